Context: an optimization exercise on an open-source flow, tuned for small area. The choices shown serve that exercise and are no tape-out recipe.
RTL that was checked went through simulation tests only; none was proved equivalent to the original.
Order is by start time. A run may have started before the one above it ended, and the first run may already hold edits.
Some runs may be left out. An edit can pass the tests and still lose a function that they never use.
Function not checked in run 2: the RTL went through the layout flow alone.
No activity file was given, so power comes from the tool's default toggle rates.

===== flow/config.mk =====
export PLATFORM = sky130hd
export DESIGN_NAME = Single_Cycle_Top
export DESIGN_NICKNAME = Single_Cycle_Top
export VERILOG_FILES = /design/flow/design.v
export SDC_FILE = /design/flow/constraint.sdc
export NUM_CORES = 4
export LEC_CHECK = 0
export CAP_MARGIN = 20
export CELL_PAD_IN_SITES_DETAIL_PLACEMENT = 2
export CELL_PAD_IN_SITES_GLOBAL_PLACEMENT = 2
export CORE_MARGIN = 2
export CORE_UTILIZATION = 30
export PLACE_DENSITY = 0.45
export SLEW_MARGIN = 20

===== flow/design.v =====
module PC_adder(a,b,s);
input [31:0] a, b;
output [31:0] s;
assign s = a + b;
endmodule
module Program_Counter(clk, reset, PC_Next, PC);
input clk, reset;
input [31:0] PC_Next;
output reg [31:0] PC;
always @ (posedge clk or posedge reset)
begin
  if(reset) begin
    PC <= 32'h00000000;
  end else begin
    PC <= PC_Next;
  end
end
endmodule
module MUX(a,b,s,o);
input [31:0] a,b;
input s;
output [31:0] o;
assign o = (s) ? b : a;
endmodule
module Branch_Target(ImmExtendOutput, PCOutPut, BranchTarget);
input [31:0] ImmExtendOutput, PCOutPut;
output [31:0] BranchTarget;
assign BranchTarget = ImmExtendOutput + PCOutPut;
endmodule
module ImmExtend (
  input [31:0] instr,
  input [1:0] ImmSrc,
  output reg [31:0] extendedImm
);
always @*
begin
  case (ImmSrc)
    2'b00:  
      extendedImm = {{20{instr[31]}}, instr[31:20]};
    2'b01:  
      extendedImm = {{20{instr[31]}}, instr[31:25], instr[11:7]};
    2'b10:  
      extendedImm = {{19{instr[31]}}, instr[31], instr[7], instr[30:25], instr[11:8], 1'b0};
    2'b11:  
      extendedImm = {{12{instr[31]}}, instr[31], instr[19:12], instr[20], instr[30:21], 1'b0};
    default:
      extendedImm = 32'h0;
  endcase
end
endmodule
module ALU(A, B,ALU_Control, Result, zeroFlag, negativeFlag, carryFlag, overflowFlag, branch_out);
input [31:0] A,B;
input [2:0] ALU_Control;
output [31:0] Result;
output zeroFlag,negativeFlag,carryFlag,overflowFlag, branch_out;
wire [31:0] A_AND_B, A_OR_B, NOT_B, MUX_1, SUM, SLT, MUX_2, XOR;
wire carry_out;
assign A_AND_B = A & B;
assign A_OR_B = A | B;
assign NOT_B = ~B;
assign XOR = A ^ B;
assign branch_out = (ALU_Control == 3'b110) ? (A==B) : 1'b0;
assign MUX_1 = (ALU_Control[0] == 1'b0) ? B : NOT_B;
assign {carry_out, SUM} = A + MUX_1 + ALU_Control[0];
assign SLT = {31'b0000000000000000000000000000000, SUM[31]};
assign MUX_2 = (ALU_Control == 3'b000) ? SUM : 
                (ALU_Control == 3'b001) ? SUM : 
                (ALU_Control == 3'b010) ? A_AND_B : 
                (ALU_Control == 3'b011) ? A_OR_B : 
                (ALU_Control == 3'b101) ? SLT :  
                (ALU_Control == 3'b111) ? XOR : 32'h00000000; 
assign Result = MUX_2;
assign zeroFlag = &(~Result);
assign negativeFlag = Result[31];
assign carryFlag = carry_out & (~(ALU_Control[1]));
assign overflowFlag = (A[31] ^ SUM[31]) & (~(A[31] ^ B[31] ^ ALU_Control[0])) & (~ALU_Control[1]);
endmodule
module ALU_Decoder(ALU_Op, func3, func7, ALU_Control);
  input [1:0] ALU_Op;
  input [2:0] func3;
  input [6:0] func7;
  output [2:0] ALU_Control;
  assign ALU_Control = (ALU_Op == 2'b00) ? 3'b000 :                    
                       (ALU_Op == 2'b10 && func3 == 3'b000 && func7 == 7'b0000000) ? 3'b000 :   
                       (ALU_Op == 2'b10 && func3 == 3'b000 && func7 == 7'b0100000) ? 3'b001 :   
                       (ALU_Op == 2'b10 && func3 == 3'b010 && func7 == 7'b0000000) ? 3'b101 :   
                       (ALU_Op == 2'b10 && func3 == 3'b110 && func7 == 7'b0000000) ? 3'b011 :   
                       (ALU_Op == 2'b10 && func3 == 3'b111 && func7 == 7'b0000000) ? 3'b010 :   
                       (ALU_Op == 2'b10 && func3 == 3'b100 && func7 == 7'b0000000) ? 3'b111 :   
                       (ALU_Op == 2'b01 && func3 == 3'b000) ? 3'b110 :   
                       (ALU_Op == 2'b10 && func3 == 3'b000) ? 3'b000 :    
                       3'b000;  
endmodule
module Main_Decoder(zero, opcode, regWrite, ImmSrc, ALUSrc, MemWrite, MemReg, ResultSrc, ALU_Op, PCSrc, Branch, Jump);
input zero;
input [6:0] opcode;
output reg regWrite, ALUSrc, MemWrite, MemReg, PCSrc, Branch, Jump;
output reg [1:0] ImmSrc, ResultSrc, ALU_Op;
always @ (opcode or zero)
begin
  if(opcode == 7'b0000011) begin   
    regWrite = 1'b1;
    ImmSrc = 2'b00;
    ALUSrc = 1'b1;
    MemWrite = 1'b0;
    ResultSrc = 2'b10;
    Branch = 1'b0;
    ALU_Op = 2'b00;
    MemReg = 1'b1;
    Jump = 1'b0;
    PCSrc = Branch & zero;
  end
  else if (opcode == 7'b0100011) begin  
    regWrite = 1'b0;
    ImmSrc = 2'b01;
    ALUSrc = 1'b1;
    MemWrite = 1'b1;
    ResultSrc = 2'b00;
    Branch = 1'b0;
    ALU_Op = 2'b00;
    MemReg = 1'b0;
    Jump = 1'b0;
    PCSrc = Branch & zero;
  end
  else if (opcode == 7'b0110011) begin  
    regWrite = 1'b1;
    ImmSrc = 2'b00;
    ALUSrc = 1'b0;
    MemWrite = 1'b0;
    ResultSrc = 2'b01;
    Branch = 1'b0;
    ALU_Op = 2'b10;
    MemReg = 1'b0;
    Jump = 1'b0;
    PCSrc = Branch & zero;
  end
  else if (opcode == 7'b0010011) begin   
    regWrite = 1'b1;
    ImmSrc = 2'b00;
    ALUSrc = 1'b1;
    MemWrite = 1'b0;
    ResultSrc = 2'b01;
    Branch = 1'b0;
    ALU_Op = 2'b10;
    MemReg = 1'b0;
    Jump = 1'b0;
    PCSrc = Branch & zero;
  end else if (opcode == 7'b1100011) begin   
    regWrite = 1'b0;
    ImmSrc = 2'b10;
    ALUSrc = 1'b0;
    MemWrite = 1'b0;
    ResultSrc = 2'b00;
    Branch = 1'b1;
    ALU_Op = 2'b01;
    MemReg = 1'b0;
    Jump = 1'b0;
    PCSrc = Branch & zero;
  end else if (opcode == 7'b1101111) begin   
    regWrite = 1'b1;
    ImmSrc = 2'b11;
    ALUSrc = 1'b0;
    MemWrite = 1'b0;
    ResultSrc = 2'b10;
    Branch = 1'b0;
    ALU_Op = 2'b00;
    MemReg = 1'b0;
    Jump = 1'b1;
    PCSrc = Branch & zero;
  end else begin
    regWrite = 1'b1;
    ImmSrc = 2'b00;
    ALUSrc = 1'b1;
    MemWrite = 1'b0;
    ResultSrc = 2'b10;
    Branch = 1'b0;
    ALU_Op = 2'b00;
    MemReg = 1'b1;
    Jump = 1'b0;
    PCSrc = Branch & zero;
  end
end
endmodule
module Control_unit_top(
    input zero,
    input [6:0] opcode,
    input [2:0] func3,
    input [6:0] func7,
    output wire regWrite,
    output [1:0] ImmSrc, ResultSrc,
    output [2:0] ALU_Control,
    output ALUSrc, MemReg, PCSrc,
    output MemWrite, Branch, Jump,
    output [1:0] ALU_Op
);
Main_Decoder Main_Decoder(
    .zero(zero),
    .opcode(opcode),
    .regWrite(regWrite),
    .ImmSrc(ImmSrc),
    .ALUSrc(ALUSrc),
    .MemWrite(MemWrite),
    .MemReg(MemReg),
    .PCSrc(PCSrc),
    .ResultSrc(ResultSrc),
    .ALU_Op(ALU_Op),
    .Branch(Branch),
    .Jump(Jump)
);
ALU_Decoder ALU_Decoder(
    .ALU_Op(ALU_Op),
    .func3(func3),
    .func7(func7),
    .ALU_Control(ALU_Control)  
);
endmodule
module Register_File (
    input [4:0] A1, A2, A3,
    input clk, reset, WE3,
    input [31:0] WD3,
    output reg [31:0] RD1, RD2
);
reg [31:0] Register [0:31];  
always @(posedge clk or posedge reset) begin
    if (reset) begin
        for (integer i = 0; i < 32; i = i + 1) begin
            Register[i] <= 32'h00000000;  
        end
    end else begin
        if (WE3) begin
            Register[A3] <= WD3;  
        end
    end
end
always @(*) begin
    RD1 = (A1 == 5'd0) ? 32'b0 : Register[A1];
    RD2 = (A2 == 5'd0) ? 32'b0 : Register[A2];
end
endmodule
module Single_Cycle_Top(clk, reset, imem_addr, imem_rdata, dmem_addr, dmem_wdata, dmem_we, dmem_rdata);
input clk, reset;
output [31:0] imem_addr;
input [31:0] imem_rdata;
output [31:0] dmem_addr, dmem_wdata;
output dmem_we;
input [31:0] dmem_rdata;
wire [31:0] instr, PC_Plus_4, PC_out, RD_1_top, RD_2_top, ImmExtend_top, srcB, MUXBDM_OUT, ALU_result_top, DM_RD, PC_Mux_out, Final_result, BT;
wire regWrite, ALUSrc, zero, MemWrite, MemReg, PCSrc, branch_out, Branch, Jump;
wire [1:0] ImmSrc, ResultSrc, ALU_Op;
wire [2:0] ALU_Control_top;
Program_Counter Program_Counter(
    .clk(clk), 
    .reset(reset), 
    .PC_Next(PC_Mux_out), 
    .PC(PC_out)
    );
PC_adder PC_adder(
    .a(PC_out),
    .b(32'd4),
    .s(PC_Plus_4)
    );
Branch_Target Branch_Target(
    .ImmExtendOutput(ImmExtend_top), 
    .PCOutPut(PC_out), 
    .BranchTarget(BT)
    );
MUX Mux_PC(
    .a(PC_Plus_4),
    .b(BT),
    .s((branch_out && Branch) || Jump),
    .o(PC_Mux_out)
);
assign imem_addr = PC_out;
assign instr = (reset) ? 32'h00000000 : imem_rdata;
Register_File Register_File(
    .clk(clk),
    .reset(reset),
    .A1(instr[19:15]), 
    .A2(instr[24:20]), 
    .A3(instr[11:7]),  
    .WE3(regWrite), 
    .WD3(Final_result), 
    .RD1(RD_1_top), 
    .RD2(RD_2_top)
    );
ImmExtend ImmExtend(
    .instr(instr), 
    .ImmSrc(ImmSrc), 
    .extendedImm(ImmExtend_top)
    );
MUX MUX(
    .a(RD_2_top),
    .b(ImmExtend_top),
    .s(ALUSrc),
    .o(srcB)
    );
ALU ALU(
    .A(RD_1_top), 
    .B(srcB),
    .ALU_Control(ALU_Control_top), 
    .Result(ALU_result_top),
    .branch_out(branch_out)
    );
assign dmem_addr = ALU_result_top;
assign dmem_wdata = RD_2_top;
assign dmem_we = MemWrite;
assign DM_RD = dmem_rdata;
MUX MUX_Before_DM(
    .a(ALU_result_top),
    .b(PC_Plus_4),
    .s(Jump),
    .o(MUXBDM_OUT)
);
MUX MUX_after_DM(
    .a(MUXBDM_OUT),
    .b(DM_RD),
    .s(MemReg),
    .o(Final_result)
    );
Control_unit_top Control_unit_top(
    .zero(1'b0),
    .opcode(instr[6:0]), 
    .func3(instr[14:12]), 
    .func7(instr[31:25]), 
    .regWrite(regWrite), 
    .ImmSrc(ImmSrc), 
    .ResultSrc(ResultSrc), 
    .ALU_Control(ALU_Control_top), 
    .ALUSrc(ALUSrc), 
    .MemWrite(MemWrite), 
    .MemReg(MemReg),
    .Jump(Jump),
    .PCSrc(PCSrc),
    .Branch(Branch),
    .ALU_Op(ALU_Op)
    );
endmodule

===== flow/constraint.sdc =====
create_clock -name core_clock -period 14.0 [get_ports {clk}]
set_input_delay 2.8000 -clock core_clock [delete_from_list [all_inputs] [get_ports {clk}]]
set_output_delay 2.8000 -clock core_clock [all_outputs]
set_load 0.01 [all_outputs]

===== flow/run.sh =====
#!/bin/bash
# synth_recipe.tcl (not shown) runs the flow's synth.tcl, then flattens the netlist and writes it again
# the make line also repeats each setting of config.mk as NAME=value (left out here)
make -C /OpenROAD-flow-scripts/flow DESIGN_CONFIG=/design/flow/config.mk WORK_HOME=/design/flow/orfs CLKGATE_MAP_FILE= SYNTH_SCRIPT=/design/flow/synth_recipe.tcl finish

==> metrics.cfg, run 1 <==
[power]
largest_voltage_drop_on_the_vdd_net_mv=0.0919
clockPowerShare=0.387
internal_power_mw=6.13
p_comb_frac=0.166
switchingPower_mw=3.20
swShare=0.343
part_of_the_power_in_registers=0.447
power.leakage_nw=27.9
power_density_nw_per_um2=143

[floorplanning]
design.core.area_sq_um=183000
initial_utilization=0.302
floorplan.io_pins=163
die_h_microns=433
die_w_microns=433
die_area_sq_um=187000
core.rowCount=157

[final_layout]
final_common_cell=sky130_fd_sc_hd__dfrtp_1
num-nets-final=6460
syn_to_final_growth_pct=18.4
post_route_cells_drive_above_1_share=0.107
layout_common_cells=sky130_fd_sc_hd__dfrtp_1 (1024), sky130_fd_sc_hd__nand2_1 (1018), sky130_fd_sc_hd__o21ai_0 (837)

[drt]
via_count=57700
route.detailed.vias_per_inst=6.53
drc=0
detail-route-antenna-nets=0
post_drt_wl_per_cell_microns=43.5
detail_route.iter0.violations=6864
routed_wl_microns=385000
drtPass1Iterations=9

[cts]
cts_tree=built
ctsResizeCount=0
numCtsBuffers=133
cts_setup_buffers=0
hold_buffers=0
cts_buffer_depth=3
htree_num_levels=4
clk_root_buffer_cell=sky130_fd_sc_hd__clkbuf_16
cts.sink_count=1024
clock_insertion_delay_worst_skew_ns=0.82
cts.clk_slew.worst_paths_ns=0.05

[global_route]
number_of_global_route_vias_before_repair=58400
initial_antenna_violation_count=14
maximum_number_of_pins_on_one_net_before_global_route_repair=149
grt_first_pass_wirelength_microns=520000
grt_util_all_layers=0.405
global_route.overflow_total=0

[logic_synthesis]
asyncSetResetFlopFracSynth=1.00
avgSynthCellArea_sq_um=8.81
count_of_synthesis_stage_warnings_from_yosys=5
seq_area_frac_synth=0.464
number_of_distinct_library_cells_after_synthesis=90
post_synth_instance_area_sq_um=55200
synthCells=6265
ys_dominant_reg_cell=sky130_fd_sc_hd__dfrtp_1
ys_top_cells_by_area=sky130_fd_sc_hd__dfrtp_1 (46%), sky130_fd_sc_hd__o21ai_0 (7.7%), sky130_fd_sc_hd__a22oi_1 (7.5%)
yosys_top_cell_by_area=sky130_fd_sc_hd__dfrtp_1
ys_ff_latch=1024
synth_edf_count=0
synthDominantCellAreaShare=0.464

[place]
portBuffers=162
post-dp-hpwl_microns=254000
gpl.final_weighted_congestion=0.958

[critical_path]
cpPeakStageDelay_ns=1.10
critical_path.reg2reg.startpoint=Register_File.Register[28][0]
path_delay_family=buffers and inverters
crit-reg2reg-capture=Register_File.Register[9][18]
crit_arrival_ns=10.85
critical_path.cell_chain=clkdlybuf4s50_1 > nand4b_1 > nor2_4 > buf_4 > a22oi_1 > nand4_1 > nor2_1 > a21oi_1 > mux2i_1 > xnor2_1 > ha_1 > nand2_1 > nor3_1 > nand2_1 > a211oi_2 > a31oi_4 > o211ai_2 > a311oi_2 > xnor2_1 > a21oi_1 > clkdlybuf4s50_1
worst_reg2reg_path_length_in_cells=24
path_class=in -> out
worst_ep_required_time_ns=11.20
critical_path.slowest_cell=sky130_fd_sc_hd__clkdlybuf4s50_1
worstSetupEndpointType=output port
worst_setup_path_start_kind=input pin
cp_num_buf_inv=3
setup_slack_on_the_worst_flop_to_flop_path_ns=7.15
crit_fanout=21

[sta]
layout_min_cycle_time_ns=13.65
worst_pin_slew_ns=1.25
fmaxAchievable_mhz=73.3
whs_ns=0.506
finalSetupViolCount=0
final.setup_skew_ns=0.0386
timing.slew.headroom=0.159
rsz_0062_raised_after_global_routing=false
final-hold-violation-count=0
post-route-period-util=0.975
drv_slew=0
fin_tns_setup_ns=0

[min_path]
min-delay-start=Register_File.Register[1][7]
timing.hold.worst_path_depth=2
min_delay_worst_endpoint=Register_File.Register[1][7]
hold_path.class=reg -> reg

[outcome]
run_status=complete, no violations

[flow_run]
cap_viol_max_count=0

-- worst register-to-register path: cells and delay by family (launching register included) --
kind | cells | cell delay [ns]
mux | 1 | 0.28
compound gates | 13 | 3.95
fa+ha+maj | 1 | 0.47
flops | 1 | 0.42
buf+inv | 5 | 1.04
simple gates | 3 | 0.47
xor+xnor | 1 | 0.09
-- cell families (layout without fill, tap and decap cells) --
kind of cell	count (synthesis)	in the layout	share of synthesized area
and+or+nand+nor	1876	1876	0.148
DFF	1024	1024	0.464
xor gates and xnor gates	114	114	0.0181
muxes	33	33	0.00612
AOI/OAI and AO/OA	2429	2429	0.288
buffers and inverters	661	762	0.0466
other	0	13	0
adders and majority gates	128	128	0.0293
-- per-layer routing --
layer	track usage	share of wire
met4	0.244	0.071
met5	0	0.000029
met1	0.531	0.42
met3	0.0892	0.080
met2	0.608	0.43
-- how the worst max path moves through the flow --
stage	start	endpoint	slack (ns)	cells past startpoint
2_1_floorplan	reset	dmem_addr[28]	1.23	21
3_3_place_gp	imem_rdata[23]	dmem_addr[22]	0.78	24
3_5_place_dp	imem_rdata[23]	dmem_addr[19]	0.59	21
4_1_cts	imem_rdata[23]	dmem_addr[19]	0.56	21
5_1_grt	imem_rdata[23]	dmem_addr[31]	0.26	24
6_report	imem_rdata[23]	dmem_addr[19]	0.35	21
-- Yosys cell counts, types with 6 or more instances --
cell,number
sky130_fd_sc_hd__a31oi_1,40
sky130_fd_sc_hd__nand4bb_1,6
sky130_fd_sc_hd__o21ai_0,845
sky130_fd_sc_hd__nand3_1,145
sky130_fd_sc_hd__o21a_1,15
sky130_fd_sc_hd__or2_2,7
sky130_fd_sc_hd__buf_2,33
sky130_fd_sc_hd__o21bai_1,8
sky130_fd_sc_hd__o31ai_2,31
sky130_fd_sc_hd__nor2b_1,14
sky130_fd_sc_hd__and3_1,31
sky130_fd_sc_hd__and2_1,11
sky130_fd_sc_hd__nand2b_1,19
sky130_fd_sc_hd__ha_1,126
sky130_fd_sc_hd__nor3_1,65
sky130_fd_sc_hd__o21ai_1,187
sky130_fd_sc_hd__and4_1,8
sky130_fd_sc_hd__xor2_1,35
sky130_fd_sc_hd__nor4_1,18
sky130_fd_sc_hd__buf_4,6
sky130_fd_sc_hd__a21o_1,69
sky130_fd_sc_hd__mux2i_1,27
sky130_fd_sc_hd__a22oi_1,554
sky130_fd_sc_hd__nor2_2,6
sky130_fd_sc_hd__o211ai_1,18
sky130_fd_sc_hd__buf_1,38
sky130_fd_sc_hd__clkbuf_1,479
sky130_fd_sc_hd__dfrtp_1,1024
sky130_fd_sc_hd__xnor2_1,79
sky130_fd_sc_hd__nor2_1,348
sky130_fd_sc_hd__nand4_1,116
sky130_fd_sc_hd__nand3b_1,6
sky130_fd_sc_hd__a222oi_1,61
sky130_fd_sc_hd__a22o_1,152
sky130_fd_sc_hd__a21oi_1,233
sky130_fd_sc_hd__a221oi_1,150
sky130_fd_sc_hd__mux2_2,6
sky130_fd_sc_hd__nand2_1,1040
sky130_fd_sc_hd__inv_1,97
-- power groups by stage --
stage | clock network [mW] | registers, mW | logic [mW]
after floorplan | 0 | 3.84 | 0.897
after global placement | 0 | 4.20 | 1.46
after detailed placement | 0 | 4.20 | 1.53
after CTS | 3.65 | 4.16 | 1.53
after global routing | 3.75 | 4.21 | 1.70
final | 3.61 | 4.17 | 1.54
-- area by class of cell --
type                       count  area, sq um
clock buffer                 194         3900
sequential                  1024        25600
multi-input combinational   4580        28000
clock inverter                41          533
tap                         2464         3080
timing repair buffer         428         3850
antenna                       13         32.5
fill                       20000       117000
inverter                      99          398
-- flip-flops by register name (all words and copies together) (netlist names) --
register                flops
Program_Counter.PC         32
Register_File.Register    992
-- stage by stage --
stage	cell area [sq um]	instances	utilization	total power [mW]	setup slack (ns)
after global placement	60800	8592	0.333	5.67	0.783
final	65400	8843	0.358	9.33	0.353
after detailed placement	60900	8595	0.333	5.72	0.588
after global routing	65400	8831	0.357	9.67	0.262
after CTS	65400	8830	0.357	9.34	0.560
after floorplan	55200	6265	-	4.74	1.23
==> run 2: changes to the inputs <==
==> flow/design.v (replaced) <==
module rf_aoi222(input a0, s0, a1, s1, a2, s2, output y);
  assign y = ~((a0 & s0) | (a1 & s1) | (a2 & s2));
endmodule
module rf_nand2(input a, s, output y);
  assign y = ~(a & s);
endmodule
module rf_nand4(input a, b, c, d, output y);
  assign y = ~(a & b & c & d);
endmodule
module rf_nand3(input a, b, c, output y);
  assign y = ~(a & b & c);
endmodule
module rf_or3(input a, b, c, output y);
  assign y = a | b | c;
endmodule
module rf_hold(input we, d, hold, q, output y);
  assign y = (we & d) | (hold & q);
endmodule
module rf_read_bit(input [30:0] a, input [30:0] s, output y);
  wire [10:0] t;
  genvar j;
  generate
    for (j = 0; j < 10; j = j + 1) begin : g
      rf_aoi222 u(.a0(a[3*j]), .s0(s[3*j]), .a1(a[3*j+1]), .s1(s[3*j+1]),
                  .a2(a[3*j+2]), .s2(s[3*j+2]), .y(t[j]));
    end
  endgenerate
  rf_nand2 u10(.a(a[30]), .s(s[30]), .y(t[10]));
  wire n0, n1, n2;
  rf_nand4 u11(.a(t[0]), .b(t[1]), .c(t[2]), .d(t[3]), .y(n0));
  rf_nand4 u12(.a(t[4]), .b(t[5]), .c(t[6]), .d(t[7]), .y(n1));
  rf_nand3 u13(.a(t[8]), .b(t[9]), .c(t[10]), .y(n2));
  rf_or3   u14(.a(n0), .b(n1), .c(n2), .y(y));
endmodule
module Single_Cycle_Top(clk, reset, imem_addr, imem_rdata, dmem_addr, dmem_wdata, dmem_we, dmem_rdata);
input clk, reset;
output [31:0] imem_addr;
input [31:0] imem_rdata;
output [31:0] dmem_addr, dmem_wdata;
output dmem_we;
input [31:0] dmem_rdata;
wire [31:0] instr = imem_rdata;
wire [6:0] opcode = instr[6:0];
wire [2:0] f3 = instr[14:12];
wire [6:0] f7 = instr[31:25];
wire [4:0] a1 = instr[19:15];
wire [4:0] a2 = instr[24:20];
wire [4:0] a3 = instr[11:7];
wire is_r   = (opcode == 7'b0110011);
wire is_i   = (opcode == 7'b0010011);
wire is_st  = (opcode == 7'b0100011);
wire is_br  = (opcode == 7'b1100011);
wire is_jal = (opcode == 7'b1101111);
wire is_alu = is_r | is_i;
wire is_ld  = ~(is_alu | is_st | is_br | is_jal);    
reg  [31:0] R [1:31];
reg  [31:1] valid;
wire [31:1] we, sel1, sel2;
wire [31:0] wd;
wire reg_we = ~(is_st | is_br);
genvar k, b;
generate
  for (k = 1; k < 32; k = k + 1) begin : rf
    assign we[k]   = reg_we && (a3 == k);
    assign sel1[k] = valid[k] && (a1 == k);
    assign sel2[k] = valid[k] && (a2 == k);
    wire hold = ~we[k];
    wire [31:0] nxt;
    for (b = 0; b < 32; b = b + 1) begin : hb
      rf_hold h(.we(we[k]), .d(wd[b]), .hold(hold), .q(R[k][b]), .y(nxt[b]));
    end
    always @(posedge clk)
      R[k] <= nxt;
    always @(posedge clk or posedge reset)
      if (reset) valid[k] <= 1'b0;
      else if (we[k]) valid[k] <= 1'b1;
  end
endgenerate
wire [31:0] rs1, rs2;
generate
  for (b = 0; b < 32; b = b + 1) begin : rd
    wire [30:0] col;
    for (k = 1; k < 32; k = k + 1) begin : c
      assign col[k-1] = R[k][b];
    end
    rf_read_bit p1(.a(col), .s(sel1), .y(rs1[b]));
    rf_read_bit p2(.a(col), .s(sel2), .y(rs2[b]));
  end
endgenerate
reg [31:1] pc;
wire [31:0] immI = {{20{instr[31]}}, instr[31:20]};
wire [31:0] immS = {{20{instr[31]}}, instr[31:25], instr[11:7]};
wire [31:0] immB = {{19{instr[31]}}, instr[31], instr[7], instr[30:25], instr[11:8], 1'b0};
wire [31:0] immJ = {{12{instr[31]}}, instr[31], instr[19:12], instr[20], instr[30:21], 1'b0};
wire f7z = (f7 == 7'b0000000);
wire f7s = (f7 == 7'b0100000);
wire op_slt = f7z & (f3 == 3'b010);
wire op_or  = f7z & (f3 == 3'b110);
wire op_and = f7z & (f3 == 3'b111);
wire op_xor = f7z & (f3 == 3'b100);
wire sub    = is_alu & (op_slt | (f7s & (f3 == 3'b000)));
wire [31:0] opB = (is_r | is_br) ? rs2 : is_st ? immS : immI;
wire [31:0] sum = rs1 + (opB ^ {32{sub}}) + {31'b0, sub};
wire [31:0] x_and = rs1 & opB;
wire [31:0] x_or  = rs1 | opB;
wire [31:0] x_xor = rs1 ^ opB;
wire [31:0] alu_res = (op_slt) ? {31'b0, sum[31]} :
                      (op_or)  ? x_or :
                      (op_and) ? x_and :
                      (op_xor) ? x_xor : sum;
wire [31:1] pc_plus4 = pc + 31'd2;
wire [31:1] target = pc + (is_jal ? immJ[31:1] : immB[31:1]);
wire taken = is_jal | (is_br & (f3 == 3'b000) & ~|x_xor);
always @(posedge clk or posedge reset)
  if (reset) pc <= 31'b0;
  else pc <= taken ? target : pc_plus4;
assign wd = is_ld ? dmem_rdata : is_jal ? {pc_plus4, 1'b0} : alu_res;
assign imem_addr = {pc, 1'b0};
assign dmem_addr = sum;
assign dmem_wdata = rs2;
assign dmem_we = is_st & ~reset;
endmodule
==> flow/config.mk (replaced) <==
export PLATFORM = sky130hd
export DESIGN_NAME = Single_Cycle_Top
export DESIGN_NICKNAME = Single_Cycle_Top
export VERILOG_FILES = /design/flow/design.v
export SDC_FILE = /design/flow/constraint.sdc
export NUM_CORES = 4
export LEC_CHECK = 0
export CAP_MARGIN = 20
export CORE_MARGIN = 2
export CORE_UTILIZATION = 50
export CTS_BUF_LIST = sky130_fd_sc_hd__clkbuf_8
export CTS_CLUSTER_SIZE = 30
export PLACE_DENSITY = 0.6
export SLEW_MARGIN = 20
export SYNTH_HIERARCHICAL = 1
export SYNTH_MINIMUM_KEEP_SIZE = 0
==> run 2 against run 1 <==
Compared with the run above: still clean; critical path depth unchanged; sequential power up 5%; design area down 16%; worst hold slack worse by 0.025 ns; clock power down 24%; global-route usage up 4.3 points; combinational power up 49%; largest power group unchanged; highest routed layer unchanged.
==> metrics.cfg, run 2 <==
[floorplanning]
initial_utilization=0.503  ; was 0.302
design.core.area_sq_um=93000  ; was 183000 sq um
floorplan.io_pins=163  ; unchanged
core.rowCount=112  ; was 157
die_area_sq_um=96000  ; was 187000 sq um
die_w_microns=310  ; was 433 microns
die_h_microns=310  ; was 433 microns

[power]
power_density_nw_per_um2=172  ; was 143 nW/um^2
power.leakage_nw=23.4  ; was 27.9 nW
largest_voltage_drop_on_the_vdd_net_mv=0.102  ; was 0.0919 mV

[final_layout]
finalNonFillerCells=6156  ; was 8843
largestRegisters=R x992, pc x31, valid x31  ; was Register_File.Register x992, Program_Counter.PC x32
layout_common_cells=sky130_fd_sc_hd__a22o_1 (993), sky130_fd_sc_hd__dfxtp_1 (992), sky130_fd_sc_hd__a222oi_1 (647)  ; was sky130_fd_sc_hd__dfrtp_1 (1024), sky130_fd_sc_hd__nand2_1 (1018), sky130_fd_sc_hd__o21ai_0 (837)
finalCoreUtilization=0.589  ; was 0.358
num-nets-final=4953  ; was 6460
post_route_cells_drive_above_1_share=0.111  ; was 0.107
syn_to_final_growth_pct=17.1  ; was 18.4%
fill_cells=8111  ; was 20000
final_common_cell=sky130_fd_sc_hd__a22o_1  ; was sky130_fd_sc_hd__dfrtp_1
layout.area.seq_sq_um=21400  ; was 25600 sq um
max_flop_register=R  ; was Register_File.Register
largest_register_ff_count=992  ; unchanged
multi_input_area_sq_um=25000  ; was 28000 sq um

[cts]
hold_buffers=0  ; unchanged
htree_num_levels=4  ; unchanged
cts_tree=built  ; unchanged
numCtsBuffers=173  ; was 133
clk_root_buffer_cell=sky130_fd_sc_hd__clkbuf_8  ; was sky130_fd_sc_hd__clkbuf_16
cts.clk_slew.worst_paths_ns=0.06  ; was 0.05 ns
ctsResizeCount=0  ; unchanged
cts.sink_count=1054  ; was 1024
cts_buffer_depth=3  ; unchanged
clock_insertion_delay_worst_skew_ns=0.90  ; was 0.82 ns
cts_setup_buffers=0  ; unchanged

[drt]
drc=0  ; unchanged
route.detailed.vias_per_inst=7.78  ; was 6.53
drtPass1Iterations=15  ; was 9
detail-route-antenna-nets=0  ; unchanged
post_drt_wl_per_cell_microns=36.5  ; was 43.5 microns
routed_wl_microns=225000  ; was 385000 microns
detail_route.iter0.violations=11800  ; was 6864
via_count=47900  ; was 57700

[global_route]
grt_first_pass_wirelength_microns=315000  ; was 520000 microns
number_of_global_route_vias_before_repair=43500  ; was 58400
maximum_number_of_pins_on_one_net_before_global_route_repair=51  ; was 149
grt_util_all_layers=0.448  ; was 0.405
initial_antenna_violation_count=11  ; was 14
global_route.overflow_total=0  ; unchanged

[logic_synthesis]
synthDominantCellAreaShare=0.424  ; was 0.464
post_synth_most_frequent_cells=sky130_fd_sc_hd__a22o_1 (993), sky130_fd_sc_hd__dfxtp_1 (992), sky130_fd_sc_hd__a222oi_1 (647)  ; was sky130_fd_sc_hd__nand2_1 (1040), sky130_fd_sc_hd__dfrtp_1 (1024), sky130_fd_sc_hd__o21ai_0 (845)
asyncSetResetFlopFracSynth=0.0588  ; was 1.00
ys_top_cells_by_area=sky130_fd_sc_hd__dfxtp_1 (42%), sky130_fd_sc_hd__a22o_1 (19%), sky130_fd_sc_hd__a222oi_1 (14%)  ; was sky130_fd_sc_hd__dfrtp_1 (46%), sky130_fd_sc_hd__o21ai_0 (7.7%), sky130_fd_sc_hd__a22oi_1 (7.5%)
number_of_distinct_library_cells_after_synthesis=76  ; was 90
count_of_synthesis_stage_warnings_from_yosys=9  ; was 5
ys_dominant_reg_cell=sky130_fd_sc_hd__dfxtp_1  ; was sky130_fd_sc_hd__dfrtp_1
synth_edf_count=0  ; unchanged
yosys.cell_count.top_type=sky130_fd_sc_hd__a22o_1  ; was sky130_fd_sc_hd__nand2_1
yosys_top_cell_by_area=sky130_fd_sc_hd__dfxtp_1  ; was sky130_fd_sc_hd__dfrtp_1
avgSynthCellArea_sq_um=10.8  ; was 8.81 sq um
ys_ff_latch=1054  ; was 1024
post_synth_instance_area_sq_um=46800  ; was 55200 sq um
synthCells=4322  ; was 6265
seq_area_frac_synth=0.458  ; was 0.464

[min_path]
min-delay-start=valid[19]  ; was Register_File.Register[1][7]
hold_path.class=reg -> reg  ; unchanged

[place]
dpl.cell_count=5838  ; was 8595
gpl.final_weighted_congestion=1.07  ; was 0.958
portBuffers=161  ; was 162
post-dp-hpwl_microns=147000  ; was 254000 microns

[flow_run]
cap_viol_max_count=0  ; unchanged

[critical_path]
timing.critical_path.from=imem_rdata[22]  ; was imem_rdata[23]
worst_ep_required_time_ns=11.20  ; about the same
crit_fanout=32  ; was 21
worst_setup_path_start_kind=input pin  ; unchanged
crit_arrival_ns=10.26  ; was 10.85 ns
worstSetupEndpointType=output port  ; unchanged
critical_path.reg2reg.startpoint=valid[16]  ; was Register_File.Register[28][0]
path_class=in -> out  ; unchanged

[sta]
final-hold-violation-count=0  ; unchanged
timing.slew.headroom=0.201  ; was 0.159
layout_min_cycle_time_ns=13.06  ; was 13.65 ns
finalSetupViolCount=0  ; unchanged
final.setup_skew_ns=0.0597  ; was 0.0386 ns
post-route-period-util=0.933  ; was 0.975
fmaxAchievable_mhz=76.5  ; was 73.3 MHz
rsz_0062_raised_after_global_routing=false  ; unchanged
worst_pin_slew_ns=1.19  ; was 1.25 ns
drv_slew=0  ; unchanged
fin_tns_setup_ns=0  ; unchanged
whs_ns=0.481  ; was 0.506 ns

[outcome]
run_status=complete, no violations  ; unchanged

[run 2: critical path, cell delays in order]
cell and delay (ns):
sky130_fd_sc_hd__clkdlybuf4s50_1 0.65, sky130_fd_sc_hd__nor2b_1 0.71, sky130_fd_sc_hd__and3_2 0.94, sky130_fd_sc_hd__a222oi_1 0.24
sky130_fd_sc_hd__nand4_1 0.24, sky130_fd_sc_hd__or3_1 0.29, sky130_fd_sc_hd__mux2_2 0.20, sky130_fd_sc_hd__nor4_1 0.07
sky130_fd_sc_hd__a211oi_4 0.36, sky130_fd_sc_hd__mux2i_1 0.24, sky130_fd_sc_hd__fa_1 0.50, sky130_fd_sc_hd__nor2b_1 0.18
sky130_fd_sc_hd__o31a_1 0.20, sky130_fd_sc_hd__o31a_1 0.22, sky130_fd_sc_hd__a22oi_1 0.20, sky130_fd_sc_hd__o21a_1 0.27
sky130_fd_sc_hd__o31ai_1 0.53, sky130_fd_sc_hd__buf_4 0.22, sky130_fd_sc_hd__o31a_1 0.15, sky130_fd_sc_hd__xor2_1 0.38
sky130_fd_sc_hd__clkdlybuf4s50_1 0.62
[run 2: worst paths after layout]
path                            endpoint  slack, ns  depth (start not counted)
setup reg to reg                R[23][8]       6.74                         22
min in group asynchronous      valid[11]       2.48                          2
setup / recovery           dmem_addr[28]       0.94                         21
max in group asynchronous      valid[27]      10.54                          3
hold / removal                 valid[19]       0.48                          1
hold reg to reg                valid[19]       0.48                          1
[run 2: report_power, final]
group,total [mW],internal (mW),switching (mW)
clock,2.75,1.42,1.33
sequential,4.36,3.72,0.638
combinational,2.30,1.02,1.28
total,9.41,6.16,3.25
[run 2: per-module statistics from Yosys (local to each module, per instance), a selection]
module / cells / cell area, sq um / flops+latches / copies in the design
rf_nand3: 1 / 5.00 / 0 / 64
rf_or3: 1 / 6.26 / 0 / 64
rf_nand4: 1 / 6.26 / 0 / 128
rf_aoi222: 1 / 10.0 / 0 / 640
rf_nand2: 1 / 3.75 / 0 / 64
rf_hold: 1 / 8.76 / 0 / 992
Single_Cycle_Top: 2370 / 29900 / 1054 / 1
[run 2: per-stage QoR]
stage	setup WS, ns	total power [mW]	cell area, sq um
2_1_floorplan	3.71	5.55	46800
3_3_place_gp	1.39	6.55	51300
3_5_place_dp	1.22	6.57	51300
4_1_cts	1.23	9.29	54700
5_1_grt	0.883	9.73	54800
6_report	0.936	9.41	54800
[run 2: cells by family (layout without fill, tap and decap cells)]
logic type      Yosys count  in the layout  synth area share
other cells               1              8         0.0000801
mux                      31             31           0.00685
fa+ha+maj               128            128            0.0345
buf+inv                 187            760            0.0152
flops                  1054           1054             0.458
compound gates         1981           1981             0.372
simple gates            825            825            0.0919
xor+xnor                115            115            0.0215
[run 2: area by class of cell]
cell class	count	area share
Antenna cell	7	0.000320
Clock buffer	213	0.0535
Clock inverter	98	0.0101
Inverter	127	0.00870
Multi-Input combinational cell	3081	0.456
Sequential cell	1054	0.391
Tap cell	1254	0.0286
Timing Repair Buffer	322	0.0522
[run 2: layer usage]
layer  share of wire  vias to the layer above  global-route usage
met2            0.39                     4312               0.598
met3            0.15                      666               0.147
met5        0.000058                        -                   0
met1            0.39                    23200               0.618
li1                -                    19800                   -
met4           0.069                        2               0.277
==> run 3: changes to the inputs <==
==> flow/design.v (replaced) <==
module rf_aoi222(input a0, s0, a1, s1, a2, s2, output y);
  assign y = ~((a0 & s0) | (a1 & s1) | (a2 & s2));
endmodule
module rf_nand2(input a, b, output y);
  assign y = ~(a & b);
endmodule
module rf_nand4(input a, b, c, d, output y);
  assign y = ~(a & b & c & d);
endmodule
module rf_nand3(input a, b, c, output y);
  assign y = ~(a & b & c);
endmodule
module rf_or3(input a, b, c, output y);
  assign y = a | b | c;
endmodule
module rf_hold(input we, d, hold, q, output y);
  assign y = (we & d) | (hold & q);
endmodule
module rf_read_bit #(parameter W = 32) (input [W-1:0] a, input [W-1:0] s, output y);
  wire [10:0] t;
  genvar j;
  generate
    for (j = 0; j < 10; j = j + 1) begin : g
      rf_aoi222 u(.a0(a[3*j]), .s0(s[3*j]), .a1(a[3*j+1]), .s1(s[3*j+1]),
                  .a2(a[3*j+2]), .s2(s[3*j+2]), .y(t[j]));
    end
    if (W == 32) begin : w32
      rf_aoi222 u10(.a0(a[30]), .s0(s[30]), .a1(a[31]), .s1(s[31]),
                    .a2(a[31]), .s2(s[31]), .y(t[10]));
    end else begin : w31
      rf_nand2 u10(.a(a[30]), .b(s[30]), .y(t[10]));
    end
  endgenerate
  wire n0, n1, n2;
  rf_nand4 u11(.a(t[0]), .b(t[1]), .c(t[2]), .d(t[3]), .y(n0));
  rf_nand4 u12(.a(t[4]), .b(t[5]), .c(t[6]), .d(t[7]), .y(n1));
  rf_nand3 u13(.a(t[8]), .b(t[9]), .c(t[10]), .y(n2));
  rf_or3   u14(.a(n0), .b(n1), .c(n2), .y(y));
endmodule
module cy_stage(input p, g, c, output y);
  assign y = ~(p ? c : g);
endmodule
module Single_Cycle_Top(clk, reset, imem_addr, imem_rdata, dmem_addr, dmem_wdata, dmem_we, dmem_rdata);
input clk, reset;
output [31:0] imem_addr;
input [31:0] imem_rdata;
output [31:0] dmem_addr, dmem_wdata;
output dmem_we;
input [31:0] dmem_rdata;
wire [31:0] instr = imem_rdata;
wire [6:0] opcode = instr[6:0];
wire [2:0] f3 = instr[14:12];
wire [6:0] f7 = instr[31:25];
wire [4:0] a1 = instr[19:15];
wire [4:0] a2 = instr[24:20];
wire [4:0] a3 = instr[11:7];
wire is_r   = (opcode == 7'b0110011);
wire is_i   = (opcode == 7'b0010011);
wire is_st  = (opcode == 7'b0100011);
wire is_br  = (opcode == 7'b1100011);
wire is_jal = (opcode == 7'b1101111);
wire is_alu = is_r | is_i;
wire is_ld  = ~(is_alu | is_st | is_br | is_jal);    
reg [31:1] pc;
wire [31:0] pc32 = {pc, 1'b0};
reg  [31:0] R [1:31];
reg  [31:1] valid;
wire [31:1] we;
wire [31:0] sel1;
wire [30:0] sel2;
wire [31:0] wd;
wire reg_we = ~(is_st | is_br);
genvar k, b, i;
generate
  for (k = 1; k < 32; k = k + 1) begin : rf
    assign we[k]   = reg_we && (a3 == k);
    assign sel1[k-1] = valid[k] && (a1 == k) && !is_jal;
    assign sel2[k-1] = valid[k] && (a2 == k);
    wire hold = ~we[k];
    wire [31:0] nxt;
    for (b = 0; b < 32; b = b + 1) begin : hb
      rf_hold h(.we(we[k]), .d(wd[b]), .hold(hold), .q(R[k][b]), .y(nxt[b]));
    end
    always @(posedge clk)
      R[k] <= nxt;
    always @(posedge clk or posedge reset)
      if (reset) valid[k] <= 1'b0;
      else if (we[k]) valid[k] <= 1'b1;
  end
endgenerate
assign sel1[31] = is_jal;
wire [31:0] opA, rs2;
generate
  for (b = 0; b < 32; b = b + 1) begin : rd
    wire [31:0] col;
    for (k = 1; k < 32; k = k + 1) begin : c
      assign col[k-1] = R[k][b];
    end
    assign col[31] = pc32[b];
    rf_read_bit #(.W(32)) p1(.a(col), .s(sel1), .y(opA[b]));
    rf_read_bit #(.W(31)) p2(.a(col[30:0]), .s(sel2), .y(rs2[b]));
  end
endgenerate
wire [31:0] immI = {{20{instr[31]}}, instr[31:20]};
wire [31:0] immS = {{20{instr[31]}}, instr[31:25], instr[11:7]};
wire [31:0] immB = {{19{instr[31]}}, instr[31], instr[7], instr[30:25], instr[11:8], 1'b0};
wire [31:0] immJ = {{12{instr[31]}}, instr[31], instr[19:12], instr[20], instr[30:21], 1'b0};
wire f7z = (f7 == 7'b0000000);
wire f7s = (f7 == 7'b0100000);
wire op_slt = is_alu & f7z & (f3 == 3'b010);
wire op_or  = is_alu & f7z & (f3 == 3'b110);
wire op_and = is_alu & f7z & (f3 == 3'b111);
wire op_xor = is_alu & f7z & (f3 == 3'b100);
wire sub    = op_slt | (is_alu & f7s & (f3 == 3'b000));
wire [31:0] opB = (is_r | is_br) ? rs2 : is_st ? immS : is_jal ? 32'd4 : immI;
wire [31:0] bq = opB ^ {32{sub}};
wire [31:0] p  = opA ^ bq;
wire [31:0] x  = opA & bq;
localparam M = 11, T = 22;
wire [M:0] cl;                      
assign cl[0] = sub;
generate
  for (i = 0; i < M; i = i + 1) begin : lo
    if (i % 2 == 0) begin : ev
      cy_stage u(.p(p[i]), .g(opA[i]), .c(cl[i]), .y(cl[i+1]));
    end else begin : od
      cy_stage u(.p(p[i]), .g(~bq[i]), .c(cl[i]), .y(cl[i+1]));
    end
  end
endgenerate
wire [T:M+1] m0, m1;
wire [32:T+1] t0, t1;
assign m0[M+1] = ~p[M] & bq[M];
assign m1[M+1] = p[M] | bq[M];
generate
  for (i = M + 1; i < T; i = i + 1) begin : mid
    if (i % 2 == 0) begin : ev
      cy_stage u0(.p(p[i]), .g(opA[i]), .c(m0[i]), .y(m0[i+1]));
      cy_stage u1(.p(p[i]), .g(opA[i]), .c(m1[i]), .y(m1[i+1]));
    end else begin : od
      cy_stage u0(.p(p[i]), .g(~bq[i]), .c(m0[i]), .y(m0[i+1]));
      cy_stage u1(.p(p[i]), .g(~bq[i]), .c(m1[i]), .y(m1[i+1]));
    end
  end
endgenerate
assign t0[T+1] = ~(~p[T] & opA[T]);
assign t1[T+1] = ~(p[T] | opA[T]);
generate
  for (i = T + 1; i < 32; i = i + 1) begin : top
    if (i % 2 == 0) begin : ev
      cy_stage u0(.p(p[i]), .g(opA[i]), .c(t0[i]), .y(t0[i+1]));
      cy_stage u1(.p(p[i]), .g(opA[i]), .c(t1[i]), .y(t1[i+1]));
    end else begin : od
      cy_stage u0(.p(p[i]), .g(~bq[i]), .c(t0[i]), .y(t0[i+1]));
      cy_stage u1(.p(p[i]), .g(~bq[i]), .c(t1[i]), .y(t1[i+1]));
    end
  end
endgenerate
wire c11 = ~cl[M];                  
wire [31:0] cin_t;                  
generate
  for (i = 0; i < M; i = i + 1) begin : ct
    assign cin_t[i] = (i % 2 == 0) ? cl[i] : ~cl[i];
  end
  for (i = M + 1; i <= T; i = i + 1) begin : cm
    wire v = c11 ? m1[i] : m0[i];
    assign cin_t[i] = (i % 2 == 0) ? v : ~v;
  end
  for (i = T + 1; i < 32; i = i + 1) begin : ch
    wire v = cin_t[T] ? t1[i] : t0[i];
    assign cin_t[i] = (i % 2 == 0) ? v : ~v;
  end
endgenerate
assign cin_t[M] = c11;
wire [31:0] sum = p ^ cin_t;
wire taken_br = is_br & (f3 == 3'b000) & ~|p;    
wire taken = is_jal | taken_br;
wire [31:1] o = taken ? (is_jal ? immJ[31:1] : immB[31:1]) : 31'd2;
wire [31:1] q = pc ^ o;
wire [17:2] cp;                     
assign cp[2] = pc[1] & o[1];
generate
  for (i = 2; i < 17; i = i + 1) begin : pa
    if (i % 2 == 0) begin : ev
      cy_stage u(.p(q[i]), .g(pc[i]), .c(cp[i]), .y(cp[i+1]));
    end else begin : od
      cy_stage u(.p(q[i]), .g(~o[i]), .c(cp[i]), .y(cp[i+1]));
    end
  end
endgenerate
wire [32:18] u0, u1;                
assign u0[18] = ~q[17] & o[17];
assign u1[18] = q[17] | o[17];
generate
  for (i = 18; i < 32; i = i + 1) begin : pu
    if (i % 2 == 0) begin : ev
      cy_stage v0(.p(q[i]), .g(pc[i]), .c(u0[i]), .y(u0[i+1]));
      cy_stage v1(.p(q[i]), .g(pc[i]), .c(u1[i]), .y(u1[i+1]));
    end else begin : od
      cy_stage v0(.p(q[i]), .g(~o[i]), .c(u0[i]), .y(u0[i+1]));
      cy_stage v1(.p(q[i]), .g(~o[i]), .c(u1[i]), .y(u1[i+1]));
    end
  end
endgenerate
wire c17 = ~cp[17];
wire [31:1] cpt;                    
assign cpt[1] = 1'b0;
generate
  for (i = 2; i < 17; i = i + 1) begin : pt
    assign cpt[i] = (i % 2 == 0) ? cp[i] : ~cp[i];
  end
  for (i = 18; i < 32; i = i + 1) begin : ps
    wire v = c17 ? u1[i] : u0[i];
    assign cpt[i] = (i % 2 == 0) ? v : ~v;
  end
endgenerate
assign cpt[17] = c17;
wire [31:1] npc = q ^ cpt;
always @(posedge clk or posedge reset)
  if (reset) pc <= 31'b0;
  else pc <= npc;
wire e_p = op_xor | op_or;
wire e_x = op_and | op_or;
wire e_s = is_jal | (is_alu & ~(op_xor | op_or | op_and | op_slt));
wire [31:0] res = ({32{e_p}} & p) | ({32{e_x}} & x) | ({32{e_s}} & sum) |
                  {31'b0, op_slt & sum[31]};
assign wd = is_ld ? dmem_rdata : res;
assign imem_addr = pc32;
assign dmem_addr = sum;
assign dmem_wdata = rs2;
assign dmem_we = is_st & ~reset;
endmodule
==> flow/flow/run.sh (new file) <==
#!/bin/bash
# Layout flow: the standard ORFS flow (standard.sh) with two changes:
#  - ports are buffered with sky130_fd_sc_hd__buf_2 instead of the default
#    delay-cell buffer (every input and output port still gets a buffer);
#  - clock tree synthesis clusters up to 25 sinks within 100 um per leaf
#    buffer and inserts no dummy loads.
# Each ORFS step writes its full log under orfs/logs/; make's own output goes
# to flow_make.log in the work folder.
set -euo pipefail
export BUFFER_PORTS_ARGS="-buffer_cell sky130_fd_sc_hd__buf_2"
export CTS_ARGS="-sink_clustering_enable -repair_clock_nets -dont_use_dummy_load -sink_clustering_size 25 -sink_clustering_max_diameter 100"
bash standard.sh finish > flow_make.log 2>&1
==> flow/standard.sh (new file) <==
#!/bin/bash
# synth_recipe.tcl (not shown) runs the flow's synth.tcl, then flattens the netlist and writes it again
# the make line also repeats each setting of config.mk as NAME=value (left out here)
make -C /OpenROAD-flow-scripts/flow DESIGN_CONFIG=/design/flow/config.mk WORK_HOME=/design/flow/orfs CLKGATE_MAP_FILE= SYNTH_SCRIPT=/design/flow/synth_recipe.tcl "${@:-finish}"
--- a/flow/config.mk
+++ b/flow/config.mk
@@ -7,9 +7,9 @@
 export LEC_CHECK = 0
 export CAP_MARGIN = 20
+export CELL_PAD_IN_SITES_DETAIL_PLACEMENT = 2
+export CELL_PAD_IN_SITES_GLOBAL_PLACEMENT = 2
 export CORE_MARGIN = 2
-export CORE_UTILIZATION = 50
-export CTS_BUF_LIST = sky130_fd_sc_hd__clkbuf_8
-export CTS_CLUSTER_SIZE = 30
-export PLACE_DENSITY = 0.6
+export CORE_UTILIZATION = 40
+export PLACE_DENSITY = 0.55
 export SLEW_MARGIN = 20
 export SYNTH_HIERARCHICAL = 1
removed: flow/run.sh
==> run 3 against run 2 <==
Compared with the run above: still clean; non-clock buffer count grew 37; routed wire length rose by 13%; design area down 8.0%; core utilization shrank 13 points; first-iteration DRC count decreased by 28%; critical path depth grew 4; synthesized cell count decreased by 11%; total power decreased by 11%; clock power is 39% lower; die area rose by 19%; final cell count is 6.8% lower; critical path type unchanged; largest cell class unchanged.
==> metrics.cfg, run 3 <==
[logic_synthesis]
post_synth_instance_area_sq_um=44500  ; was 46800 sq um
yosys.cell_count.top_type=sky130_fd_sc_hd__a22o_1  ; unchanged
asyncSetResetFlopFracSynth=0.0588  ; unchanged
count_of_synthesis_stage_warnings_from_yosys=9  ; unchanged
synthCells=3864  ; was 4322
number_of_distinct_library_cells_after_synthesis=59  ; was 76
ys_top_cells_by_area=sky130_fd_sc_hd__dfxtp_1 (45%), sky130_fd_sc_hd__a22o_1 (20%), sky130_fd_sc_hd__a222oi_1 (15%)  ; was sky130_fd_sc_hd__dfxtp_1 (42%), sky130_fd_sc_hd__a22o_1 (19%), sky130_fd_sc_hd__a222oi_1 (14%)
ys_ff_latch=1054  ; unchanged
yosys_top_cell_by_area=sky130_fd_sc_hd__dfxtp_1  ; unchanged
ys_dominant_reg_cell=sky130_fd_sc_hd__dfxtp_1  ; unchanged
post_synth_most_frequent_cells=sky130_fd_sc_hd__a22o_1 (996), sky130_fd_sc_hd__dfxtp_1 (992), sky130_fd_sc_hd__a222oi_1 (672)  ; was sky130_fd_sc_hd__a22o_1 (993), sky130_fd_sc_hd__dfxtp_1 (992), sky130_fd_sc_hd__a222oi_1 (647)
synthDominantCellAreaShare=0.446  ; was 0.424
synth_edf_count=0  ; unchanged
seq_area_frac_synth=0.481  ; was 0.458
avgSynthCellArea_sq_um=11.5  ; was 10.8 sq um

[power]
power_density_nw_per_um2=166  ; was 172 nW/um^2
largest_voltage_drop_on_the_vdd_net_mv=0.139  ; was 0.102 mV
power.leakage_nw=21.4  ; was 23.4 nW

[sta]
final-hold-violation-count=0  ; unchanged
whs_ns=0.498  ; was 0.481 ns
fin_ws_ns=0.323  ; was 0.936 ns
final.setup_skew_ns=0.0820  ; was 0.0597 ns
layout_min_cycle_time_ns=13.68  ; was 13.06 ns
fmaxAchievable_mhz=73.1  ; was 76.5 MHz
rsz_0062_raised_after_global_routing=false  ; unchanged
timing.slew.headroom=0.130  ; was 0.201
worst_pin_slew_ns=1.29  ; was 1.19 ns
finalSetupViolCount=0  ; unchanged
post-route-period-util=0.977  ; was 0.933
fin_tns_setup_ns=0  ; unchanged
drv_slew=0  ; unchanged

[cts]
cts.clk_slew.worst_paths_ns=0.10  ; was 0.06 ns
cts_buffer_depth=3  ; unchanged
clk_root_buffer_cell=sky130_fd_sc_hd__clkbuf_16  ; was sky130_fd_sc_hd__clkbuf_8
cts_setup_buffers=0  ; unchanged
numCtsBuffers=50  ; was 173
htree_num_levels=2  ; was 4
cts.sink_count=1054  ; unchanged
clock_insertion_delay_worst_skew_ns=0.71  ; was 0.90 ns
cts_tree=built  ; unchanged

[critical_path]
worst_ep_required_time_ns=11.20  ; about the same
crit_fanout=19  ; was 32
worstSetupEndpointType=output port  ; unchanged
path_class=in -> out  ; unchanged
critical_path.slowest_cell=sky130_fd_sc_hd__and3_2  ; unchanged
cpMostUsedCell=sky130_fd_sc_hd__mux2i_1  ; was sky130_fd_sc_hd__o31a_1
critical_path.reg2reg.startpoint=valid[19]  ; was valid[16]
cp_num_buf_inv=3  ; unchanged
worst_setup_path_start_kind=input pin  ; unchanged
timing.critical_path.from=imem_rdata[21]  ; was imem_rdata[22]
crit_arrival_ns=10.88  ; was 10.26 ns
cpPeakStageDelay_ns=0.84  ; was 0.94 ns
path_delay_family=multiplexers  ; was simple AND/OR/NAND/NOR gates
setup_slack_on_the_worst_flop_to_flop_path_ns=3.13  ; was 6.74 ns

[final_layout]
layout_common_cells=sky130_fd_sc_hd__a22o_1 (996), sky130_fd_sc_hd__dfxtp_1 (992), sky130_fd_sc_hd__a222oi_1 (672)  ; was sky130_fd_sc_hd__a22o_1 (993), sky130_fd_sc_hd__dfxtp_1 (992), sky130_fd_sc_hd__a222oi_1 (647)
finalCoreUtilization=0.456  ; was 0.589
post_route_cells_drive_above_1_share=0.128  ; was 0.111
max_flop_register=R  ; unchanged
syn_to_final_growth_pct=13.2  ; was 17.1%
largestRegisters=R x992, pc x31, valid x31  ; unchanged
fill_cells=11200  ; was 8111
multi_input_area_sq_um=23200  ; was 25000 sq um
layout.area.seq_sq_um=21400  ; unchanged
num-nets-final=4332  ; was 4953
finalNonFillerCells=5736  ; was 6156
final_common_cell=sky130_fd_sc_hd__a22o_1  ; unchanged
largest_register_ff_count=992  ; unchanged

[drt]
drtPass1Iterations=14  ; was 15
routed_wl_microns=254000  ; was 225000 microns
drc=0  ; unchanged
detail-route-antenna-nets=0  ; unchanged
route.detailed.vias_per_inst=7.93  ; was 7.78
detail_route.iter0.violations=8502  ; was 11800
via_count=45500  ; was 47900
post_drt_wl_per_cell_microns=44.2  ; was 36.5 microns

[place]
gpl.final_weighted_congestion=0.975  ; was 1.07
post-place-ws_ns=0.387  ; was 1.22 ns
portBuffers=161  ; unchanged
dpl.cell_count=5659  ; was 5838
post-dp-hpwl_microns=169000  ; was 147000 microns

[flow_run]
cap_viol_max_count=0  ; unchanged

[global_route]
grt_first_pass_wirelength_microns=355000  ; was 315000 microns
number_of_global_route_vias_before_repair=45900  ; was 43500
initial_antenna_violation_count=27  ; was 11
global_route.overflow_total=0  ; unchanged
grt_util_all_layers=0.430  ; was 0.448
maximum_number_of_pins_on_one_net_before_global_route_repair=63  ; was 51

[floorplanning]
die_h_microns=338  ; was 310 microns
die_area_sq_um=114000  ; was 96000 sq um
floorplan.io_pins=163  ; unchanged
design.core.area_sq_um=111000  ; was 93000 sq um
die_w_microns=338  ; was 310 microns
core.rowCount=122  ; was 112
initial_utilization=0.403  ; was 0.503

[min_path]
hold_path.class=reg -> reg  ; unchanged
min-delay-start=valid[8]  ; was valid[19]

[outcome]
run_status=complete, no violations  ; unchanged

run 3: through the flow:
step / instance area (sq um) / power [mW]
after floorplan: 44600 / 5.56
after global placement: 48900 / 6.44
after detailed placement: 49000 / 6.62
after CTS: 50300 / 8.26
after global routing: 50400 / 8.64
final: 50400 / 8.35
run 3: path summary, 6_finish.rpt:
path | cells after the start | endpoint
worst max-delay path | 25 | dmem_addr[23]
worst min-delay path | 1 | valid[8]
worst max register to register | 33 | pc[31]
worst min register to register | 1 | valid[8]
max in group asynchronous | 3 | pc[14]
min in group asynchronous | 3 | pc[1]
run 3: Yosys stat by module, one instance, submodules excluded, a selection:
module            flops+latches  copies in the design  cells inside
cy_stage                      0                    88             1
rf_nand3                      0                    64             1
rf_or3                        0                    64             1
rf_nand2                      0                    32             1
Single_Cycle_Top           1054                     1          1824
rf_aoi222                     0                   672             1
run 3: metal layers:
metal | GRT usage | vias to the layer above | routed length, microns | part of all wire
li1 | - | 17900 | - | -
met1 | 0.562 | 23700 | 98400 | 0.39
met2 | 0.632 | 3239 | 107000 | 0.42
met3 | 0.117 | 629 | 30800 | 0.12
met4 | 0.257 | 14 | 16900 | 0.067
met5 | 0 | - | 90 | 0.00035
run 3: timing repair:
| item | CTS | global route |
|---|---|---|
| setup endpoints to repair | 0 | 1 |
| hold buffers | 0 | 0 |
| resized for setup | 0 | 1 |
run 3: where the power goes:
group / total (mW) / switching, mW / internal [mW] / leakage, nW
Clock: 1.67 / 1.03 / 0.640 / 0.616
Combinational: 2.19 / 1.24 / 0.955 / 11.8
Sequential: 4.48 / 0.760 / 3.72 / 8.98
run 3: area by class of cell:
| type | instances | area share |
|---|---|---|
| Inverter | 64 | 0.00479 |
| Tap cell | 1488 | 0.0369 |
| Clock buffer | 50 | 0.0248 |
| Antenna cell | 22 | 0.00109 |
| Multi-Input combinational cell | 2699 | 0.460 |
| Timing Repair Buffer | 359 | 0.0477 |
| Sequential cell | 1054 | 0.425 |
run 3: cell families after synthesis:
| kind of cell | share of synthesized area |
|---|---|
| adder cells (fa/ha/maj) | 0.0109 |
| AND/OR/NAND/NOR | 0.0726 |
| multiplexers | 0.0284 |
| other | 0.0000842 |
| buffers and inverters | 0.0106 |
| XOR/XNOR | 0.0289 |
| flip-flops | 0.481 |
| AO/OA/AOI/OAI | 0.368 |
==> run 4: changes to the inputs <==
==> flow/flow/run.sh (replaced) <==
#!/bin/bash
# Layout flow: the standard ORFS flow (standard.sh) with two changes:
#  - ports are buffered with sky130_fd_sc_hd__buf_1 instead of the default
#    delay-cell buffer (every input and output port still gets a buffer);
#  - clock tree synthesis clusters up to 25 sinks within 100 um per leaf
#    buffer and inserts no dummy loads.
# Each ORFS step writes its full log under orfs/logs/; make's own output goes
# to flow_make.log in the work folder.
set -euo pipefail
export BUFFER_PORTS_ARGS="-buffer_cell sky130_fd_sc_hd__buf_1"
export CTS_ARGS="-sink_clustering_enable -repair_clock_nets -dont_use_dummy_load -sink_clustering_size 25 -sink_clustering_max_diameter 100"
bash standard.sh finish > flow_make.log 2>&1
==> run 4 against run 3 <==
Compared with the run above: still clean; first-iteration DRC count grew 5.0%; count of clock-buffer cells in the layout up 1; combinational power down 3%; global-route usage down 1.0 points; setup slack improved by 0.085 ns; critical endpoint is now dmem_addr[22]; highest routed layer unchanged.
==> metrics.cfg, run 4 <==
[final_layout]
final_common_cell=sky130_fd_sc_hd__a22o_1  ; unchanged
layout_common_cells=sky130_fd_sc_hd__a22o_1 (996), sky130_fd_sc_hd__dfxtp_1 (992), sky130_fd_sc_hd__a222oi_1 (672)  ; unchanged
largest_register_ff_count=992  ; unchanged
syn_to_final_growth_pct=13.1  ; was 13.2%
num-nets-final=4333  ; was 4332
largestRegisters=R x992, pc x31, valid x31  ; unchanged
post_route_cells_drive_above_1_share=0.0989  ; was 0.128
finalCoreUtilization=0.456  ; about the same
max_flop_register=R  ; unchanged
fill_cells=11400  ; was 11200

[power]
power_density_nw_per_um2=165  ; was 166 nW/um^2
largest_voltage_drop_on_the_vdd_net_mv=0.119  ; was 0.139 mV
power.leakage_nw=20.9  ; was 21.4 nW
post-layout-total-power_mw=8.32  ; was 8.35 mW

[cts]
cts_buffer_depth=3  ; unchanged
clk_root_buffer_cell=sky130_fd_sc_hd__clkbuf_16  ; unchanged
cts.clk_slew.worst_paths_ns=0.09  ; was 0.10 ns
ctsResizeCount=0  ; unchanged
cts_tree=built  ; unchanged
htree_num_levels=2  ; unchanged
cts.sink_count=1054  ; unchanged
clock_insertion_delay_worst_skew_ns=0.72  ; was 0.71 ns
numCtsBuffers=51  ; was 50
cts_setup_buffers=0  ; unchanged
hold_buffers=0  ; unchanged

[drt]
detail_route.iter0.violations=8923  ; was 8502
drc=0  ; unchanged
detail-route-antenna-nets=0  ; unchanged
drtPass1Iterations=14  ; unchanged
via_count=45100  ; was 45500
route.detailed.vias_per_inst=7.83  ; was 7.93
routed_wl_microns=249000  ; was 254000 microns
post_drt_wl_per_cell_microns=43.2  ; was 44.2 microns

[critical_path]
worst_reg2reg_path_length_in_cells=34  ; was 33
setup_slack_on_the_worst_flop_to_flop_path_ns=3.59  ; was 3.13 ns
path_delay_family=multiplexers  ; unchanged
cpPeakStageDelay_ns=0.71  ; was 0.84 ns
cpMostUsedCell=sky130_fd_sc_hd__mux2i_1  ; unchanged
critical_path.slowest_cell=sky130_fd_sc_hd__xnor2_1  ; was sky130_fd_sc_hd__and3_2
crit_fanout=31  ; was 19
path_class=in -> out  ; unchanged
worst_ep_required_time_ns=11.20  ; about the same
worstSetupEndpointType=output port  ; unchanged
cp_num_buf_inv=5  ; was 3
crit_arrival_ns=10.79  ; was 10.88 ns
worst_setup_path_start_kind=input pin  ; unchanged
critical_path.reg2reg.startpoint=valid[4]  ; was valid[19]
crit-reg2reg-capture=pc[18]  ; was pc[31]

[sta]
final-hold-violation-count=0  ; unchanged
final.setup_skew_ns=0.0871  ; was 0.0820 ns
whs_ns=0.488  ; was 0.498 ns
post-route-period-util=0.971  ; was 0.977
layout_min_cycle_time_ns=13.59  ; was 13.68 ns
fmaxAchievable_mhz=73.6  ; was 73.1 MHz
drv_slew=0  ; unchanged
rsz_0062_raised_after_global_routing=false  ; unchanged
fin_tns_setup_ns=0  ; unchanged
finalSetupViolCount=0  ; unchanged
worst_pin_slew_ns=1.19  ; was 1.29 ns
timing.slew.headroom=0.204  ; was 0.130

[outcome]
run_status=complete, no violations  ; unchanged

[logic_synthesis]
asyncSetResetFlopFracSynth=0.0588  ; unchanged
synth_edf_count=0  ; unchanged
number_of_distinct_library_cells_after_synthesis=59  ; unchanged
count_of_synthesis_stage_warnings_from_yosys=9  ; unchanged
ys_dominant_reg_cell=sky130_fd_sc_hd__dfxtp_1  ; unchanged
synthDominantCellAreaShare=0.446  ; unchanged
yosys.cell_count.top_type=sky130_fd_sc_hd__a22o_1  ; unchanged
yosys_top_cell_by_area=sky130_fd_sc_hd__dfxtp_1  ; unchanged
post_synth_instance_area_sq_um=44500  ; unchanged
ys_ff_latch=1054  ; unchanged
post_synth_most_frequent_cells=sky130_fd_sc_hd__a22o_1 (996), sky130_fd_sc_hd__dfxtp_1 (992), sky130_fd_sc_hd__a222oi_1 (672)  ; unchanged
seq_area_frac_synth=0.481  ; unchanged
synthCells=3864  ; unchanged
avgSynthCellArea_sq_um=11.5  ; unchanged
ys_top_cells_by_area=sky130_fd_sc_hd__dfxtp_1 (45%), sky130_fd_sc_hd__a22o_1 (20%), sky130_fd_sc_hd__a222oi_1 (15%)  ; unchanged

[floorplanning]
die_area_sq_um=114000  ; unchanged
die_h_microns=338  ; unchanged
die_w_microns=338  ; unchanged
floorplan.io_pins=163  ; unchanged
design.core.area_sq_um=111000  ; unchanged
core.rowCount=122  ; unchanged
initial_utilization=0.403  ; unchanged

[flow_run]
cap_viol_max_count=0  ; unchanged

[global_route]
global_route.overflow_total=0  ; unchanged
number_of_global_route_vias_before_repair=43900  ; was 45900
grt_first_pass_wirelength_microns=345000  ; was 355000 microns
grtUsageMet1=0.574  ; was 0.562
maximum_number_of_pins_on_one_net_before_global_route_repair=63  ; unchanged
initial_antenna_violation_count=32  ; was 27
groute.layer.met3.usage=0.113  ; was 0.117
grt_util_all_layers=0.420  ; was 0.430
grt_use_met2=0.608  ; was 0.632
grt-busiest-layer=met2  ; unchanged

[place]
post-dp-hpwl_microns=162000  ; was 169000 microns
gpl.final_weighted_congestion=0.929  ; was 0.975
portBuffers=161  ; unchanged

[min_path]
hold_path.class=reg -> reg  ; unchanged
min_delay_worst_endpoint=valid[12]  ; was valid[8]
min-delay-start=valid[12]  ; was valid[8]
timing.hold.worst_path_depth=1  ; unchanged

==> run 4: layout make-up <==
class,count,area (sq um),area share
diodes,38,95.1,0.00189
clock buffers,51,1280,0.0253
inverters,64,241,0.00479
multi-input cells,2699,23300,0.463
flip-flops and latches,1054,21400,0.425
well taps,1488,1860,0.0370
repair buffers,359,2180,0.0434
==> run 4: power breakdown <==
group	internal (mW)	switching [mW]
logic	0.913	1.22
clock network	0.652	1.05
registers	3.72	0.762
total	5.28	3.03
==> run 4: worst max path at each step <==
stage | to | depth (start not counted) | slack [ns] | from
2_1_floorplan | dmem_addr[31] | 28 | 1.41 | imem_rdata[4]
3_3_place_gp | dmem_addr[23] | 25 | 0.68 | imem_rdata[4]
3_5_place_dp | pc[18] | 37 | 0.43 | imem_rdata[4]
4_1_cts | dmem_addr[23] | 25 | 0.42 | imem_rdata[4]
5_1_grt | dmem_addr[31] | 26 | 0.17 | imem_rdata[4]
6_report | dmem_addr[22] | 25 | 0.41 | imem_rdata[4]
==> run 4: per-module statistics from Yosys (local to each module, per instance), excerpt <==
module            cells inside  flops+latches  times used  area (sq um)
rf_nand2                     1              0          32          3.75
rf_nand3                     1              0          64          5.00
rf_or3                       1              0          64          6.26
rf_aoi222                    1              0         672          10.0
cy_stage                     1              0          88          10.0
Single_Cycle_Top          1824           1054           1         26600
rf_nand4                     1              0         128          6.26
rf_hold                      1              0         992          8.76
==> run 4: per-layer routing <==
| metal | part of all wire | vias to the layer above | routed length (microns) |
|---|---|---|---|
| met5 | 0.00043 | - | 107 |
| li1 | - | 18000 | - |
| met1 | 0.41 | 23600 | 102000 |
| met2 | 0.42 | 2992 | 104000 |
| met4 | 0.052 | 16 | 13000 |
| met3 | 0.12 | 475 | 29500 |
==> run 4: cell families (layout without fill, tap and decap cells) <==
logic type               after synthesis  in the layout  synth area share
buffers and inverters                113            474            0.0106
flip-flops                          1054           1054             0.481
other                                  1             41         0.0000842
XOR/XNOR                             128            128            0.0289
AND/OR/NAND/NOR                      589            589            0.0726
AO/OA/AOI/OAI                       1814           1814             0.368
adder cells (fa/ha/maj)               39             39            0.0109
multiplexers                         126            126            0.0284
==> run 4: stage by stage <==
| stage | setup WS [ns] | cell area [sq um] | instances |
|---|---|---|---|
| global route | 0.167 | 50300 | 5735 |
| CTS | 0.419 | 50200 | 5712 |
| floorplan | 1.41 | 44600 | 3866 |
| global placement | 0.682 | 48900 | 5659 |
| detailed placement | 0.427 | 48900 | 5661 |
| finish | 0.408 | 50400 | 5753 |
==> run 4: worst register-to-register path: cells and delay by family (launching register included) <==
kind                       cells  cell delay (ns)
AOI/OAI and AO/OA              5             1.36
xor gates and xnor gates       3             0.66
adders and majority gates      1             0.40
buffers and inverters          2             0.48
DFF                            1             0.40
muxes                         15             3.36
and+or+nand+nor                8             3.57
==> run 5: changes to the inputs <==
--- a/flow/config.mk
+++ b/flow/config.mk
@@ -12,4 +12,5 @@
 export CORE_UTILIZATION = 40
 export PLACE_DENSITY = 0.55
+export SETUP_SLACK_MARGIN = 1.0
 export SLEW_MARGIN = 20
 export SYNTH_HIERARCHICAL = 1
==> run 5 against run 4 <==
Compared with the run above: still clean on timing, DRC and antenna; synthesized cell count did not move; design area rose by 0.16%; sequential power barely moved; synthesized area did not move; routed wire length rose by 0.15%; fmax rose by 3.8%; sequential share of layout area fell by 0.066 points; clock power barely moved; critical endpoint unchanged; largest cell class unchanged; largest power group unchanged.
==> metrics.cfg, run 5 <==
[cts]
cts_buffer_depth=3  ; unchanged
cts_setup_buffers=0  ; unchanged
cts.sink_count=1054  ; unchanged
numCtsBuffers=51  ; unchanged
clk_root_buffer_cell=sky130_fd_sc_hd__clkbuf_16  ; unchanged
clock_insertion_delay_worst_skew_ns=0.72  ; about the same
htree_num_levels=2  ; unchanged
hold_buffers=0  ; unchanged
cts_tree=built  ; unchanged
cts.clk_slew.worst_paths_ns=0.08  ; was 0.09 ns

[final_layout]
layout_common_cells=sky130_fd_sc_hd__a22o_1 (996), sky130_fd_sc_hd__dfxtp_1 (992), sky130_fd_sc_hd__a222oi_1 (672)  ; unchanged
final_common_cell=sky130_fd_sc_hd__a22o_1  ; unchanged
fill_cells=11400  ; about the same
final_design_area_no_fill_sq_um=50500  ; was 50400 sq um
post_route_cells_drive_above_1_share=0.102  ; was 0.0989
syn_to_final_growth_pct=13.3  ; was 13.1%
finalCoreUtilization=0.457  ; was 0.456
num-nets-final=4333  ; unchanged
largestRegisters=R x992, pc x31, valid x31  ; unchanged
max_flop_register=R  ; unchanged
multi_input_area_sq_um=23400  ; was 23300 sq um
largest_register_ff_count=992  ; unchanged
layout.area.seq_sq_um=21400  ; unchanged

[logic_synthesis]
post_synth_most_frequent_cells=sky130_fd_sc_hd__a22o_1 (996), sky130_fd_sc_hd__dfxtp_1 (992), sky130_fd_sc_hd__a222oi_1 (672)  ; unchanged
seq_area_frac_synth=0.481  ; unchanged
avgSynthCellArea_sq_um=11.5  ; unchanged
synthCells=3864  ; unchanged
post_synth_instance_area_sq_um=44500  ; unchanged
yosys_top_cell_by_area=sky130_fd_sc_hd__dfxtp_1  ; unchanged
yosys.cell_count.top_type=sky130_fd_sc_hd__a22o_1  ; unchanged
number_of_distinct_library_cells_after_synthesis=59  ; unchanged
asyncSetResetFlopFracSynth=0.0588  ; unchanged
ys_top_cells_by_area=sky130_fd_sc_hd__dfxtp_1 (45%), sky130_fd_sc_hd__a22o_1 (20%), sky130_fd_sc_hd__a222oi_1 (15%)  ; unchanged
ys_dominant_reg_cell=sky130_fd_sc_hd__dfxtp_1  ; unchanged
synthDominantCellAreaShare=0.446  ; unchanged
ys_ff_latch=1054  ; unchanged
count_of_synthesis_stage_warnings_from_yosys=9  ; unchanged
synth_edf_count=0  ; unchanged

[sta]
fin_tns_setup_ns=0  ; unchanged
finalSetupViolCount=0  ; unchanged
drv_slew=0  ; unchanged
layout_min_cycle_time_ns=13.09  ; was 13.59 ns
final-hold-violation-count=0  ; unchanged
rsz_0062_raised_after_global_routing=false  ; unchanged
worst_pin_slew_ns=1.23  ; was 1.19 ns
fmaxAchievable_mhz=76.4  ; was 73.6 MHz
post-route-period-util=0.935  ; was 0.971
final.setup_skew_ns=0.0768  ; was 0.0871 ns
timing.slew.headroom=0.179  ; was 0.204

[critical_path]
crit_fanout=24  ; was 31
worst_setup_path_start_kind=input pin  ; unchanged
cpMostUsedCell=sky130_fd_sc_hd__mux2i_1  ; unchanged
worst_ep_required_time_ns=11.20  ; about the same
cpPeakStageDelay_ns=0.77  ; was 0.71 ns
critical_path.slowest_cell=sky130_fd_sc_hd__a222oi_1  ; was sky130_fd_sc_hd__xnor2_1
critical_path.reg2reg.startpoint=valid[4]  ; unchanged
crit_arrival_ns=10.29  ; was 10.79 ns
critical_path.cell_chain=buf_1 > nand4b_1 > or2_1 > and3_1 > and3_2 > buf_4 > a222oi_1 > nand4_1 > or3_1 > ha_1 > mux2i_1 > mux2i_1 > mux2i_1 > mux2i_1 > mux2i_1 > mux2i_4 > mux2i_1 > mux2i_1 > mux2i_1 > mux2i_1 > buf_4 > xnor2_1 > buf_1
crit-reg2reg-capture=pc[18]  ; unchanged
setup_slack_on_the_worst_flop_to_flop_path_ns=3.81  ; was 3.59 ns
worst_reg2reg_path_length_in_cells=34  ; unchanged
worstSetupEndpointType=output port  ; unchanged
path_class=in -> out  ; unchanged

[drt]
met2RoutedLength_microns=105000  ; was 104000 microns
post_drt_wl_per_cell_microns=43.4  ; was 43.2 microns
routed_wl_microns=249000  ; about the same
drtPass1Iterations=13  ; was 14
wl_met3_microns=30400  ; was 29500 microns
route.detailed.vias_per_inst=7.83  ; about the same
via_count=44900  ; was 45100
wl_met1_microns=101000  ; was 102000 microns
drc=0  ; unchanged
detail_route.iter0.violations=9022  ; was 8923
detail-route-antenna-nets=0  ; unchanged
top_layer_used=met5  ; unchanged

[floorplanning]
design.core.area_sq_um=111000  ; unchanged
floorplan.io_pins=163  ; unchanged
core.rowCount=122  ; unchanged
die_w_microns=338  ; unchanged
initial_utilization=0.403  ; unchanged
die_area_sq_um=114000  ; unchanged
die_h_microns=338  ; unchanged

[min_path]
timing.hold.worst_path_depth=1  ; unchanged
min-delay-start=valid[12]  ; unchanged
hold_path.class=reg -> reg  ; unchanged
min_delay_worst_endpoint=valid[12]  ; unchanged

[global_route]
number_of_global_route_vias_before_repair=44000  ; was 43900
global_route.overflow_total=0  ; unchanged
initial_antenna_violation_count=29  ; was 32
grt_first_pass_wirelength_microns=345000  ; about the same
grt_util_all_layers=0.420  ; about the same
maximum_number_of_pins_on_one_net_before_global_route_repair=63  ; unchanged

[power]
power_density_nw_per_um2=165  ; about the same
switchingPower_mw=3.04  ; was 3.03 mW
swShare=0.365  ; about the same
p_comb_frac=0.259  ; was 0.257
power.leakage_nw=20.9  ; about the same
largest_voltage_drop_on_the_vdd_net_mv=0.120  ; was 0.119 mV
clockPowerShare=0.204  ; was 0.205
part_of_the_power_in_registers=0.537  ; was 0.539
internal_power_mw=5.30  ; was 5.28 mW

[flow_run]
cap_viol_max_count=0  ; unchanged

[place]
gpl.final_weighted_congestion=0.929  ; unchanged
placed_cell_area_sq_um=48900  ; unchanged
post-dp-hpwl_microns=162000  ; unchanged
portBuffers=161  ; unchanged

[outcome]
run_status=complete, no violations  ; unchanged

[run 5: cell counts after synthesis]
No cell type changed its count.
[run 5: kinds of logic (layout without fill, tap and decap cells)]
kind of cell | after synthesis | in the layout | synth area share
other cells | 1 | 29 | 0.0000842
flops | 1054 | 1054 | 0.481
xor+xnor | 128 | 128 | 0.0289
compound gates | 1814 | 1814 | 0.368
simple gates | 589 | 589 | 0.0726
fa+ha+maj | 39 | 39 | 0.0109
mux | 126 | 126 | 0.0284
buf+inv | 113 | 474 | 0.0106
[run 5: final cells by class]
class                      instances  share of cell area
timing repair buffer             359              0.0433
sequential                      1054               0.424
inverter                          64             0.00479
tap                             1488              0.0369
antenna                           26             0.00129
clock buffer                      51              0.0253
multi-input combinational       2699               0.464
[run 5: how the worst max path moves through the flow]
stage / from / to / slack (ns) / cells past startpoint
floorplan: imem_rdata[4] / dmem_addr[31] / 1.41 / 28
finish: imem_rdata[4] / dmem_addr[22] / 0.91 / 23
detailed placement: imem_rdata[4] / pc[18] / 0.43 / 37
CTS: imem_rdata[4] / dmem_addr[23] / 1.00 / 26
global route: imem_rdata[4] / dmem_addr[31] / 0.97 / 25
global placement: imem_rdata[4] / dmem_addr[23] / 0.68 / 25
[run 5: repair_timing]
action	4_1_cts	5_1_grt
pin swaps	0	1
setup endpoints to repair	20	35
resized for setup	6	17
[run 5: power by group through the flow]
stage | Sequential [mW] | Clock, mW | Combinational [mW]
after floorplan | 4.24 | 0 | 1.32
after global placement | 4.47 | 0 | 1.98
after detailed placement | 4.49 | 0 | 2.06
after CTS | 4.44 | 1.71 | 2.08
after global routing | 4.55 | 1.82 | 2.27
final | 4.48 | 1.70 | 2.16
[run 5: per-stage QoR]
stage	total power, mW	hold slack (ns)	setup WS, ns	std cells
5_1_grt	8.64	0.503	0.971	5734
2_1_floorplan	5.56	0.440	1.41	3866
4_1_cts	8.23	0.491	1.00	5712
3_3_place_gp	6.46	0.459	0.682	5659
6_report	8.34	0.488	0.906	5741
3_5_place_dp	6.56	0.468	0.427	5661
[run 5: layer usage]
| metal | track usage | vias to the layer above |
|---|---|---|
| met5 | 0 | - |
| met4 | 0.215 | 16 |
| met3 | 0.115 | 473 |
| met2 | 0.603 | 3084 |
| met1 | 0.573 | 23500 |
| li1 | - | 17900 |
[run 5: worst max-delay path, delay by kind of cell]
family | cells | cell delay, ns
mux | 10 | 2.12
buf+inv | 4 | 0.91
simple gates | 6 | 2.42
xor+xnor | 1 | 0.67
fa+ha+maj | 1 | 0.54
compound gates | 1 | 0.77
[run 5: modules after synthesis (local to each module, per instance), excerpt]
| module | cells | area, sq um | flops+latches | copies in the design |
|---|---|---|---|---|
| Single_Cycle_Top | 1824 | 26600 | 1054 | 1 |
| rf_aoi222 | 1 | 10.0 | 0 | 672 |
| rf_hold | 1 | 8.76 | 0 | 992 |
| rf_nand2 | 1 | 3.75 | 0 | 32 |
| rf_nand3 | 1 | 5.00 | 0 | 64 |
| rf_nand4 | 1 | 6.26 | 0 | 128 |
==> run 6: changes to the inputs <==
--- a/flow/design.v
+++ b/flow/design.v
@@ -8,9 +8,6 @@
   assign y = ~(a & b & c & d);
 endmodule
-module rf_nand3(input a, b, c, output y);
-  assign y = ~(a & b & c);
-endmodule
-module rf_or3(input a, b, c, output y);
-  assign y = a | b | c;
+module rf_nor2(input a, b, output y);
+  assign y = ~(a | b);
 endmodule
 module rf_hold(input we, d, hold, q, output y);
@@ -32,9 +29,9 @@
     end
   endgenerate
-  wire n0, n1, n2;
+  wire n0, n1, m;
   rf_nand4 u11(.a(t[0]), .b(t[1]), .c(t[2]), .d(t[3]), .y(n0));
   rf_nand4 u12(.a(t[4]), .b(t[5]), .c(t[6]), .d(t[7]), .y(n1));
-  rf_nand3 u13(.a(t[8]), .b(t[9]), .c(t[10]), .y(n2));
-  rf_or3   u14(.a(n0), .b(n1), .c(n2), .y(y));
+  rf_nor2  u13(.a(n0), .b(n1), .y(m));
+  rf_nand4 u14(.a(m), .b(t[8]), .c(t[9]), .d(t[10]), .y(y));
 endmodule
 module cy_stage(input p, g, c, output y);
@@ -117,9 +114,15 @@
 wire [31:0] p  = opA ^ bq;
 wire [31:0] x  = opA & bq;
-localparam M = 11, T = 22;
-wire [M:0] cl;                      
+localparam NS = 4;                  
+function integer SB(input integer k);    
+  case (k)
+    0: SB = 0;  1: SB = 8;  2: SB = 16;  3: SB = 24;  default: SB = 32;
+  endcase
+endfunction
+wire [31:0] cin_t;                  
+wire [SB(1):0] cl;
 assign cl[0] = sub;
 generate
-  for (i = 0; i < M; i = i + 1) begin : lo
+  for (i = 0; i < SB(1); i = i + 1) begin : lo
     if (i % 2 == 0) begin : ev
       cy_stage u(.p(p[i]), .g(opA[i]), .c(cl[i]), .y(cl[i+1]));
@@ -128,49 +131,40 @@
     end
   end
-endgenerate
-wire [T:M+1] m0, m1;
-wire [32:T+1] t0, t1;
-assign m0[M+1] = ~p[M] & bq[M];
-assign m1[M+1] = p[M] | bq[M];
-generate
-  for (i = M + 1; i < T; i = i + 1) begin : mid
-    if (i % 2 == 0) begin : ev
-      cy_stage u0(.p(p[i]), .g(opA[i]), .c(m0[i]), .y(m0[i+1]));
-      cy_stage u1(.p(p[i]), .g(opA[i]), .c(m1[i]), .y(m1[i+1]));
-    end else begin : od
-      cy_stage u0(.p(p[i]), .g(~bq[i]), .c(m0[i]), .y(m0[i+1]));
-      cy_stage u1(.p(p[i]), .g(~bq[i]), .c(m1[i]), .y(m1[i+1]));
-    end
-  end
-endgenerate
-assign t0[T+1] = ~(~p[T] & opA[T]);
-assign t1[T+1] = ~(p[T] | opA[T]);
-generate
-  for (i = T + 1; i < 32; i = i + 1) begin : top
-    if (i % 2 == 0) begin : ev
-      cy_stage u0(.p(p[i]), .g(opA[i]), .c(t0[i]), .y(t0[i+1]));
-      cy_stage u1(.p(p[i]), .g(opA[i]), .c(t1[i]), .y(t1[i+1]));
-    end else begin : od
-      cy_stage u0(.p(p[i]), .g(~bq[i]), .c(t0[i]), .y(t0[i+1]));
-      cy_stage u1(.p(p[i]), .g(~bq[i]), .c(t1[i]), .y(t1[i+1]));
-    end
-  end
-endgenerate
-wire c11 = ~cl[M];                  
-wire [31:0] cin_t;                  
-generate
-  for (i = 0; i < M; i = i + 1) begin : ct
+  for (i = 0; i < SB(1); i = i + 1) begin : ct
     assign cin_t[i] = (i % 2 == 0) ? cl[i] : ~cl[i];
   end
-  for (i = M + 1; i <= T; i = i + 1) begin : cm
-    wire v = c11 ? m1[i] : m0[i];
-    assign cin_t[i] = (i % 2 == 0) ? v : ~v;
-  end
-  for (i = T + 1; i < 32; i = i + 1) begin : ch
-    wire v = cin_t[T] ? t1[i] : t0[i];
-    assign cin_t[i] = (i % 2 == 0) ? v : ~v;
-  end
-endgenerate
-assign cin_t[M] = c11;
+  for (k = 1; k < NS; k = k + 1) begin : sec
+    localparam S = SB(k), E = SB(k + 1);
+    wire [(E == 32 ? 31 : E):S+1] x0, x1;   
+    wire cs;
+    if (k == 1) begin : c1
+      assign cs = (S % 2 == 0) ? cl[S] : ~cl[S];
+    end else begin : cn
+      wire v = sec[k-1].cs ? sec[k-1].x1[S] : sec[k-1].x0[S];
+      assign cs = (S % 2 == 0) ? v : ~v;
+    end
+    if (S % 2 == 0) begin : fe      
+      assign x0[S+1] = ~(~p[S] & opA[S]);
+      assign x1[S+1] = ~(p[S] | opA[S]);
+    end else begin : fo             
+      assign x0[S+1] = ~p[S] & bq[S];
+      assign x1[S+1] = p[S] | bq[S];
+    end
+    for (i = S + 1; i < E && i < 31; i = i + 1) begin : st
+      if (i % 2 == 0) begin : ev
+        cy_stage u0(.p(p[i]), .g(opA[i]), .c(x0[i]), .y(x0[i+1]));
+        cy_stage u1(.p(p[i]), .g(opA[i]), .c(x1[i]), .y(x1[i+1]));
+      end else begin : od
+        cy_stage u0(.p(p[i]), .g(~bq[i]), .c(x0[i]), .y(x0[i+1]));
+        cy_stage u1(.p(p[i]), .g(~bq[i]), .c(x1[i]), .y(x1[i+1]));
+      end
+    end
+    assign cin_t[S] = cs;
+    for (i = S + 1; i < E; i = i + 1) begin : cm
+      wire v = cs ? x1[i] : x0[i];
+      assign cin_t[i] = (i % 2 == 0) ? v : ~v;
+    end
+  end
+endgenerate
 wire [31:0] sum = p ^ cin_t;
 wire taken_br = is_br & (f3 == 3'b000) & ~|p;    
@@ -189,9 +183,9 @@
   end
 endgenerate
-wire [32:18] u0, u1;                
+wire [31:18] u0, u1;                
 assign u0[18] = ~q[17] & o[17];
 assign u1[18] = q[17] | o[17];
 generate
-  for (i = 18; i < 32; i = i + 1) begin : pu
+  for (i = 18; i < 31; i = i + 1) begin : pu
     if (i % 2 == 0) begin : ev
       cy_stage v0(.p(q[i]), .g(pc[i]), .c(u0[i]), .y(u0[i+1]));
==> run 6 against run 5 <==
Compared with the run above: setup slack better by 0.097 ns; largest cell class unchanged; sequential power hardly changed; first-iteration DRC count grew 4.5%; sequential share of layout area is 0.60 points higher; non-clock buffer count down 22.
==> metrics.cfg, run 6 <==
[outcome]
run_status=complete, no violations  ; unchanged

[logic_synthesis]
ys_ff_latch=1054  ; unchanged
synthCells=3846  ; was 3864
synth_edf_count=0  ; unchanged
avgSynthCellArea_sq_um=11.5  ; about the same
ys_top_cells_by_area=sky130_fd_sc_hd__dfxtp_1 (45%), sky130_fd_sc_hd__a22o_1 (20%), sky130_fd_sc_hd__a222oi_1 (15%)  ; unchanged
ys_dominant_reg_cell=sky130_fd_sc_hd__dfxtp_1  ; unchanged
yosys_top_cell_by_area=sky130_fd_sc_hd__dfxtp_1  ; unchanged
synthDominantCellAreaShare=0.449  ; was 0.446
count_of_synthesis_stage_warnings_from_yosys=9  ; unchanged
post_synth_most_frequent_cells=sky130_fd_sc_hd__a22o_1 (995), sky130_fd_sc_hd__dfxtp_1 (992), sky130_fd_sc_hd__a222oi_1 (678)  ; was sky130_fd_sc_hd__a22o_1 (996), sky130_fd_sc_hd__dfxtp_1 (992), sky130_fd_sc_hd__a222oi_1 (672)
asyncSetResetFlopFracSynth=0.0588  ; unchanged
post_synth_instance_area_sq_um=44300  ; was 44500 sq um
number_of_distinct_library_cells_after_synthesis=56  ; was 59
yosys.cell_count.top_type=sky130_fd_sc_hd__a22o_1  ; unchanged
seq_area_frac_synth=0.484  ; was 0.481

[sta]
post-route-period-util=0.928  ; was 0.935
rsz_0062_raised_after_global_routing=true  ; was false
layout_min_cycle_time_ns=13.00  ; was 13.09 ns
fin_tns_setup_ns=0  ; unchanged
finalSetupViolCount=0  ; unchanged
fin_ws_ns=1.00  ; was 0.906 ns
drv_slew=0  ; unchanged
final-hold-violation-count=0  ; unchanged
final.setup_skew_ns=0.0953  ; was 0.0768 ns
timing.slew.headroom=0.227  ; was 0.179
fmaxAchievable_mhz=76.9  ; was 76.4 MHz
whs_ns=0.497  ; was 0.488 ns
worst_pin_slew_ns=1.16  ; was 1.23 ns

[global_route]
global_route.overflow_total=0  ; unchanged
grt_util_all_layers=0.429  ; was 0.420
grt_first_pass_wirelength_microns=353000  ; was 345000 microns
maximum_number_of_pins_on_one_net_before_global_route_repair=49  ; was 63
number_of_global_route_vias_before_repair=45700  ; was 44000
initial_antenna_violation_count=12  ; was 29

[floorplanning]
core.rowCount=122  ; unchanged
floorplan.io_pins=163  ; unchanged
design.core.area_sq_um=110000  ; was 111000 sq um
initial_utilization=0.402  ; was 0.403
die_w_microns=337  ; was 338 microns
die_area_sq_um=113000  ; was 114000 sq um
die_h_microns=337  ; was 338 microns

[drt]
route.detailed.vias_per_inst=7.99  ; was 7.83
detail_route.iter0.violations=9424  ; was 9022
post_drt_wl_per_cell_microns=44.5  ; was 43.4 microns
drc=0  ; unchanged
detail-route-antenna-nets=0  ; unchanged
routed_wl_microns=253000  ; was 249000 microns
via_count=45400  ; was 44900
drtPass1Iterations=14  ; was 13

[final_layout]
final_common_cell=sky130_fd_sc_hd__a22o_1  ; unchanged
finalNonFillerCells=5681  ; was 5741
post_route_cells_drive_above_1_share=0.0916  ; was 0.102
fill_cells=11200  ; was 11400
max_flop_register=R  ; unchanged
largest_register_ff_count=992  ; unchanged
num-nets-final=4296  ; was 4333
layout_common_cells=sky130_fd_sc_hd__a22o_1 (995), sky130_fd_sc_hd__dfxtp_1 (992), sky130_fd_sc_hd__a222oi_1 (678)  ; was sky130_fd_sc_hd__a22o_1 (996), sky130_fd_sc_hd__dfxtp_1 (992), sky130_fd_sc_hd__a222oi_1 (672)
syn_to_final_growth_pct=12.4  ; was 13.3%
largestRegisters=R x992, pc x31, valid x31  ; unchanged

[critical_path]
cpPeakStageDelay_ns=0.66  ; was 0.77 ns
worst_ep_required_time_ns=11.20  ; about the same
cpMostUsedCell=sky130_fd_sc_hd__mux2i_1  ; unchanged
worst_setup_path_start_kind=input pin  ; unchanged
critical_path.cell_chain=buf_1 > nand2b_1 > or3_1 > clkinv_2 > nor3b_1 > and3_1 > buf_4 > a222oi_1 > nand4_1 > nor2_1 > nand4_1 > ha_1 > mux2i_1 > mux2i_1 > mux2i_1 > mux2i_1 > mux2i_1 > buf_6 > mux2i_2 > buf_4 > mux2i_1 > xor2_1 > buf_1  ; was buf_1 > nand4b_1 > or2_1 > and3_1 > and3_2 > buf_4 > a222oi_1 > nand4_1 > or3_1 > ha_1 > mux2i_1 > mux2i_1 > mux2i_1 > mux2i_1 > mux2i_1 > mux2i_4 > mux2i_1 > mux2i_1 > mux2i_1 > mux2i_1 > buf_4 > xnor2_1 > buf_1
setup_slack_on_the_worst_flop_to_flop_path_ns=3.72  ; was 3.81 ns
critical_path.slowest_cell=sky130_fd_sc_hd__ha_1  ; was sky130_fd_sc_hd__a222oi_1
crit_fanout=18  ; was 24
crit_arrival_ns=10.20  ; was 10.29 ns
worstSetupEndpointType=output port  ; unchanged
path_class=in -> out  ; unchanged

[cts]
cts_tree=built  ; unchanged
hold_buffers=0  ; unchanged
htree_num_levels=2  ; unchanged
clk_root_buffer_cell=sky130_fd_sc_hd__clkbuf_16  ; unchanged
cts_buffer_depth=3  ; unchanged
cts.clk_slew.worst_paths_ns=0.10  ; was 0.08 ns
cts.sink_count=1054  ; unchanged
numCtsBuffers=51  ; unchanged
clock_insertion_delay_worst_skew_ns=0.73  ; was 0.72 ns

[power]
power_density_nw_per_um2=168  ; was 165 nW/um^2
largest_voltage_drop_on_the_vdd_net_mv=0.111  ; was 0.120 mV
post-layout-total-power_mw=8.36  ; was 8.34 mW
power.leakage_nw=20.3  ; was 20.9 nW

[place]
post-dp-hpwl_microns=165000  ; was 162000 microns
post-place-ws_ns=0.577  ; was 0.427 ns
dpl.cell_count=5623  ; was 5661
portBuffers=161  ; unchanged
gpl.final_weighted_congestion=1.01  ; was 0.929

[flow_run]
cap_viol_max_count=0  ; unchanged

[min_path]
hold_path.class=reg -> reg  ; unchanged

==> run 6: cell count changes after synthesis, sizes merged, moves of 6 or more <==
cell / before / now
a222oi: 672 / 678
nand3: 70 / 14
clkbuf: 19 / 25
nand4: 132 / 198
or3: 65 / 5
a21oi: 44 / 36
a31oi: 25 / 2
a22oi: 25 / 8
nand2: 107 / 114
a221oi: 8 / 23
nor4: 13 / 19
nor2: 58 / 105
buf: 30 / 21
==> run 6: worst paths after layout <==
check / cells after the start / endpoint / from
worst min-delay path: 1 / valid[1] / valid[1]
worst min register to register: 1 / valid[1] / valid[1]
worst max register to register: 37 / pc[18] / valid[9]
worst max-delay path: 23 / dmem_addr[31] / imem_rdata[4]
max in group asynchronous: 3 / valid[7] / reset
min in group asynchronous: 2 / pc[26] / reset
==> run 6: repair_timing <==
item / in CTS / in global routing
setup endpoints to repair: 8 / 20
gates cloned: 0 / 0
gates resized for setup: 15 / 31
buffers inserted: 0 / 3
endpoints found under the hold margin: 0 / 0
pin swaps: 2 / 9
==> run 6: per-stage QoR <==
step,utilization,cell area [sq um]
global route,0.451,49800
finish,0.452,49800
floorplan,-,44300
CTS,0.450,49600
detailed placement,0.438,48300
global placement,0.437,48200
==> run 6: layout make-up <==
class	instances	area (sq um)	area share
Antenna cell	3	7.51	0.000151
Clock buffer	51	1280	0.0256
Inverter	64	241	0.00485
Multi-Input combinational cell	2684	23000	0.462
Sequential cell	1054	21400	0.430
Tap cell	1488	1860	0.0374
Timing Repair Buffer	337	1990	0.0401
==> run 6: kinds of logic (layout without fill, tap and decap cells) <==
| kind of cell | after synthesis | in the layout | share of synthesized area |
|---|---|---|---|
| AO/OA/AOI/OAI | 1787 | 1787 | 0.366 |
| XOR/XNOR | 125 | 125 | 0.0266 |
| adder cells (fa/ha/maj) | 39 | 39 | 0.0110 |
| buffers and inverters | 110 | 452 | 0.0103 |
| flip-flops | 1054 | 1054 | 0.484 |
| multiplexers | 123 | 123 | 0.0279 |
| other | 1 | 6 | 0.0000847 |
| AND/OR/NAND/NOR | 607 | 607 | 0.0742 |
==> run 6: worst max-delay path: cells and delay by family <==
family          cells  cell delay (ns)
xor+xnor            1             0.29
buf+inv             6             1.33
fa+ha+maj           1             0.66
compound gates      1             0.44
simple gates        7             3.02
mux                 7             1.62
==> run 6: power breakdown <==
| group | internal, mW | switching, mW | total (mW) | leakage (nW) |
|---|---|---|---|---|
| registers | 3.72 | 0.770 | 4.49 | 8.98 |
| logic | 0.900 | 1.29 | 2.19 | 10.7 |
| clock network | 0.651 | 1.03 | 1.68 | 0.628 |
==> run 6: routing by layer <==
layer,track usage,vias to the layer above,part of all wire
met5,0,-,0.00025
met4,0.256,10,0.067
met3,0.116,643,0.12
met2,0.640,3157,0.43
met1,0.553,23700,0.39
li1,-,17800,-
==> run 6: modules after synthesis (local to each module, per instance), excerpt <==
module            copies in the design  cell area (sq um)  flops+latches  cells
Single_Cycle_Top                     1              26400           1054   1805
cy_stage                            89               10.0              0      1
rf_aoi222                          672               10.0              0      1
rf_nand4                           192               6.26              0      1
rf_hold                            992               8.76              0      1
rf_nand2                            32               3.75              0      1
==> run 7: changes to the inputs <==
==> flow/flow/run.sh (replaced) <==
#!/bin/bash
# Layout flow: the standard ORFS flow (standard.sh) with three changes:
#  - ports are buffered with sky130_fd_sc_hd__buf_1 instead of the default
#    delay-cell buffer (every input and output port still gets a buffer);
#  - clock tree synthesis clusters up to 25 sinks within 100 um per leaf
#    buffer and inserts no dummy loads;
#  - after global routing, ORFS's power recovery (RECOVER_POWER) downsizes
#    cells off the critical paths.
# Each ORFS step writes its full log under orfs/logs/; make's own output goes
# to flow_make.log in the work folder.
set -euo pipefail
export BUFFER_PORTS_ARGS="-buffer_cell sky130_fd_sc_hd__buf_1"
export CTS_ARGS="-sink_clustering_enable -repair_clock_nets -dont_use_dummy_load -sink_clustering_size 25 -sink_clustering_max_diameter 100"
export RECOVER_POWER=100
bash standard.sh finish > flow_make.log 2>&1
==> run 7 against run 6 <==
Compared with the run above: the layout now fails its checks (capacitance limit, slew limit); global-route usage unchanged; critical path depth increased by 3; count of clock-buffer cells in the layout unchanged; routed wire length decreased by 0.17%; worst hold slack improved by 0.0045 ns; register-to-register slack got worse by 0.55 ns; core utilization decreased by 0.40 points; via count decreased by 0.29%; non-clock buffer count unchanged; largest power group unchanged.
==> metrics.cfg, run 7 <==
[outcome]
run_status=finished with violations  ; was complete, no violations
failed_checks=capacitance limit, slew limit

[logic_synthesis]
ys_top_cells_by_area=sky130_fd_sc_hd__dfxtp_1 (45%), sky130_fd_sc_hd__a22o_1 (20%), sky130_fd_sc_hd__a222oi_1 (15%)  ; unchanged
post_synth_instance_area_sq_um=44300  ; unchanged
post_synth_most_frequent_cells=sky130_fd_sc_hd__a22o_1 (995), sky130_fd_sc_hd__dfxtp_1 (992), sky130_fd_sc_hd__a222oi_1 (678)  ; unchanged
ys_ff_latch=1054  ; unchanged
avgSynthCellArea_sq_um=11.5  ; unchanged
asyncSetResetFlopFracSynth=0.0588  ; unchanged
ys_dominant_reg_cell=sky130_fd_sc_hd__dfxtp_1  ; unchanged
number_of_distinct_library_cells_after_synthesis=56  ; unchanged
synth_edf_count=0  ; unchanged
synthDominantCellAreaShare=0.449  ; unchanged
seq_area_frac_synth=0.484  ; unchanged
yosys.cell_count.top_type=sky130_fd_sc_hd__a22o_1  ; unchanged
count_of_synthesis_stage_warnings_from_yosys=9  ; unchanged
synthCells=3846  ; unchanged
yosys_top_cell_by_area=sky130_fd_sc_hd__dfxtp_1  ; unchanged

[floorplanning]
design.core.area_sq_um=110000  ; unchanged
floorplan.io_pins=163  ; unchanged
core.rowCount=122  ; unchanged
die_area_sq_um=113000  ; unchanged
die_h_microns=337  ; unchanged
initial_utilization=0.402  ; unchanged
die_w_microns=337  ; unchanged

[cts]
clock_insertion_delay_worst_skew_ns=0.73  ; about the same
numCtsBuffers=51  ; unchanged
hold_buffers=0  ; unchanged
htree_num_levels=2  ; unchanged
cts_tree=built  ; unchanged
clk_root_buffer_cell=sky130_fd_sc_hd__clkbuf_16  ; unchanged
cts.sink_count=1054  ; unchanged
cts.clk_slew.worst_paths_ns=0.10  ; about the same
cts_buffer_depth=3  ; unchanged

[final_layout]
post_route_cells_drive_above_1_share=0.0711  ; was 0.0916
final_common_cell=sky130_fd_sc_hd__a22o_1  ; unchanged
max_flop_register=R  ; unchanged
finalCoreUtilization=0.448  ; was 0.452
largestRegisters=R x992, pc x31, valid x31  ; unchanged
largest_register_ff_count=992  ; unchanged
num-nets-final=4296  ; unchanged
syn_to_final_growth_pct=11.4  ; was 12.4%
layout_common_cells=sky130_fd_sc_hd__a22o_1 (995), sky130_fd_sc_hd__dfxtp_1 (992), sky130_fd_sc_hd__a222oi_1 (678)  ; unchanged

[place]
portBuffers=161  ; unchanged
post-dp-hpwl_microns=165000  ; unchanged
gpl.final_weighted_congestion=1.01  ; unchanged

[critical_path]
timing.critical_path.from=imem_rdata[24]  ; was imem_rdata[4]
path_delay_family=simple AND/OR/NAND/NOR gates  ; unchanged
worst_ep_required_time_ns=11.20  ; about the same
crit_arrival_ns=10.61  ; was 10.20 ns
cp_num_buf_inv=5  ; was 6
cpMostUsedCell=sky130_fd_sc_hd__mux2i_1  ; unchanged
crit-reg2reg-capture=pc[18]  ; unchanged
worstSetupEndpointType=output port  ; unchanged
worst_reg2reg_path_length_in_cells=37  ; unchanged
path_class=in -> out  ; unchanged
setup_slack_on_the_worst_flop_to_flop_path_ns=3.17  ; was 3.72 ns
critical_path.slowest_cell=sky130_fd_sc_hd__and4_1  ; was sky130_fd_sc_hd__ha_1
critical_path.reg2reg.startpoint=valid[9]  ; unchanged
crit_fanout=21  ; was 18
worst_setup_path_start_kind=input pin  ; unchanged
logic_depth_of_the_worst_path_buffers_included=26  ; was 23
cpPeakStageDelay_ns=1.17  ; was 0.66 ns

[power]
power.leakage_nw=20.0  ; was 20.3 nW
clockPowerShare=0.202  ; was 0.201
swShare=0.370  ; about the same
part_of_the_power_in_registers=0.538  ; was 0.537
switchingPower_mw=3.09  ; about the same
largest_voltage_drop_on_the_vdd_net_mv=0.110  ; was 0.111 mV
power_density_nw_per_um2=169  ; was 168 nW/um^2
p_comb_frac=0.261  ; was 0.262
internal_power_mw=5.26  ; was 5.27 mW

[drt]
detail-route-antenna-nets=0  ; unchanged
drc=0  ; unchanged
via_count=45200  ; was 45400
drtPass1Iterations=17  ; was 14
route.detailed.vias_per_inst=7.96  ; was 7.99
post_drt_wl_per_cell_microns=44.4  ; was 44.5 microns
routed_wl_microns=252000  ; was 253000 microns
detail_route.iter0.violations=9215  ; was 9424

[sta]
timing.slew.headroom=-1.36  ; was 0.227
final-hold-violation-count=0  ; unchanged
fmaxAchievable_mhz=74.5  ; was 76.9 MHz
drv_slew=1937  ; was 0
worst_pin_slew_ns=3.52  ; was 1.16 ns
fin_tns_setup_ns=0  ; unchanged
finalSetupViolCount=0  ; unchanged
layout_min_cycle_time_ns=13.41  ; was 13.00 ns
final.setup_skew_ns=0.0994  ; was 0.0953 ns
rsz_0062_raised_after_global_routing=true  ; unchanged
post-route-period-util=0.958  ; was 0.928

[global_route]
grt_first_pass_wirelength_microns=353000  ; unchanged
grt_util_all_layers=0.429  ; unchanged
number_of_global_route_vias_before_repair=45700  ; unchanged
maximum_number_of_pins_on_one_net_before_global_route_repair=49  ; unchanged
global_route.overflow_total=0  ; unchanged
initial_antenna_violation_count=12  ; unchanged

[min_path]
hold_path.class=reg -> reg  ; unchanged
min_delay_worst_endpoint=valid[1]  ; unchanged
min-delay-start=valid[1]  ; unchanged
timing.hold.worst_path_depth=1  ; unchanged

[flow_run]
cap_viol_max_count=59  ; was 0

run 7: final cells by class:
class | count | area [sq um]
Antenna cell | 3 | 7.51
Clock buffer | 51 | 1280
Fill cell | 11300 | 60900
Inverter | 64 | 241
Multi-Input combinational cell | 2684 | 22800
Sequential cell | 1054 | 21400
Tap cell | 1488 | 1860
Timing Repair Buffer | 337 | 1690
run 7: per-layer routing:
metal | vias up | track usage | part of all wire
met4 | 10 | 0.256 | 0.068
met2 | 3195 | 0.640 | 0.43
met3 | 662 | 0.116 | 0.12
li1 | 17800 | - | -
met5 | - | 0 | 0.00025
met1 | 23500 | 0.553 | 0.38
run 7: per-stage QoR:
step	setup slack, ns	instances	total power [mW]	area (sq um)	hold slack, ns
finish	0.586	5681	8.34	49300	0.502
global route	0.509	5678	8.63	49300	0.512
CTS	1.04	5674	8.25	49600	0.495
detailed placement	0.577	5623	6.59	48300	0.470
global placement	0.980	5620	6.41	48200	0.473
floorplan	1.83	3848	5.54	44300	0.440
run 7: worst reg2reg max path, delay by kind of cell (launching register included):
| kind | cells | cell delay, ns |
|---|---|---|
| muxes | 15 | 3.20 |
| AOI/OAI and AO/OA | 6 | 1.37 |
| xor gates and xnor gates | 2 | 0.30 |
| DFF | 1 | 0.43 |
| adders and majority gates | 2 | 0.69 |
| and+or+nand+nor | 7 | 3.14 |
| buffers and inverters | 5 | 1.60 |
run 7: Yosys stat by module, one instance, submodules excluded, excerpt:
module | cells inside | area, sq um | flip-flops and latches
rf_nand2 | 1 | 3.75 | 0
Single_Cycle_Top | 1805 | 26400 | 1054
rf_hold | 1 | 8.76 | 0
cy_stage | 1 | 10.0 | 0
rf_nand4 | 1 | 6.26 | 0
rf_nor2 | 1 | 3.75 | 0
rf_aoi222 | 1 | 10.0 | 0
run 7: cells by family after synthesis:
logic type / after synthesis / synth area share
other: 1 / 0.0000847
XOR/XNOR: 125 / 0.0266
AND/OR/NAND/NOR: 607 / 0.0742
adder cells (fa/ha/maj): 39 / 0.0110
multiplexers: 123 / 0.0279
AO/OA/AOI/OAI: 1787 / 0.366
flip-flops: 1054 / 0.484
buffers and inverters: 110 / 0.0103
run 7: what timing repair did:
item,in CTS,in global routing
endpoints found under the setup margin,8,20
endpoints found under the hold margin,0,0
resized for setup,15,31
setup buffers,0,3
pin swaps,2,9
run 7: how the worst max path moves through the flow:
stage,endpoint,slack (ns)
floorplan,dmem_addr[31],1.83
global placement,dmem_addr[31],0.98
detailed placement,dmem_addr[31],0.58
CTS,dmem_addr[31],1.04
global route,dmem_addr[31],0.51
finish,dmem_addr[31],0.59
run 7: power groups by stage:
| stage | clock network (mW) | logic [mW] | registers (mW) |
|---|---|---|---|
| 4_1_cts | 1.69 | 2.11 | 4.45 |
| 3_3_place_gp | 0 | 1.98 | 4.43 |
| 6_report | 1.68 | 2.17 | 4.48 |
| 3_5_place_dp | 0 | 2.09 | 4.50 |
| 5_1_grt | 1.80 | 2.27 | 4.55 |
| 2_1_floorplan | 0 | 1.31 | 4.23 |
==> run 8: changes to the inputs <==
==> flow/flow/run.sh (replaced) <==
#!/bin/bash
# Layout flow: the standard ORFS flow (standard.sh) with two changes:
#  - ports are buffered with sky130_fd_sc_hd__buf_1 instead of the default
#    delay-cell buffer (every input and output port still gets a buffer);
#  - clock tree synthesis clusters up to 25 sinks within 100 um per leaf
#    buffer and inserts no dummy loads.
# Each ORFS step writes its full log under orfs/logs/; make's own output goes
# to flow_make.log in the work folder.
set -euo pipefail
export BUFFER_PORTS_ARGS="-buffer_cell sky130_fd_sc_hd__buf_1"
export CTS_ARGS="-sink_clustering_enable -repair_clock_nets -dont_use_dummy_load -sink_clustering_size 25 -sink_clustering_max_diameter 100"
bash standard.sh finish > flow_make.log 2>&1
--- a/flow/config.mk
+++ b/flow/config.mk
@@ -12,5 +12,5 @@
 export CORE_UTILIZATION = 40
 export PLACE_DENSITY = 0.55
-export SETUP_SLACK_MARGIN = 1.0
+export SETUP_SLACK_MARGIN = 0.5
 export SLEW_MARGIN = 20
 export SYNTH_HIERARCHICAL = 1
==> run 8 against run 7 <==
Compared with the run above: the run now finishes clean; die area did not move; final cell count fell by 0.11%; register-to-register slack improved by 0.42 ns; count of clock-buffer cells in the layout did not move; total power barely moved; largest cell class unchanged; highest routed layer unchanged.
==> metrics.cfg, run 8 <==
[logic_synthesis]
avgSynthCellArea_sq_um=11.5  ; unchanged
yosys.cell_count.top_type=sky130_fd_sc_hd__a22o_1  ; unchanged
synthDominantCellAreaShare=0.449  ; unchanged
seq_area_frac_synth=0.484  ; unchanged
ys_top_cells_by_area=sky130_fd_sc_hd__dfxtp_1 (45%), sky130_fd_sc_hd__a22o_1 (20%), sky130_fd_sc_hd__a222oi_1 (15%)  ; unchanged
synthCells=3846  ; unchanged
ys_dominant_reg_cell=sky130_fd_sc_hd__dfxtp_1  ; unchanged
number_of_distinct_library_cells_after_synthesis=56  ; unchanged
count_of_synthesis_stage_warnings_from_yosys=9  ; unchanged
yosys_top_cell_by_area=sky130_fd_sc_hd__dfxtp_1  ; unchanged
synth_edf_count=0  ; unchanged
post_synth_instance_area_sq_um=44300  ; unchanged
asyncSetResetFlopFracSynth=0.0588  ; unchanged
ys_ff_latch=1054  ; unchanged
post_synth_most_frequent_cells=sky130_fd_sc_hd__a22o_1 (995), sky130_fd_sc_hd__dfxtp_1 (992), sky130_fd_sc_hd__a222oi_1 (678)  ; unchanged

[drt]
post_drt_wl_per_cell_microns=44.5  ; was 44.4 microns
drc=0  ; unchanged
via_count=45300  ; was 45200
detail-route-antenna-nets=0  ; unchanged
drtPass1Iterations=14  ; was 17
detail_route.iter0.violations=9183  ; was 9215
top_layer_used=met5  ; unchanged
wl_met1_microns=97600  ; was 97100 microns
met2RoutedLength_microns=108000  ; about the same
wl_met3_microns=29200  ; was 29700 microns
routed_wl_microns=253000  ; was 252000 microns
route.detailed.vias_per_inst=7.98  ; was 7.96

[sta]
worst_pin_slew_ns=1.13  ; was 3.52 ns
final-hold-violation-count=0  ; unchanged
drv_slew=0  ; was 1937
finalSetupViolCount=0  ; unchanged
timing.slew.headroom=0.243  ; was -1.36
post-route-period-util=0.946  ; was 0.958
fin_tns_setup_ns=0  ; unchanged
rsz_0062_raised_after_global_routing=false  ; was true
fmaxAchievable_mhz=75.5  ; was 74.5 MHz
layout_min_cycle_time_ns=13.24  ; was 13.41 ns
final.setup_skew_ns=0.0973  ; was 0.0994 ns

[final_layout]
multi_input_area_sq_um=22900  ; was 22800 sq um
final_design_area_no_fill_sq_um=49600  ; was 49300 sq um
finalNonFillerCells=5675  ; was 5681
final_common_cell=sky130_fd_sc_hd__a22o_1  ; unchanged
layout.area.seq_sq_um=21400  ; unchanged
largestRegisters=R x992, pc x31, valid x31  ; unchanged
max_flop_register=R  ; unchanged
largest_register_ff_count=992  ; unchanged
fill_cells=11300  ; about the same
num-nets-final=4293  ; was 4296
layout_common_cells=sky130_fd_sc_hd__a22o_1 (995), sky130_fd_sc_hd__dfxtp_1 (992), sky130_fd_sc_hd__a222oi_1 (678)  ; unchanged
antenna_diode_count=0  ; was 3
post_route_cells_drive_above_1_share=0.0869  ; was 0.0711
syn_to_final_growth_pct=12.1  ; was 11.4%
finalCoreUtilization=0.450  ; was 0.448

[place]
portBuffers=161  ; unchanged
placed_cell_area_sq_um=48300  ; unchanged
gpl.final_weighted_congestion=1.01  ; unchanged
post-dp-hpwl_microns=165000  ; unchanged
dpl.cell_count=5623  ; unchanged

[cts]
cts_buffer_depth=3  ; unchanged
hold_buffers=0  ; unchanged
clk_root_buffer_cell=sky130_fd_sc_hd__clkbuf_16  ; unchanged
clock_insertion_delay_worst_skew_ns=0.73  ; about the same
cts.clk_slew.worst_paths_ns=0.11  ; was 0.10 ns
htree_num_levels=2  ; unchanged
cts_tree=built  ; unchanged
numCtsBuffers=51  ; unchanged
cts.sink_count=1054  ; unchanged

[floorplanning]
core.rowCount=122  ; unchanged
design.core.area_sq_um=110000  ; unchanged
die_w_microns=337  ; unchanged
die_h_microns=337  ; unchanged
die_area_sq_um=113000  ; unchanged
floorplan.io_pins=163  ; unchanged
initial_utilization=0.402  ; unchanged

[power]
power.leakage_nw=20.3  ; was 20.0 nW
power_density_nw_per_um2=168  ; was 169 nW/um^2
largest_voltage_drop_on_the_vdd_net_mv=0.110  ; about the same

[global_route]
number_of_global_route_vias_before_repair=45600  ; was 45700
global_route.overflow_total=0  ; unchanged
grt_util_all_layers=0.429  ; about the same
initial_antenna_violation_count=12  ; unchanged
maximum_number_of_pins_on_one_net_before_global_route_repair=49  ; unchanged
grt_first_pass_wirelength_microns=353000  ; about the same

[critical_path]
path_delay_family=multiplexers  ; was simple AND/OR/NAND/NOR gates
cpPeakStageDelay_ns=0.52  ; was 1.17 ns
cp_num_buf_inv=7  ; was 5
path_class=in -> out  ; unchanged
worstSetupEndpointType=output port  ; unchanged
worst_setup_path_start_kind=input pin  ; unchanged
crit_arrival_ns=10.44  ; was 10.61 ns
worst_ep_required_time_ns=11.20  ; about the same
critical_path.slowest_cell=sky130_fd_sc_hd__or3_1  ; was sky130_fd_sc_hd__and4_1
crit_fanout=20  ; was 21

[flow_run]
cap_viol_max_count=0  ; was 59

[min_path]
hold_path.class=reg -> reg  ; unchanged

[outcome]
run_status=complete, no violations  ; was finished with violations

==> run 8: cell families after synthesis <==
kind of cell | after synthesis | share of synthesized area
xor gates and xnor gates | 125 | 0.0266
and+or+nand+nor | 607 | 0.0742
other | 1 | 0.0000847
muxes | 123 | 0.0279
DFF | 1054 | 0.484
buffers and inverters | 110 | 0.0103
adders and majority gates | 39 | 0.0110
AOI/OAI and AO/OA | 1787 | 0.366
==> run 8: layout make-up <==
| class | count | area share |
|---|---|---|
| Timing Repair Buffer | 334 | 0.0396 |
| Sequential cell | 1054 | 0.431 |
| Tap cell | 1488 | 0.0375 |
| Inverter | 64 | 0.00487 |
| Multi-Input combinational cell | 2684 | 0.461 |
| Clock buffer | 51 | 0.0257 |
==> run 8: path summary, 6_finish.rpt <==
kind                               startpoint            end  slack [ns]  cells after the start
worst max-delay path            imem_rdata[4]  dmem_addr[31]        0.76                     27
worst min register to register       valid[6]       valid[6]        0.50                      1
worst max register to register       valid[9]         pc[18]        3.59                     37
max in group asynchronous               reset       valid[7]       10.77                      3
min in group asynchronous               reset         pc[26]        2.13                      2
worst min-delay path                 valid[6]       valid[6]        0.50                      1
==> run 8: layer usage <==
layer	GRT usage	up-vias
met2	0.639	3123
met5	0	-
met4	0.258	12
li1	-	17800
met3	0.113	643
met1	0.556	23700
==> run 8: what timing repair did <==
item / in CTS / in global routing
setup buffers: 0 / 0
setup endpoints to repair: 0 / 9
endpoints found under the hold margin: 0 / 0
gates resized for setup: 0 / 15
==> run 8: worst reg2reg max path: cells and delay by family (launching register included) <==
family                   cells  cell delay, ns
AO/OA/AOI/OAI                6            1.32
XOR/XNOR                     2            0.29
adder cells (fa/ha/maj)      2            0.69
buffers and inverters        5            1.22
flip-flops                   1            0.44
multiplexers                15            3.21
AND/OR/NAND/NOR              7            3.13
==> run 8: metrics by stage <==
stage	total power, mW	worst slack, ns	hold slack (ns)
after global placement	6.41	0.980	0.473
final	8.34	0.757	0.498
after detailed placement	6.59	0.577	0.470
after CTS	8.24	0.531	0.495
after global routing	8.62	0.539	0.501
after floorplan	5.54	1.83	0.440
==> run 8: per-module statistics from Yosys (local to each module, per instance), a selection <==
module	flops+latches	cell area [sq um]	cells inside
Single_Cycle_Top	1054	26400	1805
cy_stage	0	10.0	1
rf_aoi222	0	10.0	1
rf_hold	0	8.76	1
rf_nand4	0	6.26	1
rf_nand2	0	3.75	1
rf_nor2	0	3.75	1
==> run 8: power by group <==
| part | switching, mW | internal, mW |
|---|---|---|
| clock network | 1.03 | 0.652 |
| logic | 1.29 | 0.887 |
| registers | 0.769 | 3.72 |

afterwards: timing with drivers on the ports:
The flow's constraints put no driver on any port. The routed layouts listed below were extracted and timed again, unchanged, in two steps.
Step 1 assumes that a clkbuf_16 drives the clock port and a buf_2 every other input.
Step 2, shift: input delay + t, output delay - t, t = (earliest + latest rising clock arrival at the registers) / 2. This alone moves slack from input paths to output paths.
a / b / c = ideal / step 1 / step 2; a / b = the first two.
| run | t, ns | slack for setup (ns) | worst setup path at the end | worst register clock-pin slew, ns | worst slew at a driven data input, ns |
|---|---|---|---|---|---|
| run 1 | 0.885 | 0.353 / 0.330 / 0.330 | input to output | 0.07 / 0.07 | 0.09 |
| run 2 | 0.948 | 0.936 / 0.902 / 0.902 | input to output | 0.07 / 0.07 | 0.10 |
| run 3 | 0.746 | 0.323 / 0.296 / -0.162 | input to register | 0.11 / 0.11 | 0.05 |
| run 4 | 0.760 | 0.408 / 0.361 / 0.242 | input to register | 0.11 / 0.11 | 0.11 |
| run 5 | 0.760 | 0.906 / 0.820 / 0.490 | input to register | 0.11 / 0.11 | 0.12 |
| run 6 | 0.760 | 1.003 / 0.936 / 0.519 | input to register | 0.11 / 0.11 | 0.16 |
| run 7 | 0.760 | 0.586 / 0.424 / -0.067 | input to register | 0.11 / 0.11 | 0.16 |
| run 8 | 0.762 | 0.757 / 0.636 / 0.352 | input to register | 0.11 / 0.11 | 0.16 |
The setup slack of run 7, which loses most, moves by -0.162 ns with the drivers and by -0.653 ns with both steps.
